Source: an optimization exercise on an open RTL-to-GDS flow (aim: small area and a short achievable clock period). Production flows keep margins and buffers that such runs may drop.
The RTL was checked by simulation tests, not by an equivalence proof against the original design.
Runs are listed by start time; runs that overlapped did not see each other's results, and the first one shown may already differ from the original design.
Not every run is shown, and edits may drop behaviour that the tests do not exercise.
Power is estimated from default activity; no workload was simulated.

## design/flow/run.sh

```bash
#!/bin/bash
# synth_recipe.tcl (not shown) runs the flow's synth.tcl, then flattens the netlist and writes it again
# the make line also repeats each setting of config.mk as NAME=value (left out here)
make -C /OpenROAD-flow-scripts/flow DESIGN_CONFIG=/design/flow/config.mk WORK_HOME=/design/flow/orfs CLKGATE_MAP_FILE= SYNTH_SCRIPT=/design/flow/synth_recipe.tcl finish
```

## design/flow/config.mk

```make
export PLATFORM = sky130hd
export DESIGN_NAME = MorphologicGeneticAlgorithm
export DESIGN_NICKNAME = MorphologicGeneticAlgorithm
export VERILOG_FILES = /design/flow/design.v
export SDC_FILE = /design/flow/constraint.sdc
export NUM_CORES = 4
export LEC_CHECK = 0
export CAP_MARGIN = 20
export CORE_MARGIN = 2
export CORE_UTILIZATION = 40
export SLEW_MARGIN = 20
```

## design/flow/constraint.sdc

```tcl
create_clock -name core_clock -period 14.0 [get_ports {clk}]
set_input_delay 2.8000 -clock core_clock [delete_from_list [all_inputs] [get_ports {clk}]]
set_output_delay 2.8000 -clock core_clock [all_outputs]
set_load 0.01 [all_outputs]
```

## design/flow/design.v

```verilog
module LogicUnit #(
	parameter ImageWidth = 8,
	parameter ImageHeight = 8
) (
	input [ImageHeight*ImageWidth-1:0]imgA,
	input [ImageHeight*ImageWidth-1:0]imgB,
	input [2:0]op,
	output [ImageHeight*ImageWidth-1:0]result
);
assign result = 
	op == 3'b000 ? imgA :  
	op == 3'b001 ? imgB :  
	op == 3'b010 ? ~imgA :  
	op == 3'b011 ? ~imgB :  
	op == 3'b100 ? imgA & imgB :  
	op == 3'b101 ? imgA | imgB :  
	op == 3'b110 ? imgA ^ imgB :  
	op == 3'b111 ? ~(imgA ^ imgB) :0;  
endmodule
module Dilate #(
	parameter Width = 32,
	parameter Height = 32
) (
	input [Width*Height-1:0]imageIn,
	input [8:0]mask,
	output [Width*Height-1:0]imageOut
);
wire [Width-1:0]point[Height-1:0];
wire [Width-1:0]dil[Height-1:0];
generate
	genvar l,c;
	for (l=0;l < Height ; l = l+1)
	begin: _assign
	  assign point[l] = imageIn[ (l * Width) + (Width - 1) :l * Width];
	  assign imageOut[ (l * Width) + (Width - 1) :l * Width] = dil[l];
	end
	for (l =0; l< Height ; l = l+1)
	begin: _dil
	  for(c =0;c<Width;c = c+1)
	  begin: _dil_
	    assign dil[l][c] = |{
	      ((l > 0 && c > 0)?(point[l-1][c-1] & mask[8]):1'b0),
	      ((l>0)?(point[l-1][c] & mask[7]):1'b0),
	      ((l > 0 && c < Width-1)?(point[l-1][c+1] & mask[6]):1'b0),
	      ((c > 0)?(point[l][c-1] & mask[5]) : 1'b0 ),
	      point[l][c]   & mask[4],
	      ((c < Width-1)?(point[l][c+1] & mask[3]):1'b0),
	      ((l < Height-1 && c > 0)?(point[l+1][c-1] & mask[2]):1'b0),
	      ((l < Height-1)?(point[l+1][c] & mask[1]):1'b0),
	      ((l < Height-1 && c < Width-1)?(point[l+1][c+1] & mask[0]):1'b0)
	    };
	  end
	end
endgenerate
endmodule
module Erode #(
	parameter Width = 32,
	parameter Height = 32
) (
	input [Width*Height-1:0]imageIn,
	input [8:0]mask,
	output [Width*Height-1:0]imageOut
);
wire [Width-1:0]point[Height-1:0];
wire [Width-1:0]ero[Height-1:0];
genvar l,c;
generate
for (l=0;l < Height ; l = l+1)
begin: _assign
  assign point[l] = imageIn[ (l * Width) + (Width - 1) :l * Width];
  assign imageOut[ (l * Width) + (Width - 1) :l * Width] = ero[l];
end
for (l =0; l< Height ; l = l+1)
begin: _ero
  for(c =0;c<Width;c = c+1)
  begin: _ero_
    assign ero[l][c] = &{
      ((l>0 && c>0 )?(point[l-1][c-1] | ~mask[0] ):1'b1),
      (( l >0 )?(point[l-1][c] | ~mask[1]):1'b1),
      (( l> 0 && c < Width-1)?(point[l-1][c+1] | ~mask[2]):1'b1),
      ((c >0)?(point[l][c-1] | ~mask[3]):1'b1),
      (point[l][c] | ~mask[4]),
      ((c<Width-1)?(point[l][c+1] | ~mask[5]):1'b1),
      ((l < Height-1 && c > 0)?(point[l+1][c-1] | ~mask[6]):1'b1),
      ((l<Height-1)?(point[l+1][c] | ~mask[7]):1'b1),
      ((l<Height-1 && c < Width-1)?(point[l+1][c+1] | ~mask[8]):1'b1)
    };
  end
end
endgenerate
endmodule
module MorphologicUnit #(
	parameter ImageWidth=32,
	parameter ImageHeight=32
) (
	input [ImageWidth*ImageHeight-1:0]img,
	input [8:0]el,
	input [2:0]op,
	output [ImageWidth*ImageHeight-1:0]result
);
assign {ceDilate,swapDilate,ceErode,swapErode} =
	op == 3'b000 ? 4'b0000:  
	op == 3'b001 ? 4'b1000:  
	op == 3'b010 ? 4'b0010:  
	op == 3'b011 ? 4'b1010:  
	op == 3'b100 ? 4'b1111:  
	op == 3'b101 ? 4'b1011:  
	op == 3'b110 ? 4'b1110:  
	op == 3'b111 ? 4'b0000:4'b0000;  
wire [ImageWidth*ImageHeight-1:0]image = img;
wire [8:0]element = el;
wire [8:0]relement;
generate
	genvar l,c;
	for(l=0;l<3;l=l+1)
	begin:_el_line_
		for(c=0;c<3;c=c+1)
		begin: _el_column_
			assign relement[(3-l-1)*3+(3-c-1)] = el[l*3+c];
		end
	end
endgenerate
wire ceDilate;
wire swapDilate;
wire [ImageWidth*ImageHeight-1:0]dilateIn = image;
wire [ImageWidth*ImageHeight-1:0]dilated;
wire [ImageWidth*ImageHeight-1:0]dilateResult = ceDilate ? dilated ^ {ImageWidth*ImageHeight{swapDilate}} : dilateIn;
Dilate #(
	.Width(ImageWidth),
	.Height(ImageHeight)
)
dilate(
	.imageIn(dilateIn ^ {ImageHeight*ImageWidth{swapDilate}}),
	.mask(swapDilate?relement:element),
	.imageOut(dilated)
);
wire ceErode;
wire swapErode;
wire [ImageWidth*ImageHeight-1:0]erodeIn = dilateResult;
wire [ImageWidth*ImageHeight-1:0]eroded;
wire [ImageWidth*ImageHeight-1:0]erodeResult = ceErode ? eroded^{ImageWidth*ImageHeight{swapErode}} : erodeIn;
Erode #(
	.Width(ImageWidth),
	.Height(ImageHeight)
)
erode(
	.imageIn(erodeIn ^ {ImageWidth*ImageHeight{swapErode}}),
	.mask(swapErode?relement:element),
	.imageOut(eroded)
);
assign result = erodeResult;
endmodule
module MorphologicGeneticAlgorithm #(
	parameter ImageWidth = 8,
	parameter ImageHeight = 4,
	parameter ErrorWidth = $clog2(ImageHeight*ImageWidth),
	parameter OpcodeWidth = 16,
	parameter OpCounterWidth = 1,
	parameter InstructionWidth = OpcodeWidth * (2**OpCounterWidth),
	parameter IndividualWidth = InstructionWidth
) (
	input clk,
	input rst,
	input [ImageHeight*ImageWidth-1:0]origin,
	input [ImageWidth*ImageHeight-1:0]objetive,
	output reg [IndividualWidth-1:0]bestIndividual,
	output reg [ErrorWidth-1:0]bestError,
	output cycle
);
localparam N = ImageWidth*ImageHeight;
function [7:0] caRule(input [1:0] sel);
	caRule = sel == 2'b00 ? 8'b00011110 :
	         sel == 2'b01 ? 8'b00111100 :
	         sel == 2'b10 ? 8'b01011010 : 8'b10010110;
endfunction
function [31:0] mutationMask(input [95:0] r);
	mutationMask = r[95:64] & r[63:32] & r[31:0];
endfunction
reg void_r;       
reg hitR;         
reg [1:0] phase;  
localparam P_IDLE = 2'd0, P_E1 = 2'd1, P_E2 = 2'd2, P_W = 2'd3;
wire start = ~hitR & ~void_r;
assign cycle = start;
wire pull = hitR;
reg [4:0] qCount;
reg [3:0] rPtr;
reg [2:0] wPtr;
wire full = (qCount >= 5'd15);
wire push = ~full;
reg [31:0] qData [0:15];
reg [7:0] sCa;
reg [7:0] sRnd;
reg [5:0] sCnt;
wire [7:0] sRule = caRule(sCnt[5:4]);
wire [7:0] sCaNext;
genvar gi;
generate
	for (gi = 0; gi < 8; gi = gi + 1) begin : _sca
		assign sCaNext[gi] = sRule[{sCa[(gi+1)%8], sCa[gi], sCa[gi==0?0:gi-1]}];
	end
endgenerate
always @(posedge clk or posedge rst) begin
	if (rst) begin
		sCa <= 8'h81;
		sRnd <= 8'h00;
		sCnt <= 6'd0;
	end else if (push) begin
		sCa <= sCaNext;
		sRnd <= {sRnd[6:0], sRnd[7]} ^ sCa;
		sCnt <= sCnt + 1'b1 + ^sCa;
	end
end
wire [3:0] dadAddr = sRnd[7:4];
wire [3:0] momAddr0 = sRnd[3:0];
wire [3:0] momAddr = (momAddr0 == dadAddr) ? {momAddr0[3:1], ~momAddr0[0]} : momAddr0;
reg [29:0] cCa;
reg [2:0] cCnt;
wire [7:0] cRule = caRule(cCnt[2:1]);
wire [29:0] cCaNext;
generate
	for (gi = 0; gi < 30; gi = gi + 1) begin : _cca
		assign cCaNext[gi] = cRule[{cCa[(gi+1)%30], cCa[gi], cCa[gi==0?0:gi-1]}];
	end
endgenerate
always @(posedge clk or posedge rst) begin
	if (rst) begin
		cCa <= 30'h1555;
		cCnt <= 3'd0;
	end else if (push) begin
		cCa <= cCaNext;
		cCnt <= cCnt + 1'b1;
	end
end
wire [9:0] cRandom;
generate
	for (gi = 0; gi < 10; gi = gi + 1) begin : _cpar
		if (gi % 2) assign cRandom[gi] = ^cCa[gi*3+2:gi*3];
		else        assign cRandom[gi] = ~^cCa[gi*3+2:gi*3];
	end
endgenerate
wire [4:0] rotationIndex = cRandom[4:0];
wire [4:0] crossMaskIndex = cRandom[9:5];
wire [31:0] maskBeforeRotate = 32'hFFFFFFFF << crossMaskIndex;
wire [95:0] maskRot3 = {maskBeforeRotate, maskBeforeRotate, maskBeforeRotate} << rotationIndex;
wire [31:0] crossMask = maskRot3[63:32];
reg [15:0] pValid;
reg [31:0] pInd [0:15];
reg [4:0] pErr [0:15];
wire [31:0] dad = pValid[dadAddr] ? pInd[dadAddr] : 32'd0;
wire [31:0] mom = pValid[momAddr] ? pInd[momAddr] : 32'd0;
wire [31:0] daughter = (dad & crossMask) | (mom & ~crossMask);
wire [31:0] son = (dad & ~crossMask) | (mom & crossMask);
reg [95:0] mCa;
reg [95:0] mRnd;
reg [5:0] mCnt;
wire [7:0] mRule = caRule(mCnt[5:4]);
wire [95:0] mCaNext;
generate
	for (gi = 0; gi < 96; gi = gi + 1) begin : _mca
		assign mCaNext[gi] = mRule[{mCa[(gi+1)%96], mCa[gi], mCa[gi==0?0:gi-1]}];
	end
endgenerate
wire [95:0] mRndNext = {mRnd[94:0], mRnd[95]} ^ mCa;
wire [95:0] mRndNext2 = {mRndNext[94:0], mRndNext[95]} ^ mCaNext;
wire [31:0] maskNext = mutationMask(mRndNext);
wire [31:0] maskNext2 = mutationMask(mRndNext2);
always @(posedge clk or posedge rst) begin
	if (rst) begin
		mCa <= {3{32'b11000000100010010101111010000001}};
		mRnd <= 96'd0;
		mCnt <= 6'd0;
	end else if (pull) begin
		mCa <= mCaNext;
		mRnd <= mRndNext;
		mCnt <= mCnt + 1'b1 + ^mCa;
	end
end
reg [31:0] T;    
reg [31:0] TN;   
wire [3:0] tnSlot = rPtr + 4'd1 + {3'd0, pull};
wire [31:0] tnNext = qData[tnSlot] ^ (pull ? maskNext2 : maskNext);
reg [15:0] cValid;
reg [27:0] cTag [0:15];
reg [4:0] cErr [0:15];
wire [3:0] tnIdx = TN[31:28];
wire tnHit = cValid[tnIdx] & (cTag[tnIdx] == TN[27:0]);
reg [31:0] X;
reg [31:0] Y;
wire inE2 = (phase == P_E2);
wire [15:0] opcode = inE2 ? T[31:16] : T[15:0];
wire [N-1:0] morphIn = (~inE2 | opcode[3]) ? X : Y;
wire [N-1:0] logicA = inE2 ? Y : X;
wire [N-1:0] morphResult;
wire [N-1:0] logicResult;
MorphologicUnit #(
	.ImageWidth(ImageWidth),
	.ImageHeight(ImageHeight)
)
morphologicUnit (
	.img(morphIn),
	.el(opcode[15:7]),
	.op(opcode[6:4]),
	.result(morphResult)
);
LogicUnit #(
	.ImageWidth(ImageWidth),
	.ImageHeight(ImageHeight)
)
logicUnit (
	.imgA(logicA),
	.imgB(morphResult),
	.op(opcode[2:0]),
	.result(logicResult)
);
integer k;
reg [4:0] newErr;
always @(*) begin
	newErr = 5'd0;
	for (k = 0; k < N; k = k + 1)
		newErr = newErr + X[k];
end
always @(posedge clk) begin
	X <= inE2 ? (logicResult ^ objetive) : origin;
	Y <= logicResult;
end
wire inW = (phase == P_W);
wire [3:0] tIdx = T[31:28];
wire [4:0] cachedError = inW ? newErr : cErr[tIdx];
wire [3:0] hashAddress = {^T[31:24], ^T[23:16], ^T[15:8], ^T[7:0]};
wire [4:0] oldError = pValid[hashAddress] ? pErr[hashAddress] : 5'b11111;
wire replace = pull & (cachedError < oldError);
wire better = pull & (cachedError < bestError);
integer j;
always @(posedge clk) begin
	for (j = 0; j < 16; j = j + 1) begin
		if (push && (wPtr == j[3:1])) begin
			qData[j] <= j[0] ? son : daughter;
		end
		if (replace && hashAddress == j[3:0]) begin
			pInd[j] <= T;
			pErr[j] <= cachedError;
		end
		if (inE2 && tIdx == j[3:0]) begin
			cTag[j] <= T[27:0];
		end
		if (inW && tIdx == j[3:0]) begin
			cErr[j] <= newErr;
		end
	end
	TN <= tnNext;
	if (pull)
		T <= TN;
	else if (void_r)
		T <= daughter;
end
always @(posedge clk or posedge rst) begin
	if (rst) begin
		void_r <= 1'b1;
		hitR <= 1'b0;
		phase <= P_IDLE;
		qCount <= 5'd0;
		rPtr <= 4'd0;
		wPtr <= 3'd0;
		pValid <= 16'd0;
		cValid <= 16'd0;
		bestIndividual <= 32'd0;
		bestError <= 5'b11111;
	end else begin
		void_r <= 1'b0;
		if (inE2)
			hitR <= 1'b1;
		else if (pull)
			hitR <= tnHit;
		case (phase)
			P_IDLE: if (start) phase <= P_E1;
			P_E1: phase <= P_E2;
			P_E2: phase <= P_W;
			default: phase <= P_IDLE;
		endcase
		qCount <= qCount + {3'd0, push, 1'b0} - {4'd0, pull};
		if (pull)
			rPtr <= rPtr + 1'b1;
		if (push)
			wPtr <= wPtr + 1'b1;
		if (replace)
			pValid[hashAddress] <= 1'b1;
		if (inE2)
			cValid[tIdx] <= 1'b1;
		if (better) begin
			bestError <= cachedError;
			bestIndividual <= T;
		end
	end
end
endmodule
```

==> out/results.tsv, run 1 <==
metric	value	unit
synth.ff_latch_count	2098	
regToRegEndpoint	X[27]$_DFF_P_	
final_nets	10153	
globalRouteMet1Util	0.405	
cts-resized-gates	0	
overflow	0	
fin_hold_ws	458	ps
floorplan.initialDensity	0.401	
die_width	533	µm
grt_pass1_wl	638000	µm
synthesis.instances	10252	
detail_route.iter0.violations	14272	
synth_edf_count	1664	
timing.reg2reg.setup_slack	5450	ps
r2r.worst_path.cells	22	
num_io_pins	104	
syn_area_per_cell	10.9	µm²
root_buffer	sky130_fd_sc_hd__clkbuf_16	
grt_start_max_net_pins	171	
finalCriticalPeriod	8550	ps
areaGrowthSynthToFinish	11.3	%
netlist_area	112000	µm²
final_antenna_net_count	0	
gr-usage-met3	0.0844	
chipHeight	533	µm
timing.critical_path.required	14670	ps
worst-slew-pin-transition	1270	ps
hold_path_class	reg2reg	
worstPathArrival	9220	ps
grt_util_all_layers	0.304	
use_met2	0.455	
cts_tree	yes	
postSynth.topFlopCell	sky130_fd_sc_hd__edfxtp_1	
cts_inserted_buffers	224	
grt.busiest_layer	met2	
std_cell_rows	194	
globalplace.congestion	1.00	
postCtsSetupBuffers	0	
maxCapViolations	0	
clkSlewWorstSetupHoldPaths	70	ps
rsz_0062_raised_after_global_routing	no	
cp_max_fo	57	
placement.io_buffers	103	
timing_max_transition_violations_final	0	
cts.sink_count	2098	
slew_headroom	0.152	
rr_startpoint	phase[0]$_DFFE_PP0P_	
first_pass_iters	10	
worst_min_delay_path_endpoint	cValid[3]$_DFFE_PP0N_	
fillers	25757	
final_layout_size_suffix_gt1_frac	0.111	
run_status	finished clean	
num_vias	93490	
buffer_levels_on_the_longest_clock_path	4	
worst_hold_path.num_cells	1	
post_route_clock_skew	96.5	ps
die_outline_area	284000	µm²
core-area	279000	µm²
min-delay-start	cValid[3]$_DFFE_PP0N_	
htree_num_levels	4	
vias_in_the_first_global_route	87348	
ys_seq_area_frac	0.540	
synth-async-reset-ratio	0.161	
setup_viol_count_final	0	
route.detailed.vias_per_inst	6.74	
antenna_violations_before_repair	13	
clkLatencyLatePin	930	ps
cell_variety_after_synth	120	
hold_viol_final	0	
tns	0	ps
ys_warn_count	8	
timing.critical_path.to_type	flip-flop	
clock.fmax	117	MHz
ctsHoldBuffers	0	
crit_path_start_kind	flip-flop	
final.period_utilization	0.611	
timing.setup.critical_path_class	reg2reg	
dp_hpwl	279000	µm
drc_errors	0	
route.final.wire_length	451000	µm
routed_wire_length_per_instance	32.5	µm
postSynthNetCount	10460	
-- cell usage after synthesis, types with 220 or more instances --
| library cell | instances | area (µm²) |
|---|---|---|
| sky130_fd_sc_hd__edfxtp_1 | 1664 | 50000 |
| sky130_fd_sc_hd__nand3_1 | 220 | 1100 |
| sky130_fd_sc_hd__nand2_1 | 508 | 1910 |
| sky130_fd_sc_hd__nor2_1 | 579 | 2170 |
| sky130_fd_sc_hd__dfrtp_1 | 287 | 7180 |
| sky130_fd_sc_hd__a21oi_1 | 962 | 4810 |
| sky130_fd_sc_hd__o21ai_0 | 451 | 2260 |
| sky130_fd_sc_hd__xnor2_1 | 437 | 3830 |
| sky130_fd_sc_hd__a22oi_1 | 749 | 5620 |
| sky130_fd_sc_hd__o22ai_1 | 345 | 2160 |
| sky130_fd_sc_hd__clkbuf_1 | 781 | 2930 |
| sky130_fd_sc_hd__a31oi_1 | 278 | 1740 |
-- flip-flops by register name, indices dropped and copies added (netlist names), 3 cells and up --
signal,flops
mCnt,6
wPtr,3
rPtr,4
mRnd,96
qData,512
pValid,16
bestError,5
Y,32
cCa,30
T,32
bestIndividual,32
pInd,512
cTag,448
sCnt,6
qCount,5
cErr,80
sRnd,8
TN,32
X,32
cValid,16
cCnt,3
sCa,8
pErr,80
mCa,96
-- layout make-up --
class                   count  area, µm²  area share
clock inverters           117       1170     0.00943
inverters                 195        741     0.00595
well taps                3724       4660      0.0374
flip-flops and latches   2098      60400       0.486
diodes                     12       30.0    0.000241
repair buffers            411       3430      0.0275
multi-input cells        7015      48000       0.385
clock buffers             289       6050      0.0486
-- cell usage in the layout (no fill, tap or decap), types with 99 or more instances in the layout --
cell / n
sky130_fd_sc_hd__nand2_1: 505
sky130_fd_sc_hd__buf_4: 300
sky130_fd_sc_hd__nor2_1: 536
sky130_fd_sc_hd__inv_1: 186
sky130_fd_sc_hd__a311oi_1: 99
sky130_fd_sc_hd__edfxtp_1: 1664
sky130_fd_sc_hd__clkdlybuf4s50_1: 103
sky130_fd_sc_hd__a221oi_1: 145
sky130_fd_sc_hd__xnor2_1: 428
sky130_fd_sc_hd__a22o_1: 107
sky130_fd_sc_hd__mux2i_1: 172
sky130_fd_sc_hd__dfrtp_1: 281
sky130_fd_sc_hd__ha_1: 115
sky130_fd_sc_hd__clkbuf_16: 226
sky130_fd_sc_hd__a31oi_1: 278
sky130_fd_sc_hd__a22oi_1: 749
sky130_fd_sc_hd__nand3_1: 220
sky130_fd_sc_hd__o21ai_0: 448
sky130_fd_sc_hd__mux2_2: 147
sky130_fd_sc_hd__a21oi_1: 960
sky130_fd_sc_hd__nor2b_1: 186
sky130_fd_sc_hd__xor2_1: 129
sky130_fd_sc_hd__o22ai_1: 345
sky130_fd_sc_hd__nand4_1: 186
-- metrics by stage --
step,area (µm²),util,setup slack (ps),cells
floorplan,112000,-,1920,10252
global placement,117000,0.420,5780,13438
detailed placement,117000,0.420,5810,13440
CTS,124000,0.446,5750,13846
global route,124000,0.447,5120,13850
finish,124000,0.447,5450,13861
-- worst max-delay path, stage by stage, from the launching register on --
cell,delay [ps]
sky130_fd_sc_hd__dfrtp_1,390
sky130_fd_sc_hd__inv_1,200
sky130_fd_sc_hd__ha_4,360
sky130_fd_sc_hd__buf_4,600
sky130_fd_sc_hd__mux2i_4,320
sky130_fd_sc_hd__buf_4,600
sky130_fd_sc_hd__nand2_1,660
sky130_fd_sc_hd__buf_4,440
sky130_fd_sc_hd__a311oi_1,320
sky130_fd_sc_hd__o211a_1,270
sky130_fd_sc_hd__nor2_1,60
sky130_fd_sc_hd__nor3b_1,790
sky130_fd_sc_hd__xnor2_1,380
sky130_fd_sc_hd__a222oi_1,350
sky130_fd_sc_hd__o211ai_1,230
sky130_fd_sc_hd__mux2i_1,460
sky130_fd_sc_hd__nor2_1,140
sky130_fd_sc_hd__ha_1,310
sky130_fd_sc_hd__and2_1,150
sky130_fd_sc_hd__a21oi_1,120
sky130_fd_sc_hd__a211oi_1,130
sky130_fd_sc_hd__or4_1,530
sky130_fd_sc_hd__a31oi_1,510
-- how the worst max path moves through the flow --
stage	start	end	slack, ps
6_report	phase[0]$_DFFE_PP0P_	X[27]$_DFF_P_	5450
5_1_grt	phase[0]$_DFFE_PP0P_	X[14]$_DFF_P_	5120
4_1_cts	X[9]$_DFF_P_	pInd[9][14]$_DFFE_PP_	5750
3_5_place_dp	X[9]$_DFF_P_	pInd[9][1]$_DFFE_PP_	5810
3_3_place_gp	phase[0]$_DFFE_PP0P_	X[18]$_DFF_P_	5780
2_1_floorplan	rst	bestIndividual[0]$_DFFE_PP0P_	1920
-- routing by layer --
layer | share of wire | vias up
li1 | - | 39348
met2 | 0.43 | 6576
met1 | 0.38 | 46212
met5 | 0.000029 | -
met3 | 0.13 | 1352
met4 | 0.058 | 2
-- logic make-up (layout without fill, tap and decap cells) --
| logic type | after synthesis | after routing | share of synthesized area |
|---|---|---|---|
| AND/OR/NAND/NOR | 2193 | 2193 | 0.0970 |
| adder cells (fa/ha/maj) | 144 | 144 | 0.0177 |
| AO/OA/AOI/OAI | 3744 | 3744 | 0.224 |
| flip-flops | 2098 | 2098 | 0.540 |
| buffers and inverters | 1139 | 1012 | 0.0398 |
| other | 1 | 13 | 0.0000335 |
| multiplexers | 362 | 362 | 0.0363 |
| XOR/XNOR | 571 | 571 | 0.0450 |
Power of run 1 is not shown: default switching activity piles up to over one toggle a cycle in this logic, so the estimate is an artifact.
==> inputs of run 2 (changes only) <==
==> design/flow/design.v (replaced) <==
module MorphologicGeneticAlgorithm #(
	parameter ImageWidth = 8,
	parameter ImageHeight = 4,
	parameter ErrorWidth = $clog2(ImageHeight*ImageWidth),
	parameter OpcodeWidth = 16,
	parameter OpCounterWidth = 1,
	parameter InstructionWidth = OpcodeWidth * (2**OpCounterWidth),
	parameter IndividualWidth = InstructionWidth
) (
	input clk,
	input rst,
	input [ImageHeight*ImageWidth-1:0]origin,
	input [ImageWidth*ImageHeight-1:0]objetive,
	output reg [IndividualWidth-1:0]bestIndividual,
	output [ErrorWidth-1:0]bestError,
	output cycle
);
localparam N = ImageWidth*ImageHeight;
reg [ErrorWidth-1:0] nBestError;
assign bestError = ~nBestError;
localparam W = ImageWidth;
localparam H = ImageHeight;
function [7:0] caRule(input [1:0] sel);
	caRule = sel == 2'b00 ? 8'b00011110 :
	         sel == 2'b01 ? 8'b00111100 :
	         sel == 2'b10 ? 8'b01011010 : 8'b10010110;
endfunction
function [31:0] mutationMask(input [95:0] r);
	mutationMask = r[95:64] & r[63:32] & r[31:0];
endfunction
function [3:0] hashOf(input [31:0] v);
	hashOf = {^v[31:24], ^v[23:16], ^v[15:8], ^v[7:0]};
endfunction
function [15:0] oneHot(input [3:0] a);
	oneHot = 16'd1 << a;
endfunction
genvar gi, gj;
reg void_r;       
reg hitR;         
reg [1:0] phase;  
reg [15:0] hashOH;    
reg [4:0] oldErrR;    
reg [4:0] cErrR;      
localparam P_IDLE = 2'd0, P_E1 = 2'd1, P_E2 = 2'd2, P_W = 2'd3;
wire inE1 = (phase == P_E1);
wire inE2 = (phase == P_E2);
wire inW = (phase == P_W);
reg cycleR;       
wire start = cycleR;
assign cycle = cycleR;
wire pull = hitR;
reg [4:0] qCount;
reg [3:0] rPtr;
reg [2:0] wPtr;
wire full = (qCount >= 5'd15);
wire push = ~full;
reg [31:0] qData [0:15];
reg [7:0] sCa;
reg [7:0] sRnd;
reg [5:0] sCnt;
wire [7:0] sRule = caRule(sCnt[5:4]);
wire [7:0] sCaNext;
generate
	for (gi = 0; gi < 8; gi = gi + 1) begin : _sca
		assign sCaNext[gi] = sRule[{sCa[(gi+1)%8], sCa[gi], sCa[gi==0?0:gi-1]}];
	end
endgenerate
always @(posedge clk or posedge rst) begin
	if (rst) begin
		sCa <= 8'h81;
		sRnd <= 8'h00;
		sCnt <= 6'd0;
	end else if (push) begin
		sCa <= sCaNext;
		sRnd <= {sRnd[6:0], sRnd[7]} ^ sCa;
		sCnt <= sCnt + 1'b1 + ^sCa;
	end
end
wire [3:0] dadAddr = sRnd[7:4];
wire [3:0] momAddr0 = sRnd[3:0];
wire [3:0] momAddr = (momAddr0 == dadAddr) ? {momAddr0[3:1], ~momAddr0[0]} : momAddr0;
reg [29:0] cCa;
reg [2:0] cCnt;
wire [7:0] cRule = caRule(cCnt[2:1]);
wire [29:0] cCaNext;
generate
	for (gi = 0; gi < 30; gi = gi + 1) begin : _cca
		assign cCaNext[gi] = cRule[{cCa[(gi+1)%30], cCa[gi], cCa[gi==0?0:gi-1]}];
	end
endgenerate
always @(posedge clk or posedge rst) begin
	if (rst) begin
		cCa <= 30'h1555;
		cCnt <= 3'd0;
	end else if (push) begin
		cCa <= cCaNext;
		cCnt <= cCnt + 1'b1;
	end
end
wire [9:0] cRandom;
generate
	for (gi = 0; gi < 10; gi = gi + 1) begin : _cpar
		if (gi % 2) assign cRandom[gi] = ^cCa[gi*3+2:gi*3];
		else        assign cRandom[gi] = ~^cCa[gi*3+2:gi*3];
	end
endgenerate
wire [4:0] rotationIndex = cRandom[4:0];
wire [4:0] crossMaskIndex = cRandom[9:5];
wire [31:0] maskBeforeRotate = 32'hFFFFFFFF << crossMaskIndex;
wire [95:0] maskRot3 = {maskBeforeRotate, maskBeforeRotate, maskBeforeRotate} << rotationIndex;
wire [31:0] crossMask = maskRot3[63:32];
reg [15:0] pValid;
reg [27:0] pInd [0:15];
reg [4:0] pErr [0:15];
wire [15:0] dadOH = oneHot(dadAddr);
wire [15:0] momOH = oneHot(momAddr);
reg [27:0] dadRaw, momRaw;
integer ri;
always @(*) begin
	dadRaw = 28'd0;
	momRaw = 28'd0;
	for (ri = 0; ri < 16; ri = ri + 1) begin
		dadRaw = dadRaw | (pInd[ri] & {28{dadOH[ri] & pValid[ri]}});
		momRaw = momRaw | (pInd[ri] & {28{momOH[ri] & pValid[ri]}});
	end
end
reg pendV;
reg [15:0] pendOH;
reg [27:0] pendT;
reg [4:0] pendE;
wire [15:0] pendMask = pendOH & {16{pendV}};
wire dadPend = |(dadOH & pendMask);
wire momPend = |(momOH & pendMask);
wire dadValid = |(dadOH & (pValid | pendMask));
wire momValid = |(momOH & (pValid | pendMask));
wire [31:0] dad, mom;
generate
	for (gi = 0; gi < 4; gi = gi + 1) begin : _unpack
		wire [6:0] dadB = dadPend ? pendT[gi*7+6:gi*7] : dadRaw[gi*7+6:gi*7];
		wire [6:0] momB = momPend ? pendT[gi*7+6:gi*7] : momRaw[gi*7+6:gi*7];
		assign dad[gi*8+6:gi*8] = dadB;
		assign dad[gi*8+7] = dadValid & (dadAddr[gi] ^ (^dadB));
		assign mom[gi*8+6:gi*8] = momB;
		assign mom[gi*8+7] = momValid & (momAddr[gi] ^ (^momB));
	end
endgenerate
wire [31:0] daughter = (dad & crossMask) | (mom & ~crossMask);
wire [31:0] son = (dad & ~crossMask) | (mom & crossMask);
reg [95:0] mCa;
reg [95:0] mRnd;
reg [5:0] mCnt;
wire [7:0] mRule = caRule(mCnt[5:4]);
wire [95:0] mCaNext;
generate
	for (gi = 0; gi < 96; gi = gi + 1) begin : _mca
		assign mCaNext[gi] = mRule[{mCa[(gi+1)%96], mCa[gi], mCa[gi==0?0:gi-1]}];
	end
endgenerate
wire [95:0] mRndNext = {mRnd[94:0], mRnd[95]} ^ mCa;
wire [31:0] maskNext = mutationMask(mRndNext);
always @(posedge clk) begin
	if (void_r) begin
		mCa <= {3{32'b11000000100010010101111010000001}};
		mRnd <= 96'd0;
		mCnt <= 6'd0;
	end else if (pull) begin
		mCa <= mCaNext;
		mRnd <= mRndNext;
		mCnt <= mCnt + 1'b1 + ^mCa;
	end
end
reg [31:0] T;    
reg [31:0] TN;   
wire [3:0] tnSlot = rPtr + 4'd1 + {3'd0, pull};
wire [15:0] tnSlotOH = oneHot(tnSlot);
reg [31:0] tnEntry;
always @(*) begin
	tnEntry = 32'd0;
	for (ri = 0; ri < 16; ri = ri + 1)
		tnEntry = tnEntry | (qData[ri] & {32{tnSlotOH[ri]}});
end
wire [31:0] TNm = TN ^ maskNext;
reg [15:0] cValid;
reg [27:0] cTag [0:15];
reg [4:0] cErr [0:15];
wire [15:0] tnIdxOH = oneHot(TNm[31:28]);
reg [27:0] tnTag;
reg [4:0] tnErr;
always @(*) begin
	tnTag = 28'd0;
	tnErr = 5'd0;
	for (ri = 0; ri < 16; ri = ri + 1) begin
		tnTag = tnTag | (cTag[ri] & {28{tnIdxOH[ri]}});
		tnErr = tnErr | (cErr[ri] & {5{tnIdxOH[ri]}});
	end
end
wire tnHit = |(tnIdxOH & cValid) & (tnTag == TNm[27:0]);
wire [15:0] tIdxOH = oneHot(T[31:28]);
reg [4:0] tErr;
always @(*) begin
	tErr = 5'd0;
	for (ri = 0; ri < 16; ri = ri + 1)
		tErr = tErr | (cErr[ri] & {5{tIdxOH[ri]}});
end
reg [31:0] Z;    
reg [31:0] Y;    
wire [15:0] nextOpcode = inE1 ? T[31:16] : T[15:0];
wire [8:0] nEl = nextOpcode[15:7];
wire [8:0] nRel = {nEl[0], nEl[1], nEl[2], nEl[3], nEl[4], nEl[5], nEl[6], nEl[7], nEl[8]};
reg [3:0] nMorphCtrl;
always @(*) begin
	case (nextOpcode[6:4])
		3'b001: nMorphCtrl = 4'b1000;  
		3'b010: nMorphCtrl = 4'b0010;  
		3'b011: nMorphCtrl = 4'b1010;  
		3'b100: nMorphCtrl = 4'b1111;  
		3'b101: nMorphCtrl = 4'b1011;  
		3'b110: nMorphCtrl = 4'b1110;  
		default: nMorphCtrl = 4'b0000;  
	endcase
end
wire nCeD = nMorphCtrl[3], nSwD = nMorphCtrl[2], nCeE = nMorphCtrl[1], nSwE = nMorphCtrl[0];
wire [8:0] nMaskD = nSwD ? nRel : nEl;
wire [8:0] nMaskE = nSwE ? nRel : nEl;
wire [8:0] nDm, nEm;
generate
	for (gi = 0; gi < 9; gi = gi + 1) begin : _nm
		assign nDm[gi] = nMaskD[8-gi];
		assign nEm[gi] = nMaskE[gi];
	end
endgenerate
wire [8:0] nDa = nCeD ? (nDm & {9{~nSwD}}) : 9'b000010000;
wire [8:0] nDb = nCeD ? (nDm & {9{nSwD}}) : 9'b000000000;
wire nDs = nCeD & nSwD;
wire [8:0] nEa = nCeE ? (nEm & {9{nSwE}}) : 9'b000010000;
wire [8:0] nEb = nCeE ? (nEm & {9{~nSwE}}) : 9'b000000000;
wire nEs = nCeE & ~nSwE;
wire [8:0] nEa2 = nDs ? nEb : nEa;
wire [8:0] nEb2 = nDs ? nEa : nEb;
reg [3:0] nLut;
always @(*) begin
	case (nextOpcode[2:0])  
		3'b000: nLut = 4'b1100;  
		3'b001: nLut = 4'b1010;  
		3'b010: nLut = 4'b0011;  
		3'b011: nLut = 4'b0101;  
		3'b100: nLut = 4'b1000;  
		3'b101: nLut = 4'b1110;  
		3'b110: nLut = 4'b0110;  
		default: nLut = 4'b1001;  
	endcase
end
wire [3:0] nLut2 = nEs ? {nLut[2], nLut[3], nLut[0], nLut[1]} : nLut;
reg [8:0] fDa, fDb, fEa, fEb;
reg [3:0] fLut;
reg fE1Y;      
reg fE2;       
always @(posedge clk) begin
	fDa <= nDa;
	fDb <= nDb;
	fEa <= nEa2;
	fEb <= nEb2;
	fLut <= nLut2;
	fE1Y <= (phase == P_IDLE) & start & ~T[19];
	fE2 <= inE1;
end
wire [N-1:0] logicA = fE2 ? Y : Z;
wire [N-1:0] objMask = objetive & {N{fE2}};
wire [N-1:0] stage1;    
wire [N-1:0] stage2;    
wire [N-1:0] val;       
generate
	for (gi = 0; gi < H; gi = gi + 1) begin : _row
		for (gj = 0; gj < W; gj = gj + 1) begin : _col
			wire [8:0] t1, t2;
			genvar dl, dc;
			for (dl = 0; dl < 3; dl = dl + 1) begin : _dl
				for (dc = 0; dc < 3; dc = dc + 1) begin : _dc
					if (gi + dl - 1 >= 0 && gi + dl - 1 < H && gj + dc - 1 >= 0 && gj + dc - 1 < W) begin : _in
						assign t1[dl*3+dc] = Z[(gi+dl-1)*W + gj+dc-1] ? fDa[dl*3+dc] : fDb[dl*3+dc];
						assign t2[dl*3+dc] = stage1[(gi+dl-1)*W + gj+dc-1] ? fEa[dl*3+dc] : fEb[dl*3+dc];
					end else begin : _out
						assign t1[dl*3+dc] = 1'b0;
						assign t2[dl*3+dc] = 1'b0;
					end
				end
			end
			assign stage1[gi*W+gj] = |t1;
			assign stage2[gi*W+gj] = |t2;
			wire a = logicA[gi*W+gj];
			wire u = (a ? fLut[3] : fLut[1]) ^ objMask[gi*W+gj];
			wire v = (a ? fLut[2] : fLut[0]) ^ objMask[gi*W+gj];
			assign val[gi*W+gj] = stage2[gi*W+gj] ? u : v;
		end
	end
endgenerate
wire [23:0] diffCounts;
generate
	for (gi = 0; gi < 8; gi = gi + 1) begin : _cnt4
		assign diffCounts[3*gi+2:3*gi] = {2'b00, val[4*gi]} + {2'b00, val[4*gi+1]}
			+ {2'b00, val[4*gi+2]} + {2'b00, val[4*gi+3]};
	end
endgenerate
wire allDiff = &val;
always @(posedge clk) begin
	Z <= fE2 ? {7'd0, allDiff, diffCounts} : fE1Y ? val : origin;
	Y <= val;
end
wire [3:0] pc4 [0:3];
wire [4:0] pc5 [0:1];
generate
	for (gi = 0; gi < 4; gi = gi + 1) begin : _pc4
		assign pc4[gi] = {1'b0, Z[6*gi+2:6*gi]} + {1'b0, Z[6*gi+5:6*gi+3]};
	end
	for (gi = 0; gi < 2; gi = gi + 1) begin : _pc5
		assign pc5[gi] = {1'b0, pc4[2*gi]} + {1'b0, pc4[2*gi+1]};
	end
endgenerate
wire [4:0] newErr = pc5[0] + pc5[1];
wire ltB_1 = Z[0] ^ Z[3] ^ Z[6];
wire ltB_2 = (Z[0] & Z[3]) | (Z[0] & Z[6]) | (Z[3] & Z[6]);
wire ltB_3 = Z[9] ^ Z[12] ^ Z[15];
wire ltB_4 = (Z[9] & Z[12]) | (Z[9] & Z[15]) | (Z[12] & Z[15]);
wire ltB_5 = Z[18] ^ Z[21] ^ ~bestError[0];
wire ltB_6 = (Z[18] & Z[21]) | (Z[18] & ~bestError[0]) | (Z[21] & ~bestError[0]);
wire ltB_7 = Z[1] ^ Z[4] ^ Z[7];
wire ltB_8 = (Z[1] & Z[4]) | (Z[1] & Z[7]) | (Z[4] & Z[7]);
wire ltB_9 = Z[10] ^ Z[13] ^ Z[16];
wire ltB_10 = (Z[10] & Z[13]) | (Z[10] & Z[16]) | (Z[13] & Z[16]);
wire ltB_11 = Z[19] ^ Z[22] ^ ~bestError[1];
wire ltB_12 = (Z[19] & Z[22]) | (Z[19] & ~bestError[1]) | (Z[22] & ~bestError[1]);
wire ltB_13 = Z[2] ^ Z[5] ^ Z[8];
wire ltB_14 = (Z[2] & Z[5]) | (Z[2] & Z[8]) | (Z[5] & Z[8]);
wire ltB_15 = Z[11] ^ Z[14] ^ Z[17];
wire ltB_16 = (Z[11] & Z[14]) | (Z[11] & Z[17]) | (Z[14] & Z[17]);
wire ltB_17 = Z[20] ^ Z[23] ^ ~bestError[2];
wire ltB_18 = (Z[20] & Z[23]) | (Z[20] & ~bestError[2]) | (Z[23] & ~bestError[2]);
wire ltB_19 = 1'b1 ^ ltB_1 ^ ltB_3;
wire ltB_20 = (1'b1 & ltB_1) | (1'b1 & ltB_3) | (ltB_1 & ltB_3);
wire ltB_21 = ltB_2 ^ ltB_4 ^ ltB_6;
wire ltB_22 = (ltB_2 & ltB_4) | (ltB_2 & ltB_6) | (ltB_4 & ltB_6);
wire ltB_23 = ltB_7 ^ ltB_9 ^ ltB_11;
wire ltB_24 = (ltB_7 & ltB_9) | (ltB_7 & ltB_11) | (ltB_9 & ltB_11);
wire ltB_25 = ltB_8 ^ ltB_10 ^ ltB_12;
wire ltB_26 = (ltB_8 & ltB_10) | (ltB_8 & ltB_12) | (ltB_10 & ltB_12);
wire ltB_27 = ltB_13 ^ ltB_15 ^ ltB_17;
wire ltB_28 = (ltB_13 & ltB_15) | (ltB_13 & ltB_17) | (ltB_15 & ltB_17);
wire ltB_29 = ~bestError[3] ^ ltB_14 ^ ltB_16;
wire ltB_30 = (~bestError[3] & ltB_14) | (~bestError[3] & ltB_16) | (ltB_14 & ltB_16);
wire ltB_31 = ltB_20 ^ ltB_21 ^ ltB_23;
wire ltB_32 = (ltB_20 & ltB_21) | (ltB_20 & ltB_23) | (ltB_21 & ltB_23);
wire ltB_33 = ltB_22 ^ ltB_24 ^ ltB_25;
wire ltB_34 = (ltB_22 & ltB_24) | (ltB_22 & ltB_25) | (ltB_24 & ltB_25);
wire ltB_35 = ltB_18 ^ ltB_26 ^ ltB_28;
wire ltB_36 = (ltB_18 & ltB_26) | (ltB_18 & ltB_28) | (ltB_26 & ltB_28);
wire ltB_37 = ltB_27 ^ ltB_32 ^ ltB_33;
wire ltB_38 = (ltB_27 & ltB_32) | (ltB_27 & ltB_33) | (ltB_32 & ltB_33);
wire ltB_39 = ltB_29 ^ ltB_34 ^ ltB_35;
wire ltB_40 = (ltB_29 & ltB_34) | (ltB_29 & ltB_35) | (ltB_34 & ltB_35);
wire ltB_41 = ~bestError[4] ^ ltB_30 ^ ltB_36;
wire ltB_42 = (~bestError[4] & ltB_30) | (~bestError[4] & ltB_36) | (ltB_30 & ltB_36);
wire [6:0] ltB_r1 = {1'b0, ltB_42, ltB_40, ltB_38, ltB_37, ltB_31, ltB_5};
wire [6:0] ltB_r2 = {1'b0, 1'b1, ltB_41, ltB_39, 1'b0, 1'b0, ltB_19};
wire [6:0] ltB_v = ltB_r1 + ltB_r2;
wire ltO_1 = Z[0] ^ Z[3] ^ Z[6];
wire ltO_2 = (Z[0] & Z[3]) | (Z[0] & Z[6]) | (Z[3] & Z[6]);
wire ltO_3 = Z[9] ^ Z[12] ^ Z[15];
wire ltO_4 = (Z[9] & Z[12]) | (Z[9] & Z[15]) | (Z[12] & Z[15]);
wire ltO_5 = Z[18] ^ Z[21] ^ ~oldErrR[0];
wire ltO_6 = (Z[18] & Z[21]) | (Z[18] & ~oldErrR[0]) | (Z[21] & ~oldErrR[0]);
wire ltO_7 = Z[1] ^ Z[4] ^ Z[7];
wire ltO_8 = (Z[1] & Z[4]) | (Z[1] & Z[7]) | (Z[4] & Z[7]);
wire ltO_9 = Z[10] ^ Z[13] ^ Z[16];
wire ltO_10 = (Z[10] & Z[13]) | (Z[10] & Z[16]) | (Z[13] & Z[16]);
wire ltO_11 = Z[19] ^ Z[22] ^ ~oldErrR[1];
wire ltO_12 = (Z[19] & Z[22]) | (Z[19] & ~oldErrR[1]) | (Z[22] & ~oldErrR[1]);
wire ltO_13 = Z[2] ^ Z[5] ^ Z[8];
wire ltO_14 = (Z[2] & Z[5]) | (Z[2] & Z[8]) | (Z[5] & Z[8]);
wire ltO_15 = Z[11] ^ Z[14] ^ Z[17];
wire ltO_16 = (Z[11] & Z[14]) | (Z[11] & Z[17]) | (Z[14] & Z[17]);
wire ltO_17 = Z[20] ^ Z[23] ^ ~oldErrR[2];
wire ltO_18 = (Z[20] & Z[23]) | (Z[20] & ~oldErrR[2]) | (Z[23] & ~oldErrR[2]);
wire ltO_19 = 1'b1 ^ ltO_1 ^ ltO_3;
wire ltO_20 = (1'b1 & ltO_1) | (1'b1 & ltO_3) | (ltO_1 & ltO_3);
wire ltO_21 = ltO_2 ^ ltO_4 ^ ltO_6;
wire ltO_22 = (ltO_2 & ltO_4) | (ltO_2 & ltO_6) | (ltO_4 & ltO_6);
wire ltO_23 = ltO_7 ^ ltO_9 ^ ltO_11;
wire ltO_24 = (ltO_7 & ltO_9) | (ltO_7 & ltO_11) | (ltO_9 & ltO_11);
wire ltO_25 = ltO_8 ^ ltO_10 ^ ltO_12;
wire ltO_26 = (ltO_8 & ltO_10) | (ltO_8 & ltO_12) | (ltO_10 & ltO_12);
wire ltO_27 = ltO_13 ^ ltO_15 ^ ltO_17;
wire ltO_28 = (ltO_13 & ltO_15) | (ltO_13 & ltO_17) | (ltO_15 & ltO_17);
wire ltO_29 = ~oldErrR[3] ^ ltO_14 ^ ltO_16;
wire ltO_30 = (~oldErrR[3] & ltO_14) | (~oldErrR[3] & ltO_16) | (ltO_14 & ltO_16);
wire ltO_31 = ltO_20 ^ ltO_21 ^ ltO_23;
wire ltO_32 = (ltO_20 & ltO_21) | (ltO_20 & ltO_23) | (ltO_21 & ltO_23);
wire ltO_33 = ltO_22 ^ ltO_24 ^ ltO_25;
wire ltO_34 = (ltO_22 & ltO_24) | (ltO_22 & ltO_25) | (ltO_24 & ltO_25);
wire ltO_35 = ltO_18 ^ ltO_26 ^ ltO_28;
wire ltO_36 = (ltO_18 & ltO_26) | (ltO_18 & ltO_28) | (ltO_26 & ltO_28);
wire ltO_37 = ltO_27 ^ ltO_32 ^ ltO_33;
wire ltO_38 = (ltO_27 & ltO_32) | (ltO_27 & ltO_33) | (ltO_32 & ltO_33);
wire ltO_39 = ltO_29 ^ ltO_34 ^ ltO_35;
wire ltO_40 = (ltO_29 & ltO_34) | (ltO_29 & ltO_35) | (ltO_34 & ltO_35);
wire ltO_41 = ~oldErrR[4] ^ ltO_30 ^ ltO_36;
wire ltO_42 = (~oldErrR[4] & ltO_30) | (~oldErrR[4] & ltO_36) | (ltO_30 & ltO_36);
wire [6:0] ltO_r1 = {1'b0, ltO_42, ltO_40, ltO_38, ltO_37, ltO_31, ltO_5};
wire [6:0] ltO_r2 = {1'b0, 1'b1, ltO_41, ltO_39, 1'b0, 1'b0, ltO_19};
wire [6:0] ltO_v = ltO_r1 + ltO_r2;
wire newLtBest = Z[24] ? (bestError != 5'd0) : ~ltB_v[6];
wire newLtOld = Z[24] ? (oldErrR != 5'd0) : ~ltO_v[6];
wire [4:0] cachedError = inW ? newErr : cErrR;
wire replace = pull & (inW ? newLtOld : (cErrR < oldErrR));
wire better = pull & (inW ? newLtBest : (cErrR < bestError));
wire [3:0] tnHash = hashOf(TNm);
wire [3:0] tHash = hashOf(T);
wire [3:0] rdHash = pull ? tnHash : tHash;
wire [15:0] rdHashOH = oneHot(rdHash);
reg [4:0] rdErr;
always @(*) begin
	rdErr = 5'd0;
	for (ri = 0; ri < 16; ri = ri + 1)
		rdErr = rdErr | ((pendMask[ri] ? pendE : pValid[ri] ? pErr[ri] : 5'b11111) & {5{rdHashOH[ri]}});
end
wire sameSlot = (tnHash == tHash);
wire sameIdx = (TNm[31:28] == T[31:28]);
integer j;
always @(posedge clk) begin
	for (j = 0; j < 16; j = j + 1) begin
		if (push && (wPtr == j[3:1])) begin
			qData[j] <= j[0] ? son : daughter;
		end
		if (pendMask[j]) begin
			pInd[j] <= pendT;
			pErr[j] <= pendE;
		end
		if (inE2 && tIdxOH[j]) begin
			cTag[j] <= T[27:0];
		end
		if (inW && tIdxOH[j]) begin
			cErr[j] <= newErr;
		end
	end
	TN <= tnEntry;
	if (pull)
		T <= TNm;
	else if (void_r)
		T <= daughter;
	hashOH <= rdHashOH;
	pendOH <= hashOH;
	pendT <= {T[30:24], T[22:16], T[14:8], T[6:0]};
	pendE <= cachedError;
	oldErrR <= (pull & replace & sameSlot) ? cachedError : rdErr;
	cErrR <= pull ? ((inW & sameIdx) ? newErr : tnErr) : tErr;
	if (void_r)
		cValid <= 16'd0;
	else if (inE2)
		cValid <= cValid | tIdxOH;
end
always @(posedge clk or posedge rst) begin
	if (rst) begin
		void_r <= 1'b1;
		hitR <= 1'b0;
		cycleR <= 1'b0;
		phase <= P_IDLE;
		qCount <= 5'd0;
		rPtr <= 4'd0;
		wPtr <= 3'd0;
		pValid <= 16'd0;
		pendV <= 1'b0;
		bestIndividual <= 32'd0;
		nBestError <= 5'b00000;
	end else begin
		void_r <= 1'b0;
		if (inE2)
			hitR <= 1'b1;
		else if (pull)
			hitR <= tnHit;
		cycleR <= ~(inE2 | (pull ? tnHit : hitR));
		case (phase)
			P_IDLE: if (start) phase <= P_E1;
			P_E1: phase <= P_E2;
			P_E2: phase <= P_W;
			default: phase <= P_IDLE;
		endcase
		qCount <= qCount + {3'd0, push, 1'b0} - {4'd0, pull};
		if (pull)
			rPtr <= rPtr + 1'b1;
		if (push)
			wPtr <= wPtr + 1'b1;
		pendV <= replace;
		pValid <= pValid | pendMask;
		if (better) begin
			nBestError <= ~cachedError;
			bestIndividual <= T;
		end
	end
end
endmodule
==> design/flow/flow/run.sh (new file) <==
#!/bin/bash
# The standard ORFS layout (standard.sh: standard synthesis, same
# floorplan, power grid, placement, CTS and routing), with the timing repair
# steps asked to leave 9.7 ns of setup slack at the design's 14 ns clock,
# so that they size and buffer for a ~4.3 ns cycle. The SDC is not changed.
set -euo pipefail
bash standard.sh SETUP_SLACK_MARGIN=9.7 finish > standard.log 2>&1
==> design/flow/standard.sh (new file) <==
#!/bin/bash
# synth_recipe.tcl (not shown) runs the flow's synth.tcl, then flattens the netlist and writes it again
# the make line also repeats each setting of config.mk as NAME=value (left out here)
make -C /OpenROAD-flow-scripts/flow DESIGN_CONFIG=/design/flow/config.mk WORK_HOME=/design/flow/orfs CLKGATE_MAP_FILE= SYNTH_SCRIPT=/design/flow/synth_recipe.tcl "${@:-finish}"
--- a/design/flow/config.mk
+++ b/design/flow/config.mk
@@ -7,5 +7,8 @@
 export LEC_CHECK = 0
 export CAP_MARGIN = 20
 export CORE_MARGIN = 2
-export CORE_UTILIZATION = 40
+export CORE_UTILIZATION = 60
+export CTS_CLUSTER_DIAMETER = 50
+export CTS_CLUSTER_SIZE = 30
+export PLACE_DENSITY = 0.72
 export SLEW_MARGIN = 20
removed: design/flow/run.sh
==> run 2 against run 1 <==
  * Global-route usage grew 12 points
  * Sequential share of layout area is 0.31 points higher
  * Clock skew rose by 14 ps
  * Area after synthesis fell by 3.4%
  * Synthesized cell count shrank 5.6%
  * Design area decreased by 1.4%
  * Worst hold slack got worse by 150 ps
  * Largest cell class unchanged
  * Critical path depth decreased by 3
  * Final cell count fell by 13%
  * Count of clock-buffer cells in the layout shrank 93
  * Non-clock buffer count rose by 239
  * Fmax grew 86%
==> out/results.tsv, run 2 <==
metric	value	unit	change
root_buffer	sky130_fd_sc_hd__clkbuf_16		unchanged
grt_start_max_net_pins	187		was 171
finalCriticalPeriod	4600	ps	was 8550 ps
netlist_area	108000	µm²	was 112000 µm²
floorplan.initialDensity	0.605		was 0.401
clkLatencyLatePin	920	ps	was 930 ps
ys_seq_area_frac	0.553		was 0.540
route.detailed.vias_per_inst	7.40		was 6.74
final_antenna_net_count	0		unchanged
rsz_0062_raised_after_global_routing	yes		was no
final_layout_size_suffix_gt1_frac	0.161		was 0.111
timing.critical_path.to_type	flip-flop		unchanged
syn_area_per_cell	11.2	µm²	was 10.9 µm²
biggestRegsByFlops	qData (512), cTag (448), pInd (448)		was pInd (512), qData (512), cTag (448)
dp_hpwl	240000	µm	was 279000 µm
largest_reg_flops	512		
std_cell_rows	155		was 194
synth.ff_latch_count	2153		was 2098
detail_route.iter0.violations	16751		was 14272
yosysTopAreaCell	sky130_fd_sc_hd__edfxtp_1		unchanged
dpl-instance-area	112000	µm²	was 117000 µm²
hold_path_class	reg2reg		unchanged
drc_errors	0		unchanged
final_nets	9791		was 10153
place_inst	11498		was 13440
grt_util_all_layers	0.424		was 0.304
yosys.area.top_type_share	0.445		was 0.447
areaGrowthSynthToFinish	13.6	%	was 11.3%
vias_in_the_first_global_route	81948		was 87348
antenna_violations_before_repair	15		was 13
post_synth_main_area_contributors	sky130_fd_sc_hd__edfxtp_1, sky130_fd_sc_hd__dfxtp_1, sky130_fd_sc_hd__mux2i_1		was sky130_fd_sc_hd__edfxtp_1, sky130_fd_sc_hd__dfrtp_1, sky130_fd_sc_hd__a22oi_1
die_width	428	µm	was 533 µm
synth_commonest_cells	sky130_fd_sc_hd__edfxtp_1, sky130_fd_sc_hd__nand2_1, sky130_fd_sc_hd__clkbuf_1		was sky130_fd_sc_hd__edfxtp_1, sky130_fd_sc_hd__a21oi_1, sky130_fd_sc_hd__clkbuf_1
num_vias	89790		was 93490
maxCapViolations	0		unchanged
ys_warn_count	6		was 8
final.period_utilization	0.328		was 0.611
htree_num_levels	4		unchanged
postSynth.topFlopCell	sky130_fd_sc_hd__edfxtp_1		unchanged
synthesis.instances	9679		was 10252
worstPathArrival	5370	ps	was 9220 ps
timing_max_transition_violations_final	0		unchanged
cp_max_fo	6		was 57
count_leader_synth	sky130_fd_sc_hd__edfxtp_1		unchanged
max_flop_register	qData		
route.final.wire_length	407000	µm	was 451000 µm
placement.io_buffers	103		unchanged
finish.instance_area	123000	µm²	was 124000 µm²
post_route_clock_skew	111	ps	was 96.5 ps
num_io_pins	104		unchanged
first_pass_iters	14		was 10
ctsHoldBuffers	0		unchanged
grt_pass1_wl	574000	µm	was 638000 µm
cts.sink_count	2153		was 2098
cts_tree	yes		unchanged
setup_viol_count_final	0		unchanged
die_outline_area	183000	µm²	was 284000 µm²
worst-slew-pin-transition	1230	ps	was 1270 ps
timing.setup.critical_path_class	reg2reg		unchanged
buffer_levels_on_the_longest_clock_path	3		was 4
routed_wire_length_per_instance	33.6	µm	was 32.5 µm
core-area	179000	µm²	was 279000 µm²
crit_path_start_kind	flip-flop		unchanged
globalplace.congestion	0.982		was 1.00
most-common-layout-cells	sky130_fd_sc_hd__edfxtp_1, sky130_fd_sc_hd__nand2_1, sky130_fd_sc_hd__nand3_1		was sky130_fd_sc_hd__edfxtp_1, sky130_fd_sc_hd__a21oi_1, sky130_fd_sc_hd__a22oi_1
slew_headroom	0.175		was 0.152
postSynthNetCount	9873		was 10460
synth-async-reset-ratio	0.0585		was 0.161
run_status	finished clean		unchanged
chipHeight	428	µm	was 533 µm
clock.fmax	217	MHz	was 117 MHz
fillers	12671		was 25757
synth_edf_count	1600		was 1664
hold_viol_final	0		unchanged
tns	0	ps	unchanged
timing.critical_path.required	14770	ps	was 14670 ps
most_common_library_cell_in_the_layout_ignoring_fill_and_taps	sky130_fd_sc_hd__edfxtp_1		unchanged
cell_variety_after_synth	103		was 120
clkSlewWorstSetupHoldPaths	90	ps	was 70 ps
fin_cells	12126		was 13861
overflow	0		unchanged
cts_inserted_buffers	182		was 224
## run 2: changes by cell type after synthesis, sizes merged, moves of 100 or more
cell,before,now
dfxtp,96,427
a21oi,964,511
a31oi,278,133
mux2i,193,526
nand3,223,565
xnor2,437,337
a211oi,35,192
nor2b,187,20
nand2,512,714
nor2,582,480
a22oi,749,253
o22ai,345,64
dfrtp,287,116
## run 2: kinds of logic after synthesis
group,Yosys count,synth area share
adders and majority gates,134,0.0191
and+or+nand+nor,2500,0.114
buffers and inverters,1168,0.0425
DFF,2153,0.553
xor gates and xnor gates,417,0.0359
AOI/OAI and AO/OA,2616,0.167
other,1,0.0000347
muxes,690,0.0686
## run 2: path summary, 6_finish.rpt
| path | end | from | slack, ps | depth (start not counted) |
|---|---|---|---|---|
| min | pendOH[9]$_DFF_P_ | hashOH[9]$_DFF_P_ | 310 | 0 |
| max in group asynchronous | nBestError[4]$_DFFE_PP0P_ | rst | 10190 | 3 |
| max reg2reg | bestIndividual[11]$_DFFE_PP0P_ | Z[20]$_DFF_P_ | 9400 | 19 |
| min reg2reg | pendOH[9]$_DFF_P_ | hashOH[9]$_DFF_P_ | 310 | 0 |
| max | bestIndividual[11]$_DFFE_PP0P_ | Z[20]$_DFF_P_ | 9400 | 19 |
| min in group asynchronous | bestIndividual[5]$_DFFE_PP0P_ | rst | 2400 | 2 |
## run 2: metrics by stage
stage	hold slack [ps]	util	setup WS, ps
5_1_grt	327	0.687	9290
3_5_place_dp	312	0.624	8490
4_1_cts	327	0.673	9530
3_3_place_gp	311	0.624	8630
2_1_floorplan	310	-	9490
6_report	312	0.687	9400
## run 2: layout make-up
type | count | area (µm²) | share of cell area
Clock inverter | 147 | 1950 | 0.0159
Sequential cell | 2153 | 60000 | 0.489
Inverter | 246 | 942 | 0.00767
Antenna cell | 15 | 37.5 | 0.000306
Tap cell | 2355 | 2950 | 0.0240
Multi-Input combinational cell | 6364 | 46200 | 0.376
Timing Repair Buffer | 650 | 6030 | 0.0492
Clock buffer | 196 | 4700 | 0.0383
## run 2: routing by layer
metal	GRT usage	vias to the layer above	routed length, µm
li1	-	36907	-
met1	0.552	43194	141000
met2	0.621	7879	173000
met3	0.142	1796	62200
met4	0.246	14	30800
met5	0	-	131
## run 2: repair_timing
action,4_1_cts,5_1_grt
setup buffers,96,148
endpoints found under the setup margin,663,212
resized for setup,490,239
pin swaps,61,103
cloned,10,13
## run 2: worst max-delay path: stages, from the launching register on
cell	delay, ps
sky130_fd_sc_hd__dfxtp_4	400
sky130_fd_sc_hd__buf_6	130
sky130_fd_sc_hd__inv_4	30
sky130_fd_sc_hd__fa_1	540
sky130_fd_sc_hd__inv_2	40
sky130_fd_sc_hd__fa_2	350
sky130_fd_sc_hd__fa_1	520
sky130_fd_sc_hd__inv_2	40
sky130_fd_sc_hd__fa_1	470
sky130_fd_sc_hd__inv_1	40
sky130_fd_sc_hd__ha_1	280
sky130_fd_sc_hd__nand4b_1	90
sky130_fd_sc_hd__o21bai_1	90
sky130_fd_sc_hd__a211oi_1	350
sky130_fd_sc_hd__o211a_1	260
sky130_fd_sc_hd__o21ai_4	70
sky130_fd_sc_hd__buf_12	200
sky130_fd_sc_hd__buf_4	160
sky130_fd_sc_hd__buf_16	140
sky130_fd_sc_hd__mux2_4	300
Power of run 2 is not shown: the default activity estimate is doubtful for this run.
==> inputs of run 3 (changes only) <==
--- a/design/flow/design.v
+++ b/design/flow/design.v
@@ -40,6 +40,7 @@
 reg [1:0] phase;  
 reg [15:0] hashOH;    
 reg [4:0] oldErrR;    
+reg oldFwd;           
 reg [4:0] cErrR;      
 localparam P_IDLE = 2'd0, P_E1 = 2'd1, P_E2 = 2'd2, P_W = 2'd3;
 wire inE1 = (phase == P_E1);
@@ -128,6 +129,7 @@
 reg [15:0] pendOH;
 reg [27:0] pendT;
 reg [4:0] pendE;
+wire [4:0] oldErr = oldFwd ? pendE : oldErrR;
 wire [15:0] pendMask = pendOH & {16{pendV}};
 wire dadPend = |(dadOH & pendMask);
 wire momPend = |(momOH & pendMask);
@@ -301,22 +303,45 @@
 			+ {2'b00, val[4*gi+2]} + {2'b00, val[4*gi+3]};
 	end
 endgenerate
-wire allDiff = &val;
 always @(posedge clk) begin
-	Z <= fE2 ? {7'd0, allDiff, diffCounts} : fE1Y ? val : origin;
+	Z <= fE2 ? {8'd0, diffCounts} : fE1Y ? val : origin;
 	Y <= val;
 end
-wire [3:0] pc4 [0:3];
-wire [4:0] pc5 [0:1];
-generate
-	for (gi = 0; gi < 4; gi = gi + 1) begin : _pc4
-		assign pc4[gi] = {1'b0, Z[6*gi+2:6*gi]} + {1'b0, Z[6*gi+5:6*gi+3]};
-	end
-	for (gi = 0; gi < 2; gi = gi + 1) begin : _pc5
-		assign pc5[gi] = {1'b0, pc4[2*gi]} + {1'b0, pc4[2*gi+1]};
-	end
-endgenerate
-wire [4:0] newErr = pc5[0] + pc5[1];
+wire errS_1 = Z[0] ^ Z[3] ^ Z[6];
+wire errS_2 = (Z[0] & Z[3]) | (Z[0] & Z[6]) | (Z[3] & Z[6]);
+wire errS_3 = Z[9] ^ Z[12] ^ Z[15];
+wire errS_4 = (Z[9] & Z[12]) | (Z[9] & Z[15]) | (Z[12] & Z[15]);
+wire errS_5 = Z[1] ^ Z[4] ^ Z[7];
+wire errS_6 = (Z[1] & Z[4]) | (Z[1] & Z[7]) | (Z[4] & Z[7]);
+wire errS_7 = Z[10] ^ Z[13] ^ Z[16];
+wire errS_8 = (Z[10] & Z[13]) | (Z[10] & Z[16]) | (Z[13] & Z[16]);
+wire errS_9 = Z[2] ^ Z[5] ^ Z[8];
+wire errS_10 = (Z[2] & Z[5]) | (Z[2] & Z[8]) | (Z[5] & Z[8]);
+wire errS_11 = Z[11] ^ Z[14] ^ Z[17];
+wire errS_12 = (Z[11] & Z[14]) | (Z[11] & Z[17]) | (Z[14] & Z[17]);
+wire errS_13 = Z[18] ^ Z[21] ^ errS_1;
+wire errS_14 = (Z[18] & Z[21]) | (Z[18] & errS_1) | (Z[21] & errS_1);
+wire errS_15 = Z[19] ^ Z[22] ^ errS_2;
+wire errS_16 = (Z[19] & Z[22]) | (Z[19] & errS_2) | (Z[22] & errS_2);
+wire errS_17 = errS_4 ^ errS_5 ^ errS_7;
+wire errS_18 = (errS_4 & errS_5) | (errS_4 & errS_7) | (errS_5 & errS_7);
+wire errS_19 = Z[20] ^ Z[23] ^ errS_6;
+wire errS_20 = (Z[20] & Z[23]) | (Z[20] & errS_6) | (Z[23] & errS_6);
+wire errS_21 = errS_8 ^ errS_9 ^ errS_11;
+wire errS_22 = (errS_8 & errS_9) | (errS_8 & errS_11) | (errS_9 & errS_11);
+wire errS_23 = errS_14 ^ errS_15 ^ errS_17;
+wire errS_24 = (errS_14 & errS_15) | (errS_14 & errS_17) | (errS_15 & errS_17);
+wire errS_25 = errS_16 ^ errS_18 ^ errS_19;
+wire errS_26 = (errS_16 & errS_18) | (errS_16 & errS_19) | (errS_18 & errS_19);
+wire errS_27 = errS_10 ^ errS_12 ^ errS_20;
+wire errS_28 = (errS_10 & errS_12) | (errS_10 & errS_20) | (errS_12 & errS_20);
+wire errS_29 = errS_21 ^ errS_24 ^ errS_25;
+wire errS_30 = (errS_21 & errS_24) | (errS_21 & errS_25) | (errS_24 & errS_25);
+wire errS_31 = errS_22 ^ errS_26 ^ errS_27;
+wire errS_32 = (errS_22 & errS_26) | (errS_22 & errS_27) | (errS_26 & errS_27);
+wire [4:0] errS_r1 = {errS_32, errS_30, errS_29, errS_23, errS_3};
+wire [4:0] errS_r2 = {errS_28, errS_31, 1'b0, 1'b0, errS_13};
+wire [4:0] newErr = errS_r1 + errS_r2;
 wire ltB_1 = Z[0] ^ Z[3] ^ Z[6];
 wire ltB_2 = (Z[0] & Z[3]) | (Z[0] & Z[6]) | (Z[3] & Z[6]);
 wire ltB_3 = Z[9] ^ Z[12] ^ Z[15];
@@ -366,20 +391,20 @@
 wire ltO_2 = (Z[0] & Z[3]) | (Z[0] & Z[6]) | (Z[3] & Z[6]);
 wire ltO_3 = Z[9] ^ Z[12] ^ Z[15];
 wire ltO_4 = (Z[9] & Z[12]) | (Z[9] & Z[15]) | (Z[12] & Z[15]);
-wire ltO_5 = Z[18] ^ Z[21] ^ ~oldErrR[0];
-wire ltO_6 = (Z[18] & Z[21]) | (Z[18] & ~oldErrR[0]) | (Z[21] & ~oldErrR[0]);
+wire ltO_5 = Z[18] ^ Z[21] ^ ~oldErr[0];
+wire ltO_6 = (Z[18] & Z[21]) | (Z[18] & ~oldErr[0]) | (Z[21] & ~oldErr[0]);
 wire ltO_7 = Z[1] ^ Z[4] ^ Z[7];
 wire ltO_8 = (Z[1] & Z[4]) | (Z[1] & Z[7]) | (Z[4] & Z[7]);
 wire ltO_9 = Z[10] ^ Z[13] ^ Z[16];
 wire ltO_10 = (Z[10] & Z[13]) | (Z[10] & Z[16]) | (Z[13] & Z[16]);
-wire ltO_11 = Z[19] ^ Z[22] ^ ~oldErrR[1];
-wire ltO_12 = (Z[19] & Z[22]) | (Z[19] & ~oldErrR[1]) | (Z[22] & ~oldErrR[1]);
+wire ltO_11 = Z[19] ^ Z[22] ^ ~oldErr[1];
+wire ltO_12 = (Z[19] & Z[22]) | (Z[19] & ~oldErr[1]) | (Z[22] & ~oldErr[1]);
 wire ltO_13 = Z[2] ^ Z[5] ^ Z[8];
 wire ltO_14 = (Z[2] & Z[5]) | (Z[2] & Z[8]) | (Z[5] & Z[8]);
 wire ltO_15 = Z[11] ^ Z[14] ^ Z[17];
 wire ltO_16 = (Z[11] & Z[14]) | (Z[11] & Z[17]) | (Z[14] & Z[17]);
-wire ltO_17 = Z[20] ^ Z[23] ^ ~oldErrR[2];
-wire ltO_18 = (Z[20] & Z[23]) | (Z[20] & ~oldErrR[2]) | (Z[23] & ~oldErrR[2]);
+wire ltO_17 = Z[20] ^ Z[23] ^ ~oldErr[2];
+wire ltO_18 = (Z[20] & Z[23]) | (Z[20] & ~oldErr[2]) | (Z[23] & ~oldErr[2]);
 wire ltO_19 = 1'b1 ^ ltO_1 ^ ltO_3;
 wire ltO_20 = (1'b1 & ltO_1) | (1'b1 & ltO_3) | (ltO_1 & ltO_3);
 wire ltO_21 = ltO_2 ^ ltO_4 ^ ltO_6;
@@ -390,8 +415,8 @@
 wire ltO_26 = (ltO_8 & ltO_10) | (ltO_8 & ltO_12) | (ltO_10 & ltO_12);
 wire ltO_27 = ltO_13 ^ ltO_15 ^ ltO_17;
 wire ltO_28 = (ltO_13 & ltO_15) | (ltO_13 & ltO_17) | (ltO_15 & ltO_17);
-wire ltO_29 = ~oldErrR[3] ^ ltO_14 ^ ltO_16;
-wire ltO_30 = (~oldErrR[3] & ltO_14) | (~oldErrR[3] & ltO_16) | (ltO_14 & ltO_16);
+wire ltO_29 = ~oldErr[3] ^ ltO_14 ^ ltO_16;
+wire ltO_30 = (~oldErr[3] & ltO_14) | (~oldErr[3] & ltO_16) | (ltO_14 & ltO_16);
 wire ltO_31 = ltO_20 ^ ltO_21 ^ ltO_23;
 wire ltO_32 = (ltO_20 & ltO_21) | (ltO_20 & ltO_23) | (ltO_21 & ltO_23);
 wire ltO_33 = ltO_22 ^ ltO_24 ^ ltO_25;
@@ -402,15 +427,16 @@
 wire ltO_38 = (ltO_27 & ltO_32) | (ltO_27 & ltO_33) | (ltO_32 & ltO_33);
 wire ltO_39 = ltO_29 ^ ltO_34 ^ ltO_35;
 wire ltO_40 = (ltO_29 & ltO_34) | (ltO_29 & ltO_35) | (ltO_34 & ltO_35);
-wire ltO_41 = ~oldErrR[4] ^ ltO_30 ^ ltO_36;
-wire ltO_42 = (~oldErrR[4] & ltO_30) | (~oldErrR[4] & ltO_36) | (ltO_30 & ltO_36);
+wire ltO_41 = ~oldErr[4] ^ ltO_30 ^ ltO_36;
+wire ltO_42 = (~oldErr[4] & ltO_30) | (~oldErr[4] & ltO_36) | (ltO_30 & ltO_36);
 wire [6:0] ltO_r1 = {1'b0, ltO_42, ltO_40, ltO_38, ltO_37, ltO_31, ltO_5};
 wire [6:0] ltO_r2 = {1'b0, 1'b1, ltO_41, ltO_39, 1'b0, 1'b0, ltO_19};
 wire [6:0] ltO_v = ltO_r1 + ltO_r2;
-wire newLtBest = Z[24] ? (bestError != 5'd0) : ~ltB_v[6];
-wire newLtOld = Z[24] ? (oldErrR != 5'd0) : ~ltO_v[6];
+wire allDiff = &{Z[23], Z[20], Z[17], Z[14], Z[11], Z[8], Z[5], Z[2]};
+wire newLtBest = allDiff ? (bestError != 5'd0) : ~ltB_v[6];
+wire newLtOld = allDiff ? (oldErr != 5'd0) : ~ltO_v[6];
 wire [4:0] cachedError = inW ? newErr : cErrR;
-wire replace = pull & (inW ? newLtOld : (cErrR < oldErrR));
+wire replace = pull & (inW ? newLtOld : (cErrR < oldErr));
 wire better = pull & (inW ? newLtBest : (cErrR < bestError));
 wire [3:0] tnHash = hashOf(TNm);
 wire [3:0] tHash = hashOf(T);
@@ -450,7 +476,8 @@
 	pendOH <= hashOH;
 	pendT <= {T[30:24], T[22:16], T[14:8], T[6:0]};
 	pendE <= cachedError;
-	oldErrR <= (pull & replace & sameSlot) ? cachedError : rdErr;
+	oldErrR <= (pull & sameSlot) ? oldErr : rdErr;
+	oldFwd <= pull & sameSlot & replace;
 	cErrR <= pull ? ((inW & sameIdx) ? newErr : tnErr) : tErr;
 	if (void_r)
 		cValid <= 16'd0;
==> run 3 against run 2 <==
  * Design area shrank 2.9%
  * Setup slack improved by 110 ps
  * Wire length is 6.4% lower
==> out/results.tsv, run 3 <==
metric	value	unit	change
run_status	finished clean		unchanged
vias_in_the_first_global_route	78302		was 81948
overflow	0		unchanged
timing_max_transition_violations_final	0		unchanged
worst-slew-pin-transition	1250	ps	was 1230 ps
globalplace.congestion	0.981		was 0.982
route.detailed.vias_per_inst	7.28		was 7.40
buffer_levels_on_the_longest_clock_path	3		unchanged
htree_num_levels	4		unchanged
num_vias	85113		was 89790
chipHeight	426	µm	was 428 µm
cell_variety_after_synth	105		was 103
synthesis.instances	9398		was 9679
std_cell_rows	154		was 155
most_common_library_cell_in_the_layout_ignoring_fill_and_taps	sky130_fd_sc_hd__edfxtp_1		unchanged
worstPathArrival	5210	ps	was 5370 ps
ys_seq_area_frac	0.559		was 0.553
max_flop_register	qData		unchanged
vdd.ir_drop.worst	0.270	mV	
first_pass_iters	13		was 14
synth_commonest_cells	sky130_fd_sc_hd__edfxtp_1, sky130_fd_sc_hd__nand2_1, sky130_fd_sc_hd__clkbuf_1		unchanged
drc_errors	0		unchanged
rsz_0062_raised_after_global_routing	yes		unchanged
num_io_pins	104		unchanged
biggestRegsByFlops	qData (512), cTag (448), pInd (448)		unchanged
timing.critical_path.required	14720	ps	was 14770 ps
cp_max_fo	6		unchanged
final_layout_size_suffix_gt1_frac	0.143		was 0.161
count_leader_synth	sky130_fd_sc_hd__edfxtp_1		unchanged
hold_path_class	reg2reg		unchanged
slew_headroom	0.164		was 0.175
dpl-instance-area	110000	µm²	was 112000 µm²
crit_path_start_kind	flip-flop		unchanged
tns	0	ps	unchanged
yosys.area.top_type_share	0.449		was 0.445
multi_input_gate_area_in_the_final_layout	44300	µm²	was 46200 µm²
grt_start_max_net_pins	118		was 187
postSynth.topFlopCell	sky130_fd_sc_hd__edfxtp_1		unchanged
placement.io_buffers	103		unchanged
grt_pass1_wl	541000	µm	was 574000 µm
routed_wire_length_per_instance	32.6	µm	was 33.6 µm
pwr_density_cell	253	nW/µm²	
netlist_area	107000	µm²	was 108000 µm²
synth.ff_latch_count	2154		was 2153
largest_reg_flops	512		unchanged
crit_path_cell_trace	inv_4, fa_1, inv_2, fa_2, fa_1, inv_2, fa_1, inv_1, ha_1, a41o_1, a211oi_2, nor2_1, a21oi_2, a22o_4, buf_12, nand2_8, mux2_4		was buf_6, inv_4, fa_1, inv_2, fa_2, fa_1, inv_2, fa_1, inv_1, ha_1, nand4b_1, o21bai_1, a211oi_1, o211a_1, o21ai_4, buf_12, buf_4, buf_16, mux2_4
core-area	176000	µm²	was 179000 µm²
antenna_violations_before_repair	32		was 15
most-common-layout-cells	sky130_fd_sc_hd__edfxtp_1, sky130_fd_sc_hd__nand2_1, sky130_fd_sc_hd__mux2i_1		was sky130_fd_sc_hd__edfxtp_1, sky130_fd_sc_hd__nand2_1, sky130_fd_sc_hd__nand3_1
clock.fmax	223	MHz	was 217 MHz
final-seq-area	60000	µm²	about the same
floorplan.initialDensity	0.606		was 0.605
cts.sink_count	2154		was 2153
clkLatencyLatePin	900	ps	was 920 ps
final_nets	9369		was 9791
cpLargestDelayFamily	adder cells		unchanged
fillers	12765		was 12671
detail_route.iter0.violations	15219		was 16751
critical-path-max-stage-delay	550	ps	was 540 ps
die_outline_area	182000	µm²	was 183000 µm²
syn_area_per_cell	11.4	µm²	was 11.2 µm²
die_width	426	µm	was 428 µm
final.period_utilization	0.321		was 0.328
post_route_clock_skew	61.5	ps	was 111 ps
clkSlewWorstSetupHoldPaths	70	ps	was 90 ps
leakage	41.4	nW	
hold_viol_final	0		unchanged
crit_buf_inv	5		was 8
final_antenna_net_count	0		unchanged
timing.setup.critical_path_class	reg2reg		unchanged
ys_warn_count	6		unchanged
setup_viol_count_final	0		unchanged
synth-async-reset-ratio	0.0585		about the same
grt_util_all_layers	0.407		was 0.424
yosysTopAreaCell	sky130_fd_sc_hd__edfxtp_1		unchanged
cts_inserted_buffers	179		was 182
ctsHoldBuffers	0		unchanged
finalCriticalPeriod	4490	ps	was 4600 ps
finish.instance_area	119000	µm²	was 123000 µm²
critPathSlowestCell	sky130_fd_sc_hd__fa_1		unchanged
areaGrowthSynthToFinish	11.5	%	was 13.6%
post_synth_main_area_contributors	sky130_fd_sc_hd__edfxtp_1, sky130_fd_sc_hd__dfxtp_1, sky130_fd_sc_hd__mux2i_1		unchanged
maxCapViolations	0		unchanged
critical-path-top-cell-by-count	sky130_fd_sc_hd__fa_1		unchanged
synth_edf_count	1600		unchanged
dp_hpwl	229000	µm	was 240000 µm
root_buffer	sky130_fd_sc_hd__clkbuf_16		unchanged
postSynthNetCount	9584		was 9873
cts_tree	yes		unchanged
timing.critical_path.to_type	flip-flop		unchanged
route.final.wire_length	381000	µm	was 407000 µm
[run 3: cell type report]
cell class,instances,share of cell area
clock inverters,143,0.0168
multi-input cells,6122,0.372
repair buffers,481,0.0359
flip-flops and latches,2154,0.503
well taps,2340,0.0246
inverters,245,0.00790
clock buffers,196,0.0398
diodes,12,0.000252
[run 3: worst paths after layout]
check | startpoint | end | slack (ps) | depth (start not counted)
setup / recovery | Z[20]$_DFF_P_ | bestIndividual[22]$_DFFE_PP0P_ | 9510 | 17
hold / removal | hashOH[12]$_DFF_P_ | pendOH[12]$_DFF_P_ | 330 | 0
setup reg to reg | Z[20]$_DFF_P_ | bestIndividual[22]$_DFFE_PP0P_ | 9510 | 17
hold reg to reg | hashOH[12]$_DFF_P_ | pendOH[12]$_DFF_P_ | 330 | 0
max in group asynchronous | rst | hitR$_DFF_PP0_ | 10300 | 3
min in group asynchronous | rst | cCa[9]$_DFFE_PP0P_ | 2360 | 2
[run 3: metal layers]
layer,vias to the layer above,track usage,wire (µm)
met2,6788,0.603,165000
li1,35558,-,-
met1,41251,0.530,134000
met5,-,0,162
met4,22,0.226,26200
met3,1494,0.131,56000
[run 3: what timing repair did]
| action | CTS | global route |
|---|---|---|
| buffers inserted | 38 | 69 |
| gates cloned | 8 | 5 |
| pin swaps | 22 | 42 |
| endpoints found under the setup margin | 698 | 185 |
| gates resized for setup | 354 | 165 |
[run 3: power by group]
| group | switching, mW | internal, mW | total, mW |
|---|---|---|---|
| clock | 2.81 | 2.84 | 5.66 |
| sequential | 1.09 | 8.71 | 9.79 |
| combinational | 9.55 | 5.17 | 14.7 |
[run 3: cells by family after synthesis]
group | after synthesis | synth area share
compound gates | 2603 | 0.168
xor+xnor | 403 | 0.0342
fa+ha+maj | 123 | 0.0180
buf+inv | 1127 | 0.0411
flops | 2154 | 0.559
mux | 780 | 0.0795
other cells | 1 | 0.0000351
simple gates | 2207 | 0.0996
[run 3: through the flow]
step | hold WS, ps | util | setup WS (ps) | total power [mW] | cells
global placement | 310 | 0.623 | 8560 | 22.8 | 11220
finish | 329 | 0.675 | 9510 | 30.2 | 11693
floorplan | 310 | - | 9650 | 17.9 | 9398
global route | 332 | 0.675 | 9440 | 30.9 | 11682
CTS | 329 | 0.668 | 9530 | 29.1 | 11607
detailed placement | 313 | 0.623 | 8390 | 23.1 | 11222
==> inputs of run 4 (changes only) <==
==> design/flow/flow/run.sh (replaced) <==
#!/bin/bash
# The standard ORFS layout (standard.sh: standard synthesis, same
# floorplan, power grid, placement, CTS and routing), with the timing repair
# steps asked to leave 9.5 ns of setup slack at the design's 14 ns clock,
# so that they size and buffer for a ~4.5 ns cycle. The SDC is not changed.
set -euo pipefail
bash standard.sh SETUP_SLACK_MARGIN=9.5 finish > standard.log 2>&1
==> run 4 against run 3 <==
  * Die area is the same
  * Non-clock buffer count shrank 47
  * Sequential cell count is the same
  * Utilization shrank 0.61 points
  * Design area shrank 0.90%
  * Synthesized cell count is the same
  * Clock power shrank 1%
  * Fmax shrank 2.3%
  * First-iteration DRC count shrank 3.0%
==> out/results.tsv, run 4 <==
metric	value	unit	change
run_status	finished clean		unchanged
synth.ff_latch_count	2154		unchanged
timing.critical_path.required	14540	ps	was 14720 ps
worst_case_setup_margin_in_the_final_layout	9410	ps	was 9510 ps
grt_util_all_layers	0.409		was 0.407
critical-path-max-stage-delay	660	ps	was 550 ps
timing.setup.critical_path_class	reg2reg		unchanged
power_switching_share	0.447		was 0.446
overflow	0		unchanged
clock.fmax	218	MHz	was 223 MHz
route.final.wire_length	379000	µm	was 381000 µm
drc_errors	0		unchanged
synth_edf_count	1600		unchanged
rr_startpoint	sRnd[2]$_DFFE_PP0P_		was Z[20]$_DFF_P_
clkSlewWorstSetupHoldPaths	80	ps	was 70 ps
setup_viol_count_final	0		unchanged
count_leader_synth	sky130_fd_sc_hd__edfxtp_1		unchanged
grt_pass1_wl	542000	µm	was 541000 µm
final.period_utilization	0.328		was 0.321
htree_num_levels	4		unchanged
timing.critical_path.to_type	flip-flop		unchanged
slew_headroom	0.167		was 0.164
antenna_violations_before_repair	23		was 32
final_antenna_net_count	0		unchanged
areaGrowthSynthToFinish	10.5	%	was 11.5%
dp_hpwl	234000	µm	was 229000 µm
ys_warn_count	6		unchanged
chipHeight	426	µm	unchanged
floorplan.initialDensity	0.606		unchanged
cts.sink_count	2154		unchanged
biggestRegsByFlops	qData (512), cTag (448), pInd (448)		unchanged
hold_path_class	reg2reg		unchanged
num_io_pins	104		unchanged
vdd.ir_drop.worst	0.212	mV	was 0.270 mV
grt_start_max_net_pins	118		unchanged
finalCoreUtilization	0.669		was 0.675
die_outline_area	182000	µm²	unchanged
finalCriticalPeriod	4590	ps	was 4490 ps
most_common_library_cell_in_the_layout_ignoring_fill_and_taps	sky130_fd_sc_hd__edfxtp_1		unchanged
synth_commonest_cells	sky130_fd_sc_hd__edfxtp_1, sky130_fd_sc_hd__nand2_1, sky130_fd_sc_hd__clkbuf_1		unchanged
timing.critical_path.depth	12		was 17
cell_variety_after_synth	105		unchanged
ys_seq_area_frac	0.559		unchanged
critPathCapture	qData[0][23]$_DFFE_PP_		was bestIndividual[22]$_DFFE_PP0P_
postSynth.topFlopCell	sky130_fd_sc_hd__edfxtp_1		unchanged
placement.io_buffers	103		unchanged
die_width	426	µm	unchanged
cts_inserted_buffers	176		was 179
leakage	40.9	nW	was 41.4 nW
clkLatencyLatePin	860	ps	was 900 ps
switchingPower	13.3	mW	was 13.4 mW
postSynthNetCount	9584		unchanged
tns	0	ps	unchanged
synth-async-reset-ratio	0.0585		unchanged
worst-slew-pin-transition	1240	ps	was 1250 ps
worst_setup_path_startpoint	sRnd[2]$_DFFE_PP0P_		was Z[20]$_DFF_P_
cpLargestDelayFamily	simple AND/OR/NAND/NOR gates		was adder cells
hold_viol_final	0		unchanged
vias_in_the_first_global_route	77692		was 78302
clkPwrFrac	0.188		was 0.187
detail_route.iter0.violations	14769		was 15219
routed_wire_length_per_instance	32.6	µm	about the same
fillers	12997		was 12765
critical-path-top-cell-by-count	sky130_fd_sc_hd__buf_4		was sky130_fd_sc_hd__fa_1
pwr_density_cell	252	nW/µm²	was 253 nW/µm²
most-common-layout-cells	sky130_fd_sc_hd__edfxtp_1, sky130_fd_sc_hd__nand2_1, sky130_fd_sc_hd__mux2i_1		unchanged
num_vias	84025		was 85113
cp_max_fo	29		was 6
worstPathArrival	5140	ps	was 5210 ps
timing.reg2reg.setup_slack	9410	ps	was 9510 ps
yosys.area.top_type_share	0.449		unchanged
core-area	176000	µm²	unchanged
cts_tree	yes		unchanged
yosysTopAreaCell	sky130_fd_sc_hd__edfxtp_1		unchanged
pwr-share-comb	0.484		was 0.488
internal_power	16.5	mW	was 16.7 mW
final_nets	9319		was 9369
maxCapViolations	0		unchanged
regToRegEndpoint	qData[0][23]$_DFFE_PP_		was bestIndividual[22]$_DFFE_PP0P_
critPathSlowestCell	sky130_fd_sc_hd__o21ai_0		was sky130_fd_sc_hd__fa_1
post_route_clock_skew	43.2	ps	was 61.5 ps
std_cell_rows	154		unchanged
largest_reg_flops	512		unchanged
sequentialPowerShare	0.328		was 0.325
final_layout_size_suffix_gt1_frac	0.127		was 0.143
syn_area_per_cell	11.4	µm²	unchanged
root_buffer	sky130_fd_sc_hd__clkbuf_16		unchanged
crit_buf_inv	2		was 5
r2r.worst_path.cells	12		was 17
crit_path_start_kind	flip-flop		unchanged
crit_path_cell_trace	buf_4, nor4bb_4, buf_4, and3_1, a22o_1, a221o_1, nor3_1, o21ai_0, xnor2_1, xnor3_1, nand3_1, nand2_1		was inv_4, fa_1, inv_2, fa_2, fa_1, inv_2, fa_1, inv_1, ha_1, a41o_1, a211oi_2, nor2_1, a21oi_2, a22o_4, buf_12, nand2_8, mux2_4
max_flop_register	qData		unchanged
route.detailed.vias_per_inst	7.22		was 7.28
timing_max_transition_violations_final	0		unchanged
post_synth_main_area_contributors	sky130_fd_sc_hd__edfxtp_1, sky130_fd_sc_hd__dfxtp_1, sky130_fd_sc_hd__mux2i_1		unchanged
min-delay-start	hashOH[15]$_DFF_P_		was hashOH[12]$_DFF_P_
rsz_0062_raised_after_global_routing	yes		unchanged
buffer_levels_on_the_longest_clock_path	3		unchanged
post-place-ws	8440	ps	was 8390 ps
first_pass_iters	10		was 13
netlist_area	107000	µm²	unchanged
globalplace.congestion	0.988		was 0.981
synthesis.instances	9398		unchanged
[run 4: worst reg2reg max path, delay by kind of cell, from the launching register on]
family,cells,cell delay [ps]
xor+xnor,2,500
buf+inv,2,910
simple gates,5,1450
compound gates,3,1010
flops,1,400
[run 4: per-stage QoR]
stage          power, mW  instance area (µm²)  cells  hold WS (ps)
2_1_floorplan       17.9               107000   9398           310
3_3_place_gp        22.9               110000  11222           310
3_5_place_dp        23.2               110000  11223           313
4_1_cts             29.0               117000  11600           330
5_1_grt             30.7               118000  11630           332
6_report            29.7               118000  11637           329
[run 4: kinds of logic after synthesis]
family | after synthesis | share of synthesized area
compound gates | 2603 | 0.168
xor+xnor | 403 | 0.0342
fa+ha+maj | 123 | 0.0180
buf+inv | 1127 | 0.0411
flops | 2154 | 0.559
mux | 780 | 0.0795
other cells | 1 | 0.0000351
simple gates | 2207 | 0.0996
[run 4: worst min path at each step]
| stage | end | slack [ps] | cells after the start |
|---|---|---|---|
| finish | pendOH[15]$_DFF_P_ | 330 | 0 |
| global route | pendOH[8]$_DFF_P_ | 330 | 0 |
| CTS | pendOH[7]$_DFF_P_ | 330 | 0 |
| detailed placement | pendOH[7]$_DFF_P_ | 310 | 0 |
| global placement | pendOH[9]$_DFF_P_ | 310 | 0 |
| floorplan | pendOH[0]$_DFF_P_ | 310 | 0 |
[run 4: layer usage]
metal / up-vias / GRT usage / share of wire / wire length (µm)
met5: - / 0 / 0.00019 / 73
met4: 10 / 0.239 / 0.073 / 27700
met3: 1422 / 0.118 / 0.14 / 52000
met2: 6322 / 0.605 / 0.43 / 164000
met1: 40837 / 0.538 / 0.36 / 135000
li1: 35434 / - / - / -
[run 4: what timing repair did]
| item | 4_1_cts | 5_1_grt |
|---|---|---|
| setup endpoints to repair | 558 | 139 |
| pin swaps | 11 | 11 |
| hold buffers | 0 | 0 |
| cloned | 6 | 1 |
| setup buffers | 37 | 28 |
| resized for setup | 187 | 114 |
[run 4: power groups by stage]
stage | logic [mW] | clock network, mW | registers (mW)
after floorplan | 8.61 | 0 | 9.28
after global placement | 13.1 | 0 | 9.82
after detailed placement | 13.3 | 0 | 9.85
after CTS | 13.7 | 5.62 | 9.69
after global routing | 15.0 | 5.86 | 9.81
final | 14.4 | 5.60 | 9.75
[run 4: final cells by class]
class	instances	area [µm²]	area share
flip-flops and latches	2154	59900	0.507
multi-input cells	6122	44000	0.372
clock buffers	191	4590	0.0388
repair buffers	434	3700	0.0314
well taps	2340	2930	0.0248
clock inverters	143	2090	0.0177
inverters	245	927	0.00785
diodes	8	20.0	0.000169

## port drivers added, routing unchanged
The results above use ideal ports. As a check the final layouts listed here were re-extracted and re-timed, cells and wires unchanged. Step 1: set_driving_cell puts a clkbuf_16 on clk and a buf_2 on each other input, an assumption about the parent block. Step 2 also shifts input and output timing later by t, the mid clock arrival at the registers, as if the neighbouring blocks saw the same clock. Three values: no drivers, after step 1, after step 2; two values: the first two.
run | shift t [ns] | setup WS [ns] | clock arrival spread, ns
run 1 | 0.984 | 5.450 / 5.450 / 5.450 | 0.099 / 0.099
run 2 | 0.954 | 9.402 / 9.402 / 8.770 | 0.111 / 0.111
run 3 | 0.950 | 9.511 / 9.511 / 9.030 | 0.075 / 0.075
run 4 | 0.933 | 9.406 / 9.406 / 8.967 | 0.058 / 0.058
After both steps setup and hold are still met in every run listed. For run 2, which loses most, drivers alone change the setup slack by 0.000 ns; drivers and shift together by -0.632 ns.
